Context: an optimization exercise on an open-source flow, tuned for small area. The choices shown serve that exercise and are no tape-out recipe. Where RTL was checked, it was by simulation tests only, not by an equivalence proof against the original. Runs are listed by start time; runs that overlapped did not see each other's results, and the first one shown may already differ from the original design. The series may have gaps, and a smaller design here may also do less where the tests do not look. Only the layout flow was run in runs 6 to 9; the RTL was not checked for function there.

===== design/flow/config.mk =====
export PLATFORM = sky130hd
export DESIGN_NAME = uart_pwm_top
export DESIGN_NICKNAME = uart_pwm_top
export VERILOG_FILES = /design/flow/design.v
export SDC_FILE = /design/flow/constraint.sdc
export NUM_CORES = 4
export LEC_CHECK = 0
export CAP_MARGIN = 20
export CORE_MARGIN = 2
export CORE_UTILIZATION = 40
export SLEW_MARGIN = 20

===== design/flow/constraint.sdc =====
create_clock -name core_clock -period 20.0 [get_ports {clk}]
set_input_delay 4.0000 -clock core_clock [delete_from_list [all_inputs] [get_ports {clk}]]
set_output_delay 4.0000 -clock core_clock [all_outputs]
set_load 0.01 [all_outputs]

===== design/flow/design.v =====
`timescale 1ns / 1ps
module uart_rx #(
    parameter integer CLK_FREQ = 50_000_000,    
    parameter integer BAUD_RATE = 115200,       
    parameter integer OVERSAMPLING = 16,        
    parameter integer RX_BUFFER_DEPTH = 32      
) (
    input  logic        clk_50mhz,      
    input  logic        rst_n,          
    input  logic        rx_in,          
    input  logic         fifo_read,       
    output logic [7:0]  rx_data,        
    output logic        rx_valid,       
    output logic        eos_flag,       
    output logic        buffer_full,     
    output logic [7:0]   fifo_data,       
    output logic         fifo_empty       
);
    localparam integer BAUD_TICK_DIVIDER = CLK_FREQ / BAUD_RATE;
    localparam integer SAMPLE_POINT = BAUD_TICK_DIVIDER / 2;  
    typedef enum logic [1:0] {
        IDLE,
        START_BIT,
        DATA_BITS,
        STOP_BIT
    } rx_state_e;
    rx_state_e current_state, next_state;
    logic [9:0]           baud_tick_counter;  
    logic                 baud_tick;          
    logic [3:0]           bit_count_reg;      
    logic [7:0]           data_reg;
    logic                 rx_in_d1, rx_in_d2;  
    logic [4:0]           head_ptr, tail_ptr;
    logic [7:0]           rx_buffer [RX_BUFFER_DEPTH-1:0];
    logic [5:0]           buffer_count;
    logic [7:0]           rx_data_reg;
    logic                 rx_valid_reg;
    logic                 eos_flag_reg;
    logic                 buffer_full_reg;
    always_ff @(posedge clk_50mhz or negedge rst_n) begin
        if (!rst_n) begin
            baud_tick_counter <= '0;
            baud_tick         <= 1'b0;
        end else begin
            if (baud_tick_counter == BAUD_TICK_DIVIDER - 1) begin
                baud_tick_counter <= '0;
                baud_tick         <= 1'b1;
            end else begin
                baud_tick_counter <= baud_tick_counter + 1;
                baud_tick         <= 1'b0;
            end
            if (current_state == IDLE && !rx_in_d2) begin
                baud_tick_counter <= '0;
            end
        end
    end
    always_ff @(posedge clk_50mhz or negedge rst_n) begin
        if (!rst_n) begin
            rx_in_d1 <= 1'b1;  
            rx_in_d2 <= 1'b1;
        end else begin
            rx_in_d1 <= rx_in;
            rx_in_d2 <= rx_in_d1;
        end
    end
    always_ff @(posedge clk_50mhz or negedge rst_n) begin
        if (!rst_n) begin
            current_state <= IDLE;
            bit_count_reg <= '0;
            data_reg      <= '0;
            rx_data_reg   <= '0;
            rx_valid_reg  <= 1'b0;
            eos_flag_reg  <= 1'b0;
        end else begin
            current_state <= next_state;
            rx_valid_reg  <= 1'b0;  
            case (current_state)
                IDLE: begin
                    if (!rx_in_d2) begin  
                        bit_count_reg <= '0;
                        data_reg      <= '0;
                    end
                end
                START_BIT: begin
                    eos_flag_reg <= 1'b0;  
                    if (baud_tick_counter == SAMPLE_POINT) begin  
                        if (rx_in_d2) begin  
                        end
                    end
                    if (baud_tick) begin  
                        bit_count_reg <= '0;  
                    end
                end
                DATA_BITS: begin
                    if (baud_tick_counter == SAMPLE_POINT) begin  
                        data_reg <= {rx_in_d2, data_reg[7:1]};  
                    end
                    if (baud_tick) begin  
                        bit_count_reg <= bit_count_reg + 1;
                        if (bit_count_reg == 8) begin
                            rx_data_reg <= data_reg;  
                        end
                    end
                end
                STOP_BIT: begin
                    if (baud_tick_counter == SAMPLE_POINT) begin  
                    end
                    if (baud_tick) begin  
                        rx_valid_reg <= 1'b1;
                        if (data_reg == 8'h0D || data_reg == 8'h0A) begin  
                            eos_flag_reg <= 1'b1;
                        end
                        bit_count_reg <= '0;  
                        data_reg      <= '0;
                    end
                end
            endcase
        end
    end
    always_comb begin
        next_state = current_state;
        case (current_state)
            IDLE: begin
                if (!rx_in_d2) begin  
                    next_state = START_BIT;
                end
            end
            START_BIT: begin
                if (baud_tick_counter == BAUD_TICK_DIVIDER - 1) begin 
                    if (rx_in_d2) begin 
                        next_state = IDLE;  
                    end else begin
                        next_state = DATA_BITS;
                    end
                end
            end
            DATA_BITS: begin
                if (bit_count_reg == 8 && baud_tick) begin
                    next_state = STOP_BIT;
                end
            end
            STOP_BIT: begin
                if (baud_tick) begin 
                    next_state = IDLE;
                end
            end
        endcase
    end
    always_ff @(posedge clk_50mhz or negedge rst_n) begin
        if (!rst_n) begin
            head_ptr <= '0;
            tail_ptr <= '0;
            buffer_count <= '0;
            buffer_full_reg <= 1'b0;
        end else begin
            if (rx_valid_reg && !buffer_full_reg) begin
                rx_buffer[head_ptr] <= rx_data_reg;
                head_ptr <= head_ptr + 1;
            end
            if (fifo_read && (buffer_count > 0)) begin
                tail_ptr <= tail_ptr + 1;
            end
            if ((rx_valid_reg && !buffer_full_reg) && !(fifo_read && buffer_count > 0)) begin
                buffer_count <= buffer_count + 1;
            end
            else if (!(rx_valid_reg && !buffer_full_reg) && (fifo_read && buffer_count > 0)) begin
                buffer_count <= buffer_count - 1;
            end
            if (eos_flag_reg) begin  
                head_ptr     <= '0;
                tail_ptr     <= '0;
                buffer_count <= '0;
            end
            buffer_full_reg <= (buffer_count == RX_BUFFER_DEPTH);
        end
    end
    assign rx_data = rx_data_reg;
    assign rx_valid = rx_valid_reg;
    assign eos_flag = eos_flag_reg;
    assign buffer_full = buffer_full_reg;
    assign fifo_data = rx_buffer[tail_ptr];
    assign fifo_empty = (buffer_count == 0);
endmodule
`timescale 1ns / 1ps
module uart_tx #(
    parameter integer CLK_FREQ = 50_000_000,    
    parameter integer BAUD_RATE = 115200        
) (
    input  logic        clk_50mhz,      
    input  logic        rst_n,          
    input  logic        tx_start,       
    input  logic [7:0]  tx_data,        
    output logic        tx_out,         
    output logic        tx_busy         
);
    localparam integer BaudTickDivider = CLK_FREQ / BAUD_RATE;
    typedef enum logic [2:0] {
        IDLE,
        START_BIT,
        DATA_BITS,
        STOP_BIT,
        INTER_BYTE_DELAY
    } tx_state_e;
    tx_state_e current_state, next_state;
    logic [9:0]           baud_tick_counter;
    logic                 baud_tick;
    logic [7:0]           shifter_reg;    
    logic [3:0]           bit_count;      
    logic                 tx_reg;         
    logic                 tx_busy_reg;
    always_ff @(posedge clk_50mhz or negedge rst_n) begin
        if (!rst_n) begin
            baud_tick_counter <= '0;
            baud_tick         <= 1'b0;
        end else begin
            if (baud_tick_counter == BaudTickDivider - 1) begin
                baud_tick_counter <= '0;
                baud_tick         <= 1'b1;
            end else begin
                baud_tick_counter <= baud_tick_counter + 1;
                baud_tick         <= 1'b0;
            end
        end
    end
    always_ff @(posedge clk_50mhz) begin
        if (!rst_n) begin
            current_state <= IDLE;
            shifter_reg   <= '0;
            bit_count     <= '0;
            tx_reg        <= 1'b1;  
            tx_busy_reg   <= 1'b0;
        end else begin
            tx_busy_reg <= (current_state != IDLE);
            case (current_state)
                IDLE: begin
                    tx_reg <= 1'b1;  
                    if (tx_start) begin
                        shifter_reg   <= tx_data;  
                        current_state <= START_BIT;
                        tx_reg        <= 1'b0;     
                    end
                end
                START_BIT: begin
                    if (baud_tick) begin
                        current_state <= DATA_BITS;
                        tx_reg        <= shifter_reg[0];  
                        shifter_reg   <= shifter_reg >> 1;  
                        bit_count     <= '0;
                    end
                end
                DATA_BITS: begin
                    if (baud_tick) begin
                        if (bit_count == 7) begin
                            current_state <= STOP_BIT;
                            tx_reg        <= 1'b1;  
                        end else begin
                            bit_count     <= bit_count + 1;
                            tx_reg        <= shifter_reg[0];  
                            shifter_reg   <= shifter_reg >> 1;  
                        end
                    end
                end
                STOP_BIT: begin
                    if (baud_tick) begin
                        current_state <= INTER_BYTE_DELAY;
                    end
                end
                INTER_BYTE_DELAY: begin
                    if (baud_tick) begin
                        current_state <= IDLE;
                    end
                end
                default: current_state <= IDLE;
            endcase
        end
    end
    assign tx_out  = tx_reg;
    assign tx_busy = tx_busy_reg;
endmodule
`timescale 1ns / 1ps
module pwm_gen #(
    parameter integer CLK_FREQ = 50_000_000,
    parameter integer REF_FREQ = 50_000
)(
    input  logic        clk,
    input  logic        rst_n,
    input  logic [1:0]  pow2,        
    input  logic [1:0]  pow5,        
    input  logic [6:0]  duty_cycle,  
    output logic        pwm_out,
    output logic        cycle_done
);
    localparam int Div50K = CLK_FREQ / REF_FREQ;  
    logic [9:0] cnt_50k;
    logic       ce_50k;
    always_ff @(posedge clk or negedge rst_n) begin
        if (!rst_n) begin
            cnt_50k <= '0;
            ce_50k  <= 1'b0;
        end else begin
            if (cnt_50k == Div50K - 1) begin
                cnt_50k <= '0;
                ce_50k  <= 1'b1;
            end else begin
                cnt_50k <= cnt_50k + 1'b1;
                ce_50k  <= 1'b0;
            end
        end
    end
    logic [1:0] active_pow2;
    logic [1:0] active_pow5;
    logic [6:0] active_dc;
    always_ff @(posedge clk or negedge rst_n) begin
        if (!rst_n) begin
            active_pow2 <= 2'd0;
            active_pow5 <= 2'd0;
            active_dc   <= 7'd0;
        end else if (cycle_done) begin
            active_pow2 <= pow2;
            active_pow5 <= pow5;
            active_dc   <= duty_cycle;
        end
    end
    logic [9:0] val_pow2;
    logic [9:0] val_pow5;
    logic [9:0] n_period;
    always_comb begin
        case (active_pow2)
            2'd0: val_pow2 = 1;  2'd1: val_pow2 = 2;
            2'd2: val_pow2 = 4;  2'd3: val_pow2 = 8;
            default: val_pow2 = 1;
        endcase
        case (active_pow5)
            2'd0: val_pow5 = 1;  2'd1: val_pow5 = 5;
            2'd2: val_pow5 = 25; 2'd3: val_pow5 = 125;
            default: val_pow5 = 1;
        endcase
    end
    assign n_period = val_pow2 * val_pow5;
    logic [9:0] period_cnt;
    assign cycle_done = (period_cnt >= n_period - 1) && ce_50k;
    always_ff @(posedge clk or negedge rst_n) begin
        if (!rst_n) begin
            period_cnt <= '0;
        end else if (ce_50k) begin
            if (period_cnt >= n_period - 1) begin
                period_cnt <= '0;
            end else begin
                period_cnt <= period_cnt + 1'b1;
            end
        end
    end
    logic [16:0] mult_res;
    logic [9:0]  n_pulse;
    assign mult_res = n_period * active_dc;
    assign n_pulse  = (mult_res + 99) / 100;
    logic [9:0] cnt_start;
    logic [9:0] cnt_end;
    assign cnt_start = (n_period - n_pulse) >> 1;
    assign cnt_end   = cnt_start + n_pulse - 1;
    always_ff @(posedge clk or negedge rst_n) begin
        if (!rst_n) begin
            pwm_out <= 1'b0;
        end else begin
            if (active_dc == 0) begin
                pwm_out <= 1'b0;
            end else if (period_cnt >= cnt_start && period_cnt <= cnt_end) begin
                pwm_out <= 1'b1;
            end else begin
                pwm_out <= 1'b0;
            end
        end
    end
endmodule
`timescale 1ns / 1ps
module uart_pwm_top (
    input  logic        clk,
    input  logic        rst_n,
    input  logic        rx_in,
    input  logic        fifo_read,
    output logic [7:0]  rx_data,
    output logic        rx_valid,
    output logic        eos_flag,
    output logic        buffer_full,
    output logic [7:0]  fifo_data,
    output logic        fifo_empty,
    input  logic        tx_start,
    input  logic [7:0]  tx_data,
    output logic        tx_out,
    output logic        tx_busy,
    input  logic [1:0]  pow2,
    input  logic [1:0]  pow5,
    input  logic [6:0]  duty_cycle,
    output logic        pwm_out,
    output logic        cycle_done
);
    uart_rx u_rx (
        .clk_50mhz   (clk),
        .rst_n       (rst_n),
        .rx_in       (rx_in),
        .fifo_read   (fifo_read),
        .rx_data     (rx_data),
        .rx_valid    (rx_valid),
        .eos_flag    (eos_flag),
        .buffer_full (buffer_full),
        .fifo_data   (fifo_data),
        .fifo_empty  (fifo_empty)
    );
    uart_tx u_tx (
        .clk_50mhz (clk),
        .rst_n     (rst_n),
        .tx_start  (tx_start),
        .tx_data   (tx_data),
        .tx_out    (tx_out),
        .tx_busy   (tx_busy)
    );
    pwm_gen u_pwm (
        .clk        (clk),
        .rst_n      (rst_n),
        .pow2       (pow2),
        .pow5       (pow5),
        .duty_cycle (duty_cycle),
        .pwm_out    (pwm_out),
        .cycle_done (cycle_done)
    );
endmodule

===== design/flow/run.sh =====
#!/bin/bash
# synth_recipe.tcl (not shown) runs the flow's synth.tcl, then flattens the netlist and writes it again
# the make line also repeats each setting of config.mk as NAME=value (left out here)
make -C /OpenROAD-flow-scripts/flow DESIGN_CONFIG=/design/flow/config.mk WORK_HOME=/design/flow/orfs CLKGATE_MAP_FILE= SYNTH_SCRIPT=/design/flow/synth_recipe.tcl finish

==> impl_metrics.yaml, run 1 <==
logic_synthesis:
  ys_warn_count: 4
  yosysMostFrequentCell: "edfxtp_1"
  synth_cell_types: 121
  synth_cells: 2089
  ys_ff_latch: 371
  syn_nets: 2313
  syn_area_per_cell_um2: 10.97
  synth.yosys.seq_area_share: 0.4575
  synth_edf_count: 256
  async_flop_share: 0.2642
  synth_common_cells: "edfxtp_1, nor2_1, ha_1, nand2_1, inv_1"
  yosys-top-cells-area: "edfxtp_1, dfrtp_1, ha_1, fa_1, nor2_1"
  syn_area_um2: 22910
  synth_top_area_frac: 0.3355
  synth_top_area_cell: "edfxtp_1"
  synth_flop_cell: "edfxtp_1"
min_path:
  hp-class: "flip-flop to flip-flop"
  hold_end: "u_rx.rx_in_d2$_DFF_PN1_"
  hold_depth: 0
  holdCritStartpoint: "u_rx.rx_in_d1$_DFF_PN1_"
die:
  io_pins: 48
  core-area_um2: 56500
  initial_core_util: 0.4055
  fp.dieH_um: 243.3
  die_area_um2: 59210
  fp-row-count: 87
  die_x_um: 243.3
cells_and_area:
  layout-drive-gt1-share: 0.09462
  num_antenna_cells: 0
  largest_register_ffs: 256
  nets: 2349
  top_register: "u_rx.rx_buffer"
  syn_to_final_growth_pct: 11.56
  fill_cells: 5242
sta:
  slew_headroom: 0.2081
  setup_viol: 0
  worst_pin_slew_ns: 1.184
  hold_violations: 0
  finalCritPeriodShare: 0.9208
  clock_skew_ns: 0.02296
  fmax_mhz: 54.30
  finalMaxSlewViolations: 0
  rsz0062_at_grt: "no"
  finalSetupTns_ns: 0
  fin_crit_ns: 18.42
clocking:
  clock_latency_ns: 0.57
  cts_tree: "built"
  clkTransAtPathRegs_ns: 0.06
  clockBufferDepth: 3
  htreeDepth: 2
  cts_sinks: 371
  cts_made_buffers: 42
  root_buffer: "clkbuf_16"
global_route:
  grt.total_usage: 0.2024
  grt_pass1_wl_mm: 94.69
  grt_overflow_total: 0
  antenna_found_initial: 0
  grt_max_degree: 70
  grt_pass1_vias: 16730
critical_path:
  cp_max_fo: 12
  timing.rr.end: "u_pwm.pwm_out$_DFF_PN0_"
  worstSetupStartpoint: "u_pwm.active_pow2[1]$_DFFE_PN0P_"
  critPathMaxStageDelay_ns: 0.59
  cp_top_family: "compound AO/OA/AOI/OAI gates"
  r2r_cells: 69
  cp.arrival_ns: 18.88
  path_buf_inv: 6
  crit_top_cell: "ha_1"
  reg2reg_from: "u_pwm.active_pow2[1]$_DFFE_PN0P_"
  required_ns: 20.47
  crit_slowest_cell: "nor2_1"
  worstSetupEndpointType: "flip-flop"
  crit_type: "flip-flop to flip-flop"
  r2r_setup_slack_ns: 1.58
  cp-start-kind: "flip-flop"
drt:
  first_pass_iters: 6
  vias: 16800
  routedWlPerCell_um: 20.62
  drcViolationCount: 0
  drtAntennaViolNets: 0
  via_per_inst: 5.770
  drt-initial-drc-count: 1361
  drt-total-wl_mm: 60.05
placement:
  portBuffers: 47
  place_congestion: 0.8828
  dp_hpwl_mm: 42.47
run_status:
  status: "no timing/DRC/antenna violations"
flow_run:
  max_cap_violations: 0
[worst max path at each step]
stage / endpoint / cells past startpoint / slack, ns
5_1_grt: u_pwm.pwm_out$_DFF_PN0_ / 67 / 0.1
6_report: u_pwm.pwm_out$_DFF_PN0_ / 69 / 1.58
2_1_floorplan: u_pwm.pwm_out$_DFF_PN0_ / 72 / 3.51
3_5_place_dp: u_pwm.pwm_out$_DFF_PN0_ / 67 / 1.06
4_1_cts: u_pwm.pwm_out$_DFF_PN0_ / 67 / 0.99
3_3_place_gp: u_pwm.pwm_out$_DFF_PN0_ / 67 / 1.59
[cells by family (layout without fill, tap and decap cells)]
family | after synthesis | after routing | share of synthesized area
simple gates | 654 | 654 | 0.1448
mux | 53 | 53 | 0.02545
buf+inv | 186 | 253 | 0.03342
compound gates | 522 | 522 | 0.1725
xor+xnor | 99 | 99 | 0.03817
fa+ha+maj | 204 | 204 | 0.1281
flops | 371 | 371 | 0.4575
[metal layers]
metal  part of all wire  track usage  wire, µm
met2               0.47       0.3307     27970
met3              0.063      0.02985      3765
met5                  0            0         0
met4              0.029      0.06424      1746
met1               0.44       0.2771     26570
[area by class of cell]
type / instances / area (µm²) / share of cell area
timing repair buffer: 72 / 659.4 / 0.02580
clock inverter: 19 / 173.9 / 0.006804
inverter: 106 / 400.4 / 0.01566
sequential: 371 / 10490 / 0.4102
multi-input combinational: 1532 / 11730 / 0.4588
clock buffer: 56 / 1169 / 0.04572
tap: 756 / 945.9 / 0.03701
[cells in the final DEF, fill, tap and decap left out, drive strengths merged, types with 19 or more instances in the layout]
master,netlist,final
nor2b,25,25
dfrtp,96,96
and2,75,75
clkdlybuf4s50,0,46
ha,148,148
buf,24,26
fa,52,52
nand2b,19,19
xor2,46,46
nor2,179,179
a21o,29,29
and3,25,25
a211oi,21,21
o21ai,78,78
nor3,36,36
xnor2,53,53
nand4,34,34
inv,105,109
a22oi,68,68
nand3,58,58
a21oi,106,106
mux2,29,29
nand2,140,140
edfxtp,256,256
o211ai,23,23
clkbuf,56,56
mux2i,24,24
[what timing repair did]
action / in CTS / in global routing
hold buffers: 0 / 0
buffers inserted: 0 / 3
setup endpoints to repair: 0 / 1
resized for setup: 0 / 4
[through the flow]
| stage | hold slack [ns] | worst slack (ns) | util | area, µm² | std cells |
|---|---|---|---|---|---|
| 3_3_place_gp | 0.3494 | 1.586 | 0.4271 | 24130 | 2832 |
| 3_5_place_dp | 0.3587 | 1.063 | 0.4278 | 24170 | 2834 |
| 4_1_cts | 0.3694 | 0.9901 | 0.4516 | 25510 | 2909 |
| 6_report | 0.3687 | 1.585 | 0.4524 | 25560 | 2912 |
| 2_1_floorplan | 0.3452 | 3.506 | - | 22910 | 2089 |
| 5_1_grt | 0.3741 | 0.09888 | 0.4524 | 25560 | 2912 |
Power of run 1 is not shown: the default activity estimate is doubtful for this run.
==> run 2: changes to the inputs <==
==> design/flow/design.v (replaced) <==
`timescale 1ns / 1ps
module uart_rx #(
    parameter integer CLK_FREQ = 50_000_000,
    parameter integer BAUD_RATE = 115200,
    parameter integer OVERSAMPLING = 16,
    parameter integer RX_BUFFER_DEPTH = 32
) (
    input  logic        clk_50mhz,
    input  logic        rst_n,
    input  logic        rx_in,
    input  logic        fifo_read,
    output logic [7:0]  rx_data,
    output logic        rx_valid,
    output logic        eos_flag,
    output logic        buffer_full,
    output logic [7:0]  fifo_data,
    output logic        fifo_empty
);
    localparam logic [1:0] IDLE = 2'd0, START_BIT = 2'd1, DATA_BITS = 2'd2, STOP_BIT = 2'd3;
    logic [1:0] state;
    logic [8:0] cnt;
    logic       tick;
    logic       rx_in_d1, rx_in_d2;
    logic [8:0] sh;
    logic [7:0] rx_data_reg;
    logic       rx_valid_reg;
    logic       eos_flag_reg;
    assign tick = &cnt;
    always_ff @(posedge clk_50mhz or negedge rst_n) begin
        if (!rst_n) begin
            rx_in_d1 <= 1'b1;
            rx_in_d2 <= 1'b1;
        end else begin
            rx_in_d1 <= rx_in;
            rx_in_d2 <= rx_in_d1;
        end
    end
    always_ff @(posedge clk_50mhz or negedge rst_n) begin
        if (!rst_n) cnt <= 9'd511;
        else if (state == IDLE && !rx_in_d2) cnt <= 9'd511;
        else if (tick) cnt <= 9'd78;
        else cnt <= cnt + 9'd1;
    end
    always_ff @(posedge clk_50mhz or negedge rst_n) begin
        if (!rst_n) begin
            state        <= IDLE;
            rx_data_reg  <= 8'd0;
            rx_valid_reg <= 1'b0;
            eos_flag_reg <= 1'b0;
        end else begin
            rx_valid_reg <= 1'b0;
            case (state)
                IDLE: if (!rx_in_d2) state <= START_BIT;
                START_BIT: begin
                    eos_flag_reg <= 1'b0;
                    if (cnt == 9'd510) state <= rx_in_d2 ? IDLE : DATA_BITS;
                end
                DATA_BITS: if (tick && sh[0]) begin
                    state       <= STOP_BIT;
                    rx_data_reg <= sh[8:1];
                end
                STOP_BIT: if (tick) begin
                    state        <= IDLE;
                    rx_valid_reg <= 1'b1;
                    if (rx_data_reg == 8'h0D || rx_data_reg == 8'h0A) eos_flag_reg <= 1'b1;
                end
            endcase
        end
    end
    always_ff @(posedge clk_50mhz) begin
        if (state != DATA_BITS) sh <= 9'h100;
        else if (cnt == 9'd294) sh <= {rx_in_d2, sh[8:1]};
    end
    logic [255:0] ring;
    logic [4:0]   rp, wp;
    logic [5:0]   count;
    logic         pending;
    logic         buffer_full_reg;
    logic         wr, rd, ins;
    assign wr  = rx_valid_reg && !buffer_full_reg;
    assign rd  = fifo_read && (count != 6'd0);
    assign ins = pending && (wp == 5'd1);
    always_ff @(posedge clk_50mhz) begin
        ring <= {(ins ? rx_data_reg : ring[7:0]), ring[255:8]};
    end
    always_ff @(posedge clk_50mhz or negedge rst_n) begin
        if (!rst_n) begin
            rp              <= 5'd0;
            wp              <= 5'd0;
            count           <= 6'd0;
            pending         <= 1'b0;
            buffer_full_reg <= 1'b0;
        end else begin
            buffer_full_reg <= (count == 6'd32);
            if (eos_flag_reg) begin
                rp      <= 5'd0;
                wp      <= 5'd0;
                count   <= 6'd0;
                pending <= 1'b0;
            end else begin
                rp <= rd ? rp : rp - 5'd1;
                wp <= wr ? wp : wp - 5'd1;
                if (wr && !rd) count <= count + 6'd1;
                else if (!wr && rd) count <= count - 6'd1;
                if (wr) pending <= 1'b1;
                else if (ins) pending <= 1'b0;
            end
        end
    end
    logic [7:0] ring_out;
    assign ring_out = ring[rp*8 +: 8];
    assign rx_data     = rx_data_reg;
    assign rx_valid    = rx_valid_reg;
    assign eos_flag    = eos_flag_reg;
    assign buffer_full = buffer_full_reg;
    assign fifo_data   = (pending && count == 6'd1) ? rx_data_reg : ring_out;
    assign fifo_empty  = (count == 6'd0);
endmodule
`timescale 1ns / 1ps
module uart_tx #(
    parameter integer CLK_FREQ = 50_000_000,
    parameter integer BAUD_RATE = 115200
) (
    input  logic        clk_50mhz,
    input  logic        rst_n,
    input  logic        tx_start,
    input  logic [7:0]  tx_data,
    output logic        tx_out,
    output logic        tx_busy
);
    logic [8:0] cnt;
    logic       tick;
    assign tick = &cnt;
    always_ff @(posedge clk_50mhz or negedge rst_n) begin
        if (!rst_n) cnt <= 9'd511;
        else if (tick) cnt <= 9'd78;
        else cnt <= cnt + 9'd1;
    end
    logic [3:0] seq;
    logic [8:0] sh;      
    logic       busy_q;
    always_ff @(posedge clk_50mhz) begin
        if (!rst_n) begin
            seq    <= 4'd0;
            sh[0]  <= 1'b1;
            busy_q <= 1'b0;
        end else begin
            busy_q <= (seq != 4'd0);
            if (seq == 4'd0) begin
                sh  <= {tx_data, ~tx_start};
                seq <= tx_start ? 4'd5 : 4'd0;
            end else if (tick) begin
                sh  <= {1'b1, sh[8:1]};
                seq <= seq + 4'd1;
            end
        end
    end
    assign tx_out  = sh[0];
    assign tx_busy = busy_q;
endmodule
`timescale 1ns / 1ps
module pwm_gen #(
    parameter integer CLK_FREQ = 50_000_000,
    parameter integer REF_FREQ = 50_000
)(
    input  logic        clk,
    input  logic        rst_n,
    input  logic [1:0]  pow2,
    input  logic [1:0]  pow5,
    input  logic [6:0]  duty_cycle,
    output logic        pwm_out,
    output logic        cycle_done
);
    logic [9:0] kcnt;
    logic       ce;
    assign ce = &kcnt;
    always_ff @(posedge clk or negedge rst_n) begin
        if (!rst_n) kcnt <= 10'd23;
        else if (ce) kcnt <= 10'd24;
        else kcnt <= kcnt + 10'd1;
    end
    logic [1:0] a2, a5;
    logic [6:0] dc;
    logic [9:0] n_val;       
    logic [9:0] h_start;     
    logic [9:0] h_end;       
    logic       w0;          
    logic [6:0] thr;         
    always_comb begin
        unique case ({a2, a5})
            4'b00_00: begin n_val = 10'd24;   h_start = -10'sd0;   h_end = 10'd0;   thr = 7'd1;   end  
            4'b01_00: begin n_val = 10'd25;   h_start = -10'sd1;   h_end = 10'd0;   thr = 7'd1;   end  
            4'b10_00: begin n_val = 10'd27;   h_start = -10'sd2;   h_end = 10'd1;   thr = 7'd51;  end  
            4'b11_00: begin n_val = 10'd31;   h_start = -10'sd4;   h_end = 10'd3;   thr = 7'd76;  end  
            4'b00_01: begin n_val = 10'd28;   h_start = -10'sd2;   h_end = 10'd2;   thr = 7'd61;  end  
            4'b01_01: begin n_val = 10'd33;   h_start = -10'sd5;   h_end = 10'd4;   thr = 7'd81;  end  
            4'b10_01: begin n_val = 10'd43;   h_start = -10'sd10;  h_end = 10'd9;   thr = 7'd91;  end  
            4'b11_01: begin n_val = 10'd63;   h_start = -10'sd20;  h_end = 10'd19;  thr = 7'd96;  end  
            4'b00_10: begin n_val = 10'd48;   h_start = -10'sd12;  h_end = 10'd12;  thr = 7'd93;  end  
            4'b01_10: begin n_val = 10'd73;   h_start = -10'sd25;  h_end = 10'd24;  thr = 7'd97;  end  
            4'b10_10: begin n_val = 10'd123;  h_start = -10'sd50;  h_end = 10'd49;  thr = 7'd99;  end  
            4'b11_10: begin n_val = 10'd223;  h_start = -10'sd100; h_end = 10'd99;  thr = 7'd127; end  
            4'b00_11: begin n_val = 10'd148;  h_start = -10'sd62;  h_end = 10'd62;  thr = 7'd99;  end  
            4'b01_11: begin n_val = 10'd273;  h_start = -10'sd125; h_end = 10'd124; thr = 7'd127; end  
            4'b10_11: begin n_val = 10'd523;  h_start = -10'sd250; h_end = 10'd249; thr = 7'd127; end  
            default:  begin n_val = 10'd1023; h_start = -10'sd500; h_end = 10'd499; thr = 7'd127; end  
        endcase
    end
    assign w0 = (a2 != 2'd0);    
    logic [9:0] h;
    logic       first;       
    assign cycle_done = ce & (h == h_end);
    always_ff @(posedge clk or negedge rst_n) begin
        if (!rst_n) begin
            a2    <= 2'd0;
            a5    <= 2'd0;
            dc    <= 7'd0;
            h     <= 10'd0;
            first <= 1'b1;
        end else if (cycle_done) begin
            a2    <= pow2;
            a5    <= pow5;
            dc    <= duty_cycle;
            first <= 1'b1;
        end else if (ce) begin
            h     <= h + 10'd1;
            first <= 1'b0;
        end else if (first) begin
            h     <= h_start;
        end
    end
    logic [9:0] np;
    logic [6:0] acc;
    logic       run;
    logic [7:0] sum;
    assign sum = {1'b0, acc} + {1'b0, dc};
    always_ff @(posedge clk) begin
        if (cycle_done) begin
            np  <= 10'd0;
            acc <= 7'd99;
            run <= 1'b1;
        end else if (run) begin
            if (sum >= 8'd100) begin
                acc <= 7'(sum - 8'd100);
                np  <= np + 10'd1;
            end else begin
                acc <= sum[6:0];
            end
            if (kcnt == n_val) run <= 1'b0;
        end
    end
    logic [9:0] m;
    logic       sgn;
    assign sgn = h[9];
    assign m   = {h[8:0] ^ {9{sgn}}, w0 ^ sgn};
    always_ff @(posedge clk or negedge rst_n) begin
        if (!rst_n) pwm_out <= 1'b0;
        else if (first) pwm_out <= (dc >= thr);
        else pwm_out <= (m < np);
    end
endmodule
`timescale 1ns / 1ps
module uart_pwm_top (
    input  logic        clk,
    input  logic        rst_n,
    input  logic        rx_in,
    input  logic        fifo_read,
    output logic [7:0]  rx_data,
    output logic        rx_valid,
    output logic        eos_flag,
    output logic        buffer_full,
    output logic [7:0]  fifo_data,
    output logic        fifo_empty,
    input  logic        tx_start,
    input  logic [7:0]  tx_data,
    output logic        tx_out,
    output logic        tx_busy,
    input  logic [1:0]  pow2,
    input  logic [1:0]  pow5,
    input  logic [6:0]  duty_cycle,
    output logic        pwm_out,
    output logic        cycle_done
);
    uart_rx u_rx (
        .clk_50mhz   (clk),
        .rst_n       (rst_n),
        .rx_in       (rx_in),
        .fifo_read   (fifo_read),
        .rx_data     (rx_data),
        .rx_valid    (rx_valid),
        .eos_flag    (eos_flag),
        .buffer_full (buffer_full),
        .fifo_data   (fifo_data),
        .fifo_empty  (fifo_empty)
    );
    uart_tx u_tx (
        .clk_50mhz (clk),
        .rst_n     (rst_n),
        .tx_start  (tx_start),
        .tx_data   (tx_data),
        .tx_out    (tx_out),
        .tx_busy   (tx_busy)
    );
    pwm_gen u_pwm (
        .clk        (clk),
        .rst_n      (rst_n),
        .pow2       (pow2),
        .pow5       (pow5),
        .duty_cycle (duty_cycle),
        .pwm_out    (pwm_out),
        .cycle_done (cycle_done)
    );
endmodule
--- a/design/flow/config.mk
+++ b/design/flow/config.mk
@@ -8,4 +8,6 @@
 export CAP_MARGIN = 20
 export CORE_MARGIN = 2
-export CORE_UTILIZATION = 40
+export CORE_UTILIZATION = 70
+export CTS_BUF_LIST = sky130_fd_sc_hd__clkbuf_4
+export CTS_CLUSTER_SIZE = 30
 export SLEW_MARGIN = 20
==> run 2 against run 1 <==
Effect of this change:
- first-iteration DRC count down 69%
- critical path type is now flip-flop to primary output
- worst hold slack worse by 0.059 ns
- synthesized cell count down 42%
- sequential cell count up 9
- critical endpoint is now fifo_data[0]
- sequential share of layout area up 8.2 points
- final cell count down 44%
- highest routed layer unchanged
- routed wire length down 54%
==> impl_metrics.yaml, run 2 <==
placement:
  portBuffers: 47
  dp_hpwl_mm: 17.41
  dp_cells: 1476
  place_congestion: 0.8321
min_path:
  hold_depth: 0
  hp-class: "flip-flop to flip-flop"
sta:
  hold_violations: 0
  fin_crit_ns: 8.248
  slew_headroom: 0.2584
  hold-worst-slack_ns: 0.3100
  fmax_mhz: 121.2
  finalCritPeriodShare: 0.4124
  setup_viol: 0
  finalSetupTns_ns: 0
  clock_skew_ns: 0.05886
  finalMaxSlewViolations: 0
  worst_pin_slew_ns: 1.108
  rsz0062_at_grt: "no"
drt:
  drt-initial-drc-count: 428
  via_per_inst: 5.678
  first_pass_iters: 7
  vias: 9300
  routedWlPerCell_um: 16.83
  drt-total-wl_mm: 27.57
  drtAntennaViolNets: 0
  drcViolationCount: 0
global_route:
  antenna_found_initial: 1
  grt.total_usage: 0.2613
  grt_max_degree: 68
  grt_overflow_total: 0
  grt_pass1_wl_mm: 46.22
  grt_pass1_vias: 9442
logic_synthesis:
  synth_flop_cell: "dfxtp_1"
  syn_area_um2: 14740
  synth.yosys.seq_area_share: 0.5517
  ys_warn_count: 3
  ys_ff_latch: 380
  syn_nets: 1293
  syn_area_per_cell_um2: 12.15
  synth_edf_count: 8
  synth_cell_types: 72
  async_flop_share: 0.2184
  yosysMostFrequentCell: "dfxtp_1"
  synth_top_area_frac: 0.3924
  synth_cells: 1214
  synth_common_cells: "dfxtp_1, nand2_1, mux4_2, nor2_1, dfrtp_1"
  synth_top_area_cell: "dfxtp_1"
  yosys-top-cells-area: "dfxtp_1, mux4_2, dfrtp_1, ha_1, dfstp_2"
cells_and_area:
  final_common_cell: "dfxtp_1"
  final_cell_mix: "dfxtp_1, clkbuf_4, nand2_1"
  syn_to_final_growth_pct: 12.14
  seqCellArea_um2: 8139
  layout-drive-gt1-share: 0.2144
  largest_register_ffs: 256
  nets: 1372
  final_cells: 1638
  multi_input_area_um2: 6211
  top_register: "u_rx.ring"
  fill_cells: 1295
critical_path:
  crit_type: "flip-flop to primary output"
  cp.arrival_ns: 4.25
  cp-start-kind: "flip-flop"
  cp_max_fo: 46
  r2r_cells: 8
  required_ns: 16.00
  worstSetupEndpointType: "primary output"
clocking:
  postCtsSetupBuffers: 0
  cts_made_buffers: 90
  htreeDepth: 3
  cts_tree: "built"
  cts_resized: 0
  clock_latency_ns: 0.72
  clkTransAtPathRegs_ns: 0.06
  clockBufferDepth: 3
  cts_hold_buf: 0
  cts_sinks: 380
  root_buffer: "clkbuf_4"
run_status:
  status: "no timing/DRC/antenna violations"
die:
  die_area_um2: 22240
  io_pins: 48
  core-area_um2: 20820
  initial_core_util: 0.7081
  fp-row-count: 53
  fp.dieH_um: 149.1
  die_x_um: 149.1
flow_run:
  max_cap_violations: 0
run 2: cell count changes after synthesis, moves of 72 or more:
| cell | change |
|---|---|
| dfxtp_1 | +272 |
| edfxtp_1 | -248 |
| nor2_1 | -108 |
| ha_1 | -94 |
| mux4_2 | +81 |
| inv_1 | -72 |
run 2: cell families after synthesis:
group | after synthesis | synth area share
DFF | 380 | 0.5517
AOI/OAI and AO/OA | 165 | 0.06908
xor gates and xnor gates | 70 | 0.04158
muxes | 127 | 0.1566
buffers and inverters | 99 | 0.02707
adders and majority gates | 55 | 0.04718
and+or+nand+nor | 318 | 0.1068
run 2: worst paths after layout:
check                                           to  slack (ns)               startpoint
setup / recovery                      fifo_data[0]       11.75   u_rx.rp[0]$_DFFE_PN0P_
hold / removal               u_rx.ring[56]$_DFF_P_        0.31    u_rx.ring[64]$_DFF_P_
setup reg to reg            u_pwm.h[3]$_DFFE_PN0P_       16.17  u_pwm.a5[1]$_DFFE_PN0P_
hold reg to reg              u_rx.ring[56]$_DFF_P_        0.31    u_rx.ring[64]$_DFF_P_
max in group asynchronous   u_rx.rp[0]$_DFFE_PN0P_       15.59                    rst_n
min in group asynchronous  u_pwm.a2[1]$_DFFE_PN0P_        3.21                    rst_n
run 2: area by class of cell:
class	instances	share of cell area
diodes	1	0.0001514
clock buffers	136	0.06175
clock inverters	25	0.01059
inverters	32	0.007265
multi-input cells	735	0.3757
flip-flops and latches	380	0.4923
well taps	275	0.02081
repair buffers	54	0.03148
run 2: metrics by stage:
stage | worst slack, ns | area [µm²] | utilization
2_1_floorplan | 13.49 | 14740 | -
3_3_place_gp | 12.42 | 15330 | 0.7365
3_5_place_dp | 12.39 | 15330 | 0.7365
4_1_cts | 11.60 | 16530 | 0.7939
5_1_grt | 11.41 | 16530 | 0.7940
6_report | 11.75 | 16530 | 0.7940
run 2: critical path, stage by stage (launching register included):
cell and delay, ns:
dfrtp_4 0.72, buf_4 0.76, mux4_2 0.58, mux4_2 0.49, mux2i_1 0.32, o21ai_0 0.15, clkdlybuf4s50_1 0.52
run 2: routing by layer:
metal / wire length [µm] / track usage
met5: 0 / 0
met1: 12660 / 0.3578
met3: 1016 / 0.05291
met4: 557 / 0.08857
met2: 13340 / 0.4226
Power of run 2 is not shown: the default activity estimate is doubtful for this run.
==> run 3: changes to the inputs <==
--- a/design/flow/config.mk
+++ b/design/flow/config.mk
@@ -9,5 +9,3 @@
 export CORE_MARGIN = 2
 export CORE_UTILIZATION = 70
-export CTS_BUF_LIST = sky130_fd_sc_hd__clkbuf_4
-export CTS_CLUSTER_SIZE = 30
 export SLEW_MARGIN = 20
==> run 3 against run 2 <==
Effect of this change:
- still clean
- global-route usage up 1.4 points
- via count down 1.5%
- clock skew down 0.037 ns
- fmax up 2.2%
- non-clock buffer count unchanged
- first-iteration DRC count up 23%
- synthesized cell count unchanged
- die area unchanged
- worst setup slack better by 0.18 ns
- clock-buffer cell count down 86
==> impl_metrics.yaml, run 3 <==
global_route:
  antenna_found_initial: 0
  grt_max_degree: 68
  grt_overflow_total: 0
  grt_pass1_vias: 9449
  grt.total_usage: 0.2751
  grt_pass1_wl_mm: 48.34
critical_path:
  path_buf_inv: 2
  worstSetupEndpointType: "primary output"
  path_cells: "buf_4 > mux4_2 > mux4_2 > mux2i_1 > o21ai_0 > clkdlybuf4s50_1"
  crit_type: "flip-flop to primary output"
  timing.rr.end: "u_pwm.h[3]$_DFFE_PN0P_"
  cp_max_fo: 46
  required_ns: 16.00
  crit_top_cell: "mux4_2"
  r2r_setup_slack_ns: 16.16
  reg2reg_from: "u_pwm.a5[1]$_DFFE_PN0P_"
  cp-start-kind: "flip-flop"
  cp_top_family: "multiplexers"
  crit_slowest_cell: "buf_4"
  r2r_cells: 8
  cp.arrival_ns: 4.07
  critPathMaxStageDelay_ns: 0.74
cells_and_area:
  syn_to_final_growth_pct: 12.47
  layout-drive-gt1-share: 0.1634
  largest_register_ffs: 256
  final_common_cell: "dfxtp_1"
  num_antenna_cells: 0
  top_register: "u_rx.ring"
  nets: 1319
  final_cell_mix: "dfxtp_1, nand2_1, mux4_2"
  fill_cells: 1216
logic_synthesis:
  syn_nets: 1293
  ys_warn_count: 3
  async_flop_share: 0.2184
  synth-simple-area-share: 0.1068
  synth-xor-area-share: 0.04158
  synth_common_cells: "dfxtp_1, nand2_1, mux4_2, nor2_1, dfrtp_1"
  synth_edf_count: 8
  ys_ff_latch: 380
  yosysMostFrequentCell: "dfxtp_1"
  synth_fa_ha_area_frac: 0.04718
  synth_top_area_cell: "dfxtp_1"
  synth_cell_types: 72
  synth_cells: 1214
  synth_top_family_by_area: "multiplexers"
  yosys-top-cells-area: "dfxtp_1, mux4_2, dfrtp_1, ha_1, dfstp_2"
  synth_compound_area_frac: 0.06908
  synth.yosys.seq_area_share: 0.5517
  synth_top_area_frac: 0.3924
  synthMuxAreaShare: 0.1566
  syn_area_um2: 14740
  syn_area_per_cell_um2: 12.15
  synth_flop_cell: "dfxtp_1"
die:
  die_area_um2: 22240
  io_pins: 48
  fp.dieH_um: 149.1
  core-area_um2: 20820
  die_x_um: 149.1
  initial_core_util: 0.7081
  fp-row-count: 53
sta:
  slew_headroom: 0.2643
  fmax_mhz: 123.9
  fin_crit_ns: 8.070
  worst_pin_slew_ns: 1.099
  rsz0062_at_grt: "no"
  clock_skew_ns: 0.02177
  finalSetupTns_ns: 0
  finalMaxSlewViolations: 0
  fin_ws_ns: 11.93
  setup_viol: 0
  finalCritPeriodShare: 0.4035
  hold_violations: 0
placement:
  portBuffers: 47
  dp_hpwl_mm: 17.41
  place_congestion: 0.8321
  place_ws_ns: 12.39
drt:
  drtAntennaViolNets: 0
  drt-total-wl_mm: 29.31
  drt-initial-drc-count: 528
  drcViolationCount: 0
  routedWlPerCell_um: 19.01
  first_pass_iters: 5
  vias: 9156
  via_per_inst: 5.938
clocking:
  clockBufferDepth: 3
  cts_made_buffers: 37
  cts_hold_buf: 0
  cts_tree: "built"
  htreeDepth: 2
  cts_resized: 0
  root_buffer: "clkbuf_16"
  cts_sinks: 380
  clock_latency_ns: 0.54
  postCtsSetupBuffers: 0
  clkTransAtPathRegs_ns: 0.07
min_path:
  hold_depth: 0
  hp-class: "flip-flop to flip-flop"
  holdCritStartpoint: "u_rx.ring[66]$_DFF_P_"
  hold_end: "u_rx.ring[58]$_DFF_P_"
flow_run:
  max_cap_violations: 0
run_status:
  status: "no timing/DRC/antenna violations"
## run 3: area by class of cell
| cell class | instances | area [µm²] | area share |
|---|---|---|---|
| sequential | 380 | 8139 | 0.4908 |
| inverter | 32 | 120.1 | 0.007244 |
| tap | 275 | 344.1 | 0.02075 |
| clock buffer | 50 | 1080 | 0.06512 |
| clock inverter | 16 | 167.7 | 0.01011 |
| multi-input combinational | 735 | 6211 | 0.3746 |
| timing repair buffer | 54 | 520.5 | 0.03139 |
## run 3: per-layer routing
metal	share of wire	track usage	vias to the layer above
met5	0	0	-
met4	0.021	0.08143	0
met3	0.042	0.04343	54
met2	0.49	0.4675	210
met1	0.44	0.3697	4519
li1	-	-	4373
## run 3: cell families after synthesis
logic type / after synthesis
DFF: 380
xor gates and xnor gates: 70
muxes: 127
and+or+nand+nor: 318
adders and majority gates: 55
buffers and inverters: 99
AOI/OAI and AO/OA: 165
## run 3: worst max-delay path by stage
| stage | from | to | slack (ns) | cells after the start |
|---|---|---|---|---|
| 6_report | u_rx.rp[0]$_DFFE_PN0P_ | fifo_data[0] | 11.93 | 6 |
| 5_1_grt | u_rx.rp[0]$_DFFE_PN0P_ | fifo_data[0] | 11.65 | 6 |
| 4_1_cts | u_rx.rp[0]$_DFFE_PN0P_ | fifo_data[0] | 11.84 | 6 |
| 3_5_place_dp | u_rx.rp[0]$_DFFE_PN0P_ | fifo_data[0] | 12.39 | 6 |
| 3_3_place_gp | u_rx.rp[0]$_DFFE_PN0P_ | fifo_data[0] | 12.42 | 6 |
| 2_1_floorplan | u_rx.rp[0]$_DFFE_PN0P_ | fifo_data[4] | 13.49 | 7 |
## run 3: metrics by stage
| stage | instance area (µm²) | std cells | util | hold WS (ns) |
|---|---|---|---|---|
| final | 16580 | 1542 | 0.7964 | 0.3397 |
| after global routing | 16580 | 1542 | 0.7964 | 0.3452 |
| after CTS | 16580 | 1542 | 0.7964 | 0.3390 |
| after detailed placement | 15330 | 1476 | 0.7365 | 0.3318 |
| after global placement | 15330 | 1476 | 0.7365 | 0.3285 |
| after floorplan | 14740 | 1214 | - | 0.3259 |
Power of run 3 is not shown: the default activity estimate is doubtful for this run.
==> run 4: changes to the inputs <==
==> design/flow/flow/run.sh (new file) <==
#!/bin/bash
# Standard layout with two changes: port buffers use the smallest buffer, and
# clock tree synthesis inserts no dummy loads.
set -euo pipefail
bash standard.sh \
  'BUFFER_PORTS_ARGS=-buffer_cell sky130_fd_sc_hd__buf_1' \
  'CTS_ARGS=-sink_clustering_enable -repair_clock_nets -dont_use_dummy_load' \
  finish > flow_make.log 2>&1
==> design/flow/standard.sh (new file) <==
#!/bin/bash
# synth_recipe.tcl (not shown) runs the flow's synth.tcl, then flattens the netlist and writes it again
# the make line also repeats each setting of config.mk as NAME=value (left out here)
make -C /OpenROAD-flow-scripts/flow DESIGN_CONFIG=/design/flow/config.mk WORK_HOME=/design/flow/orfs CLKGATE_MAP_FILE= SYNTH_SCRIPT=/design/flow/synth_recipe.tcl "${@:-finish}"
removed: design/flow/run.sh
==> run 4 against run 3 <==
Effect of this change:
- design area is 3.7% lower
- register-to-register slack better by 0.03 ns
- clock-buffer cell count is 13 lower
- area after synthesis stayed put
- highest routed layer unchanged
- worst hold slack worse by 0.016 ns
- die area stayed put
- global-route usage is 1.3 points lower
- still clean on timing, DRC and antenna
- critical path depth stayed put
==> impl_metrics.yaml, run 4 <==
die:
  fp-row-count: 53
  core-area_um2: 20820
  die_x_um: 149.1
  fp.dieH_um: 149.1
  die_area_um2: 22240
  io_pins: 48
  initial_core_util: 0.7081
clocking:
  clock_latency_ns: 0.53
  postCtsSetupBuffers: 0
  htreeDepth: 2
  clkTransAtPathRegs_ns: 0.06
  cts_sinks: 380
  cts_hold_buf: 0
  cts_made_buffers: 37
  cts_tree: "built"
  cts_resized: 0
  clockBufferDepth: 3
  root_buffer: "clkbuf_16"
logic_synthesis:
  synth_top_area_frac: 0.3924
  synth_cell_types: 72
  syn_area_um2: 14740
  yosysMostFrequentCell: "dfxtp_1"
  async_flop_share: 0.2184
  yosys-top-cells-area: "dfxtp_1, mux4_2, dfrtp_1, ha_1, dfstp_2"
  syn_area_per_cell_um2: 12.15
  syn_nets: 1293
  synth_cells: 1214
  synth_top_area_cell: "dfxtp_1"
  synth.yosys.seq_area_share: 0.5517
  synth_edf_count: 8
  synth_common_cells: "dfxtp_1, nand2_1, mux4_2, nor2_1, dfrtp_1"
  ys_ff_latch: 380
  ys_warn_count: 3
  synth_flop_cell: "dfxtp_1"
cells_and_area:
  final_common_cell: "dfxtp_1"
  fill_cells: 1351
  largest_register_ffs: 256
  num_antenna_cells: 0
  layout-drive-gt1-share: 0.1494
  top_register: "u_rx.ring"
  final_cell_mix: "dfxtp_1, nand2_1, mux4_2"
  syn_to_final_growth_pct: 8.333
  nets: 1319
min_path:
  holdCritStartpoint: "u_rx.ring[133]$_DFF_P_"
  hold_end: "u_rx.ring[125]$_DFF_P_"
  hp-class: "flip-flop to flip-flop"
  hold_depth: 0
global_route:
  grt.total_usage: 0.2622
  antenna_found_initial: 0
  grt_max_degree: 68
  grt_pass1_vias: 9181
  grt_overflow_total: 0
  grt_pass1_wl_mm: 46.40
critical_path:
  crit_type: "flip-flop to primary output"
  required_ns: 16.00
  worstSetupEndpointType: "primary output"
  r2r_cells: 8
  cp.arrival_ns: 3.67
  cp_max_fo: 41
  r2r_setup_slack_ns: 16.19
  worstSetupStartpoint: "u_rx.rp[0]$_DFFE_PN0P_"
  timing.rr.end: "u_pwm.h[3]$_DFFE_PN0P_"
  cp-start-kind: "flip-flop"
  reg2reg_from: "u_pwm.a5[1]$_DFFE_PN0P_"
drt:
  drtAntennaViolNets: 0
  drt-initial-drc-count: 377
  routedWlPerCell_um: 18.79
  via_per_inst: 5.956
  drcViolationCount: 0
  vias: 9012
  drt-total-wl_mm: 28.43
  first_pass_iters: 5
sta:
  rsz0062_at_grt: "no"
  fin_crit_ns: 7.666
  fmax_mhz: 130.4
  finalSetupTns_ns: 0
  finalMaxSlewViolations: 0
  worst_pin_slew_ns: 1.080
  finalCritPeriodShare: 0.3833
  hold_violations: 0
  slew_headroom: 0.2766
  setup_viol: 0
  hold-worst-slack_ns: 0.3233
  clock_skew_ns: 0.04324
placement:
  place_congestion: 0.8191
  portBuffers: 47
  dp_hpwl_mm: 17.55
run_status:
  status: "no timing/DRC/antenna violations"
flow_run:
  max_cap_violations: 0
run 4: cell type report:
type / instances / area [µm²] / area share
timing repair buffer: 54 / 232.7 / 0.01457
inverter: 32 / 120.1 / 0.007520
clock buffer: 37 / 925.9 / 0.05797
multi-input combinational: 735 / 6211 / 0.3888
tap: 275 / 344.1 / 0.02154
sequential: 380 / 8139 / 0.5096
run 4: worst max-delay path by stage:
stage                     slack [ns]      endpoint  cells past startpoint
after floorplan                13.49  fifo_data[4]                      7
after global placement         12.84  fifo_data[7]                      6
after detailed placement       12.77  fifo_data[7]                      6
after CTS                      12.23  fifo_data[7]                      6
after global routing           12.08  fifo_data[7]                      6
final                          12.33  fifo_data[7]                      6
run 4: metrics by stage:
stage                       util  area, µm²  setup slack, ns  std cells
after floorplan                -      14740            13.49       1214
after global routing      0.7671      15970            12.08       1513
after global placement    0.7226      15050            12.84       1476
after detailed placement  0.7226      15050            12.77       1476
final                     0.7671      15970            12.33       1513
after CTS                 0.7671      15970            12.23       1513
run 4: cell families after synthesis:
family | Yosys count | synth area share
muxes | 127 | 0.1566
xor gates and xnor gates | 70 | 0.04158
AOI/OAI and AO/OA | 165 | 0.06908
DFF | 380 | 0.5517
and+or+nand+nor | 318 | 0.1068
adders and majority gates | 55 | 0.04718
buffers and inverters | 99 | 0.02707
run 4: metal layers:
layer  share of wire  up-vias  track usage
met5               0        -            0
met4           0.022        0      0.07143
met3           0.038       47      0.03792
met2            0.50      183       0.4516
met1            0.44     4447       0.3514
li1                -     4335            -
run 4: critical path, cell delays in order, from the launching register on:
cell	delay, ns
dfrtp_4	0.74
buf_4	0.73
mux4_2	0.60
mux4_2	0.49
mux2i_1	0.21
o21ai_0	0.17
buf_1	0.19
Power of run 4 is not shown: the default activity estimate is doubtful for this run.
==> run 5: changes to the inputs <==
==> design/flow/flow/run.sh (replaced) <==
#!/bin/bash
# Standard layout with two changes: port buffers use the smallest buffer, and
# clock tree synthesis inserts no dummy loads.
set -euo pipefail
bash standard.sh \
  'BUFFER_PORTS_ARGS=-buffer_cell sky130_fd_sc_hd__buf_1' \
  'CTS_ARGS=-sink_clustering_enable -repair_clock_nets -dont_use_dummy_load -buf_list sky130_fd_sc_hd__clkbuf_8' \
  finish > flow_make.log 2>&1
==> run 5 against run 4 <==
Effect of this change:
- still clean on timing, DRC and antenna
- first-iteration DRC count is 6.1% higher
- design area fell by 0.97%
- clock skew is 0.023 ns higher
- worst hold slack got worse by 0.017 ns
- clock-buffer cell count is 19 higher
- global-route usage decreased by 0.48 points
- highest routed layer unchanged
==> impl_metrics.yaml, run 5 <==
run_status:
  status: "no timing/DRC/antenna violations"
logic_synthesis:
  async_flop_share: 0.2184
  synth_flop_cell: "dfxtp_1"
  syn_area_per_cell_um2: 12.15
  synth_cell_types: 72
  synth_cells: 1214
  yosys-top-cells-area: "dfxtp_1, mux4_2, dfrtp_1, ha_1, dfstp_2"
  synth_top_area_frac: 0.3924
  syn_nets: 1293
  synth_common_cells: "dfxtp_1, nand2_1, mux4_2, nor2_1, dfrtp_1"
  synth_edf_count: 8
  synth_top_area_cell: "dfxtp_1"
  syn_area_um2: 14740
  ys_ff_latch: 380
  synth.yosys.seq_area_share: 0.5517
  yosysMostFrequentCell: "dfxtp_1"
  ys_warn_count: 3
die:
  initial_core_util: 0.7081
  fp.dieH_um: 149.1
  die_area_um2: 22240
  io_pins: 48
  die_x_um: 149.1
  fp-row-count: 53
  core-area_um2: 20820
clocking:
  root_buffer: "clkbuf_8"
  postCtsSetupBuffers: 0
  cts_made_buffers: 56
  clock_latency_ns: 0.60
  cts_tree: "built"
  cts_hold_buf: 0
  cts_resized: 0
  clkTransAtPathRegs_ns: 0.06
  clockBufferDepth: 3
  cts_sinks: 380
  htreeDepth: 2
global_route:
  grt.total_usage: 0.2574
  grt_max_degree: 68
  antenna_found_initial: 0
  grt_pass1_wl_mm: 45.71
  grt_overflow_total: 0
  grt_pass1_vias: 9264
placement:
  place_ws_ns: 12.77
  dp_hpwl_mm: 17.55
  portBuffers: 47
  place_congestion: 0.8191
sta:
  hold-worst-slack_ns: 0.3064
  slew_headroom: 0.2937
  fin_crit_ns: 7.709
  finalMaxSlewViolations: 0
  finalCritPeriodShare: 0.3854
  worst_pin_slew_ns: 1.055
  finalSetupTns_ns: 0
  fmax_mhz: 129.7
  hold_violations: 0
  rsz0062_at_grt: "no"
  fin_ws_ns: 12.29
  setup_viol: 0
  clock_skew_ns: 0.06597
critical_path:
  timing.rr.end: "u_pwm.h[3]$_DFFE_PN0P_"
  cp.arrival_ns: 3.71
  worstSetupEndpointType: "primary output"
  worstSetupStartpoint: "u_rx.rp[0]$_DFFE_PN0P_"
  r2r_setup_slack_ns: 16.21
  crit_type: "flip-flop to primary output"
  cp_max_fo: 41
  r2r_cells: 8
  required_ns: 16.00
  cp-start-kind: "flip-flop"
  crit_path_end: "fifo_data[7]"
  reg2reg_from: "u_pwm.a5[1]$_DFFE_PN0P_"
cells_and_area:
  layout-drive-gt1-share: 0.1623
  final_cell_mix: "dfxtp_1, nand2_1, mux4_2"
  final_common_cell: "dfxtp_1"
  nets: 1338
  syn_to_final_growth_pct: 7.281
  num_antenna_cells: 0
  top_register: "u_rx.ring"
  post-route-util: 0.7596
  largest_register_ffs: 256
drt:
  vias: 9052
  drtAntennaViolNets: 0
  drt-initial-drc-count: 400
  via_per_inst: 5.909
  routedWlPerCell_um: 18.08
  first_pass_iters: 5
  drt-total-wl_mm: 27.70
  drcViolationCount: 0
flow_run:
  max_cap_violations: 0
min_path:
  hp-class: "flip-flop to flip-flop"
## run 5: layout make-up
class | count | area, µm²
well taps | 275 | 344.1
fillers | 1395 | 5005
multi-input cells | 735 | 6211
repair buffers | 54 | 232.7
inverters | 32 | 120.1
clock buffers | 56 | 770.7
flip-flops and latches | 380 | 8139
## run 5: logic make-up after synthesis
group | after synthesis | synth area share
mux | 127 | 0.1566
buf+inv | 99 | 0.02707
compound gates | 165 | 0.06908
flops | 380 | 0.5517
simple gates | 318 | 0.1068
xor+xnor | 70 | 0.04158
fa+ha+maj | 55 | 0.04718
## run 5: routing by layer
layer  share of wire  track usage
met1            0.45       0.3451
met2            0.49       0.4359
met3           0.039      0.04006
met4           0.020      0.08095
met5               0            0
## run 5: how the worst min path moves through the flow
| stage | startpoint | endpoint | slack (ns) | cells after the start |
|---|---|---|---|---|
| detailed placement | u_rx.ring[232]$_DFF_P_ | u_rx.ring[224]$_DFF_P_ | 0.33 | 0 |
| CTS | u_rx.ring[109]$_DFF_P_ | u_rx.ring[101]$_DFF_P_ | 0.31 | 0 |
| finish | u_rx.ring[109]$_DFF_P_ | u_rx.ring[101]$_DFF_P_ | 0.31 | 0 |
| floorplan | u_rx.ring[112]$_DFF_P_ | u_rx.ring[104]$_DFF_P_ | 0.33 | 0 |
| global placement | u_rx.ring[38]$_DFF_P_ | u_rx.ring[30]$_DFF_P_ | 0.33 | 0 |
| global route | u_rx.ring[16]$_DFF_P_ | u_rx.ring[8]$_DFF_P_ | 0.33 | 0 |
## run 5: per-stage QoR
stage	instance area (µm²)	cells
2_1_floorplan	14740	1214
3_3_place_gp	15050	1476
3_5_place_dp	15050	1476
4_1_cts	15820	1532
5_1_grt	15820	1532
6_report	15820	1532
## run 5: worst max-delay path, cell delays in order, from the launching register on
cell and delay [ns]:
dfrtp_4 0.75, buf_4 0.72, mux4_2 0.59, mux4_2 0.51, mux2i_1 0.22, o21ai_0 0.18, buf_1 0.19
Power of run 5 is not shown: the default activity estimate is doubtful for this run.
==> run 6: changes to the inputs <==
--- a/design/flow/design.v
+++ b/design/flow/design.v
@@ -108,6 +108,11 @@
         end
     end
-    logic [7:0] ring_out;
-    assign ring_out = ring[rp*8 +: 8];
+    logic [7:0]  ring_out;
+    logic [31:0] rsel;
+    always_comb begin
+        rsel     = 32'd1 << rp;
+        ring_out = 8'd0;
+        for (int i = 0; i < 32; i++) ring_out = ring_out | (ring[i*8 +: 8] & {8{rsel[i]}});
+    end
     assign rx_data     = rx_data_reg;
     assign rx_valid    = rx_valid_reg;
@@ -172,90 +177,113 @@
     output logic        cycle_done
 );
-    logic [9:0] kcnt;
-    logic       ce;
-    assign ce = &kcnt;
+    logic [2:0] c8;
+    logic [2:0] k0, k1, k2;      
+    logic       ce, u0, u9, mz;
+    assign ce = (&c8) & k0[2] & ~k0[0] & k1[2] & k2[2];
+    assign u0 = (c8 == 3'd0) & (k0 == 3'd0) & (k1 == 3'd0) & (k2 == 3'd0);
+    assign u9 = c8[0] & k0[2] & ~k0[0];
     always_ff @(posedge clk or negedge rst_n) begin
-        if (!rst_n) kcnt <= 10'd23;
-        else if (ce) kcnt <= 10'd24;
-        else kcnt <= kcnt + 10'd1;
+        if (!rst_n) begin
+            c8 <= 3'd7;
+            k0 <= 3'd5;
+            k1 <= 3'd4;
+            k2 <= 3'd4;
+        end else begin
+            c8 <= c8 + 3'd1;
+            k0 <= k0[2] ? 3'd0 : k0 + 3'd1;
+            if (k0[2]) begin
+                k1 <= k1[2] ? 3'd0 : k1 + 3'd1;
+                if (k1[2]) k2 <= k2[2] ? 3'd0 : k2 + 3'd1;
+            end
+        end
     end
     logic [1:0] a2, a5;
-    logic [6:0] dc;
-    logic [9:0] n_val;       
-    logic [9:0] h_start;     
-    logic [9:0] h_end;       
-    logic       w0;          
-    logic [6:0] thr;         
+    logic [6:0] d;           
+    logic       first;       
+    logic       asc;         
+    assign mz = (a2 == 2'd3 || !c8[0]) && (a2[1] || !c8[1]) && (a2 != 2'd0 || !c8[2]) &&
+                (a5 == 2'd3 || k0 == 3'd0) && (a5[1] || k1 == 3'd0) && (a5 != 2'd0 || k2 == 3'd0);
+    logic [2:0] p;               
+    logic [2:0] q0, q1, q2;      
+    logic [2:0] pmask;
+    logic       cp, cq0, cq1, last, mid;
+    assign pmask = (a2 == 2'd0) ? 3'b000 : (a2 == 2'd1) ? 3'b001 : (a2 == 2'd2) ? 3'b011 : 3'b111;
+    assign cp    = (p == pmask);
+    assign cq0   = cp  & (a5 == 2'd0 || q0[2]);
+    assign cq1   = cq0 & (!a5[1] || q1[2]);
+    assign last  = cq1 & (a5 != 2'd3 || q2[2]);
+    assign mid   = (p == ((a2 == 2'd0) ? 3'b000 : (a2 == 2'd1) ? 3'b001 : (a2 == 2'd2) ? 3'b010 : 3'b100)) &&
+                   (a5 == 2'd0 || q0 == 3'd2) && (!a5[1] || q1 == 3'd2) && (a5 != 2'd3 || q2 == 3'd2);
+    assign cycle_done = ce & last;
+    logic [10:0] t;
+    logic        t_up, t_en, two, t_le1, t_le0, t_lem2, t_lem3, neg_next;
+    logic        u1;
+    assign u1  = (c8 == 3'd1) & (k0 == 3'd0) & (k1 == 3'd0) & (k2 == 3'd0);
+    assign two = asc | ~mid;
+    assign t_up = first | asc | (mid & (a2 != 2'd0));
+    assign t_en = first ? (mz && d == 7'd0) : (u0 | (u1 & two));
+    assign t_le0  = t[10] | (t == 11'd0);
+    assign t_le1  = t_le0 | (t == 11'd1);
+    assign t_lem2 = t[10] & ~(&t);
+    assign t_lem3 = t_lem2 & ~(t == 11'h7FE);
+    assign neg_next = asc ? t_lem3 : mid ? ((a2 != 2'd0) ? t_lem2 : t_le0) : t_le1;
+    logic [6:0] thr;
     always_comb begin
         unique case ({a2, a5})
-            4'b00_00: begin n_val = 10'd24;   h_start = -10'sd0;   h_end = 10'd0;   thr = 7'd1;   end  
-            4'b01_00: begin n_val = 10'd25;   h_start = -10'sd1;   h_end = 10'd0;   thr = 7'd1;   end  
-            4'b10_00: begin n_val = 10'd27;   h_start = -10'sd2;   h_end = 10'd1;   thr = 7'd51;  end  
-            4'b11_00: begin n_val = 10'd31;   h_start = -10'sd4;   h_end = 10'd3;   thr = 7'd76;  end  
-            4'b00_01: begin n_val = 10'd28;   h_start = -10'sd2;   h_end = 10'd2;   thr = 7'd61;  end  
-            4'b01_01: begin n_val = 10'd33;   h_start = -10'sd5;   h_end = 10'd4;   thr = 7'd81;  end  
-            4'b10_01: begin n_val = 10'd43;   h_start = -10'sd10;  h_end = 10'd9;   thr = 7'd91;  end  
-            4'b11_01: begin n_val = 10'd63;   h_start = -10'sd20;  h_end = 10'd19;  thr = 7'd96;  end  
-            4'b00_10: begin n_val = 10'd48;   h_start = -10'sd12;  h_end = 10'd12;  thr = 7'd93;  end  
-            4'b01_10: begin n_val = 10'd73;   h_start = -10'sd25;  h_end = 10'd24;  thr = 7'd97;  end  
-            4'b10_10: begin n_val = 10'd123;  h_start = -10'sd50;  h_end = 10'd49;  thr = 7'd99;  end  
-            4'b11_10: begin n_val = 10'd223;  h_start = -10'sd100; h_end = 10'd99;  thr = 7'd127; end  
-            4'b00_11: begin n_val = 10'd148;  h_start = -10'sd62;  h_end = 10'd62;  thr = 7'd99;  end  
-            4'b01_11: begin n_val = 10'd273;  h_start = -10'sd125; h_end = 10'd124; thr = 7'd127; end  
-            4'b10_11: begin n_val = 10'd523;  h_start = -10'sd250; h_end = 10'd249; thr = 7'd127; end  
-            default:  begin n_val = 10'd1023; h_start = -10'sd500; h_end = 10'd499; thr = 7'd127; end  
+            4'b00_00: thr = 7'd1;     
+            4'b01_00: thr = 7'd1;     
+            4'b10_00: thr = 7'd51;    
+            4'b11_00: thr = 7'd76;    
+            4'b00_01: thr = 7'd61;    
+            4'b01_01: thr = 7'd81;    
+            4'b10_01: thr = 7'd91;    
+            4'b11_01: thr = 7'd96;    
+            4'b00_10: thr = 7'd93;    
+            4'b01_10: thr = 7'd97;    
+            4'b10_10: thr = 7'd99;    
+            4'b00_11: thr = 7'd99;    
+            default:  thr = 7'd127;   
         endcase
     end
-    assign w0 = (a2 != 2'd0);    
-    logic [9:0] h;
-    logic       first;       
-    assign cycle_done = ce & (h == h_end);
     always_ff @(posedge clk or negedge rst_n) begin
         if (!rst_n) begin
-            a2    <= 2'd0;
-            a5    <= 2'd0;
-            dc    <= 7'd0;
-            h     <= 10'd0;
-            first <= 1'b1;
-        end else if (cycle_done) begin
-            a2    <= pow2;
-            a5    <= pow5;
-            dc    <= duty_cycle;
-            first <= 1'b1;
-        end else if (ce) begin
-            h     <= h + 10'd1;
-            first <= 1'b0;
-        end else if (first) begin
-            h     <= h_start;
-        end
-    end
-    logic [9:0] np;
-    logic [6:0] acc;
-    logic       run;
-    logic [7:0] sum;
-    assign sum = {1'b0, acc} + {1'b0, dc};
-    always_ff @(posedge clk) begin
-        if (cycle_done) begin
-            np  <= 10'd0;
-            acc <= 7'd99;
-            run <= 1'b1;
-        end else if (run) begin
-            if (sum >= 8'd100) begin
-                acc <= 7'(sum - 8'd100);
-                np  <= np + 10'd1;
+            a2      <= 2'd0;
+            a5      <= 2'd0;
+            d       <= 7'd0;
+            first   <= 1'b1;
+            asc     <= 1'b0;
+            p       <= 3'd0;
+            q0      <= 3'd0;
+            q1      <= 3'd0;
+            q2      <= 3'd0;
+            pwm_out <= 1'b0;
+        end else begin
+            if (cycle_done) begin
+                a2    <= pow2;
+                a5    <= pow5;
+                d     <= duty_cycle;
+                first <= 1'b1;
+                asc   <= 1'b0;
+                p     <= 3'd0;
+                q0    <= 3'd0;
+                q1    <= 3'd0;
+                q2    <= 3'd0;
             end else begin
-                acc <= sum[6:0];
+                if (u9 && d != 7'd0) d <= d - 7'd1;
+                if (ce) begin
+                    first <= 1'b0;
+                    p     <= cp ? 3'd0 : ((p + 3'd1) & pmask);
+                    if (cp)  q0 <= (a5 == 2'd0 || q0[2]) ? 3'd0 : q0 + 3'd1;
+                    if (cq0) q1 <= (!a5[1] || q1[2]) ? 3'd0 : q1 + 3'd1;
+                    if (cq1) q2 <= (a5 != 2'd3 || q2[2]) ? 3'd0 : q2 + 3'd1;
+                end
+                if (ce && mid) asc <= 1'b1;
             end
-            if (kcnt == n_val) run <= 1'b0;
+            if (u0) pwm_out <= first ? (d >= thr) : neg_next;
         end
     end
-    logic [9:0] m;
-    logic       sgn;
-    assign sgn = h[9];
-    assign m   = {h[8:0] ^ {9{sgn}}, w0 ^ sgn};
-    always_ff @(posedge clk or negedge rst_n) begin
-        if (!rst_n) pwm_out <= 1'b0;
-        else if (first) pwm_out <= (dc >= thr);
-        else pwm_out <= (m < np);
+    always_ff @(posedge clk) begin
+        if (cycle_done) t <= -11'sd2;
+        else if (t_en) t <= t_up ? t + 11'd1 : t - 11'd1;
     end
 endmodule
==> design/flow/flow/run.sh (replaced) <==
#!/bin/bash
# The standard layout (standard.sh) with three changes:
#  * synthesis maps the logic with an area-oriented ABC script (flow/abc.script)
#    in place of ORFS's abc_speed.script; the scripts folder is otherwise
#    ORFS's own, copied here unchanged;
#  * port buffers use the smallest buffer;
#  * clock tree synthesis uses clkbuf_8 and inserts no dummy loads.
set -euo pipefail
rm -rf orfs_scripts
cp -r "$FLOW_HOME/scripts" orfs_scripts
cp flow/abc.script orfs_scripts/abc_speed.script
bash standard.sh \
  "SCRIPTS_DIR=$PWD/orfs_scripts" \
  'BUFFER_PORTS_ARGS=-buffer_cell sky130_fd_sc_hd__buf_1' \
  'CTS_ARGS=-sink_clustering_enable -repair_clock_nets -dont_use_dummy_load -buf_list sky130_fd_sc_hd__clkbuf_8 -sink_clustering_size 16' \
  finish > flow_make.log 2>&1
==> design/flow/flow/abc.script (new file) <==
strash
&get -n
&st
&syn2
&dch -f
&nf -a -R 1000
&put
mfs2
strash
&get -n
&st
&dch -f
&nf -a -R 1000
&put
==> run 6 against run 5 <==
Effect of this change:
- register-to-register slack better by 0.78 ns
- worst hold slack worse by 0.014 ns
- critical path depth grew 4
- non-clock buffer count decreased by 1
- critical endpoint is now cycle_done
- largest cell class unchanged
==> impl_metrics.yaml, run 6 <==
run_status:
  status: "no timing/DRC/antenna violations"
die:
  io_pins: 48
  die_area_um2: 19700
  core-area_um2: 18090
  die_x_um: 140.4
  fp.dieH_um: 140.4
  initial_core_util: 0.7198
  fp-row-count: 49
clocking:
  cts_made_buffers: 55
  postCtsSetupBuffers: 0
  cts_hold_buf: 0
  cts_resized: 0
  clock_latency_ns: 0.60
  clkTransAtPathRegs_ns: 0.07
  cts_sinks: 378
  root_buffer: "clkbuf_8"
  cts_tree: "built"
  htreeDepth: 2
  clockBufferDepth: 3
drt:
  via_per_inst: 6.390
  drcViolationCount: 0
  routedWlPerCell_um: 20.80
  drt-initial-drc-count: 954
  vias: 9393
  first_pass_iters: 7
  drtAntennaViolNets: 0
  drt-total-wl_mm: 30.57
cells_and_area:
  num_antenna_cells: 0
  top_register: "u_rx.ring"
  largest_register_ffs: 256
  layout-drive-gt1-share: 0.07333
  fill_cells: 1177
  final_cell_mix: "dfxtp_1, nor2_1, nand2_1"
  syn_to_final_growth_pct: 9.746
  nets: 1327
  final_common_cell: "dfxtp_1"
  largestRegisters: "u_rx.ring: 256 flops, u_pwm.t: 11 flops"
placement:
  place_congestion: 0.9290
  portBuffers: 47
  dp_hpwl_mm: 20.51
  place_ws_ns: 13.14
sta:
  finalMaxSlewViolations: 0
  finalSetupTns_ns: 0
  setup_viol: 0
  worst_pin_slew_ns: 0.8694
  hold_violations: 0
  rsz0062_at_grt: "no"
  fmax_mhz: 134.3
  fin_crit_ns: 7.444
  fin_ws_ns: 12.56
  slew_headroom: 0.4188
  clock_skew_ns: 0.06842
  finalCritPeriodShare: 0.3722
logic_synthesis:
  ys_warn_count: 3
  synth_cell_types: 52
  synth_common_cells: "dfxtp_1, nor2_1, nand2_1, a21oi_1"
  synth_edf_count: 8
  syn_nets: 1217
  synth.yosys.seq_area_share: 0.6240
  synth_top_area_frac: 0.4337
  yosys-top-cells-area: "dfxtp_1, dfrtp_1, ha_1, dfstp_2, a222oi_1"
  syn_area_per_cell_um2: 11.49
  synth_cells: 1133
  synth_flop_cell: "dfxtp_1"
  syn_area_um2: 13020
  ys_ff_latch: 378
  synth_top_area_cell: "dfxtp_1"
  yosysMostFrequentCell: "dfxtp_1"
  async_flop_share: 0.2328
flow_run:
  max_cap_violations: 0
global_route:
  grt_overflow_total: 0
  grt_pass1_wl_mm: 48.84
  grt_pass1_vias: 9311
  grt.total_usage: 0.3160
  antenna_found_initial: 0
  grt_max_degree: 57
critical_path:
  cp_max_fo: 33
  cp-start-kind: "flip-flop"
  cp.arrival_ns: 3.44
  crit_slowest_cell: "dfrtp_1"
  critPathMaxStageDelay_ns: 0.53
  required_ns: 16.00
  crit_type: "flip-flop to primary output"
  worstSetupEndpointType: "primary output"
  path_cells: "nor2_1 > clkinv_1 > ha_1 > nand4_1 > or2_0 > nor2_1 > o211ai_1 > buf_4 > clkinv_1 > buf_1"
min_path:
  hp-class: "flip-flop to flip-flop"
==> run 6: cell types whose count changed after synthesis, moves of 19 or more <==
cell | previous run | this run
mux4_2 | 81 | 1
clkinv_1 | 0 | 46
clkbuf_1 | 45 | 0
a222oi_1 | 1 | 45
a22oi_1 | 1 | 33
inv_1 | 32 | 0
xor2_1 | 39 | 12
and2_0 | 0 | 26
mux2i_1 | 27 | 2
nand2_1 | 106 | 81
mux2_2 | 19 | 0
nand4_1 | 12 | 31
==> run 6: kinds of logic after synthesis <==
family,synth area share
xor gates and xnor gates,0.01682
muxes,0.01711
AOI/OAI and AO/OA,0.1389
and+or+nand+nor,0.1323
buffers and inverters,0.01326
DFF,0.6240
adders and majority gates,0.05767
==> run 6: per-layer routing <==
metal  wire length [µm]  track usage  share of wire  vias up
li1                   -            -              -     4369
met1              12700       0.4145           0.42     4486
met2              14270       0.5121           0.47      421
met3               2156      0.05880          0.071      117
met4               1439       0.1505          0.047        0
met5                  0            0              0        -
==> run 6: final cells by class <==
cell class	instances	area (µm²)	share of cell area
sequential	378	8123	0.5686
multi-input combinational	709	4722	0.3305
clock buffer	55	757.0	0.05299
inverter	46	172.7	0.01209
timing repair buffer	53	225.2	0.01576
tap	229	286.5	0.02006
==> run 6: final timing paths <==
| check | cells past startpoint | end | slack (ns) | startpoint |
|---|---|---|---|---|
| max | 10 | cycle_done | 12.56 | u_pwm.a2[1]$_DFFE_PN0P_ |
| min | 0 | u_rx.ring[106]$_DFF_P_ | 0.29 | u_rx.ring[114]$_DFF_P_ |
| max reg2reg | 10 | u_pwm.d[5]$_DFFE_PN0P_ | 16.99 | u_pwm.a2[1]$_DFFE_PN0P_ |
| min reg2reg | 0 | u_rx.ring[106]$_DFF_P_ | 0.29 | u_rx.ring[114]$_DFF_P_ |
| max in group asynchronous | 2 | u_pwm.k1[0]$_DFFE_PN0P_ | 15.45 | rst_n |
| min in group asynchronous | 1 | u_rx.rx_data_reg[0]$_DFFE_PN0P_ | 3.42 | rst_n |
==> run 6: worst max-delay path, delay by kind of cell (launching register included) <==
kind / cells / cell delay [ns]
simple gates: 4 / 1.18
buf+inv: 4 / 0.71
flops: 1 / 0.53
fa+ha+maj: 1 / 0.31
compound gates: 1 / 0.16
==> run 6: stage by stage <==
| step | hold slack [ns] | cells | area, µm² | utilization |
|---|---|---|---|---|
| after global placement | 0.3316 | 1415 | 13530 | 0.7480 |
| after global routing | 0.3107 | 1470 | 14290 | 0.7899 |
| final | 0.2929 | 1470 | 14290 | 0.7899 |
| after detailed placement | 0.3361 | 1415 | 13530 | 0.7480 |
| after floorplan | 0.3262 | 1133 | 13020 | - |
| after CTS | 0.3029 | 1470 | 14290 | 0.7899 |
Power of run 6 is not shown: the default activity estimate is doubtful for this run.
==> run 7: changes to the inputs <==
--- a/design/flow/flow/run.sh
+++ b/design/flow/flow/run.sh
@@ -13,4 +13,4 @@
   "SCRIPTS_DIR=$PWD/orfs_scripts" \
   'BUFFER_PORTS_ARGS=-buffer_cell sky130_fd_sc_hd__buf_1' \
-  'CTS_ARGS=-sink_clustering_enable -repair_clock_nets -dont_use_dummy_load -buf_list sky130_fd_sc_hd__clkbuf_8 -sink_clustering_size 16' \
+  'CTS_ARGS=-sink_clustering_enable -repair_clock_nets -dont_use_dummy_load -buf_list sky130_fd_sc_hd__clkbuf_8' \
   finish > flow_make.log 2>&1
==> run 7 against run 6 <==
Effect of this change:
- still clean on timing, DRC and antenna
- sequential share of layout area is the same
- critical path depth shrank 2
- synthesized cell count is the same
- global-route usage is essentially flat
- non-clock buffer count is the same
- register-to-register slack is essentially flat
- clock skew shrank 0.0035 ns
- worst setup slack lost 0.025 ns
- utilization is the same
- first-iteration DRC count shrank 0.21%
- fmax shrank 0.33%
- via count shrank 0.40%
- highest routed layer unchanged
==> impl_metrics.yaml, run 7 <==
min_path:
  hp-class: "flip-flop to flip-flop"
  hold_depth: 0
  hold_end: "u_rx.ring[106]$_DFF_P_"
  holdCritStartpoint: "u_rx.ring[114]$_DFF_P_"
global_route:
  grt.total_usage: 0.3157
  grt_max_degree: 57
  antenna_found_initial: 0
  grt_pass1_wl_mm: 48.80
  grt_overflow_total: 0
  grt_pass1_vias: 9308
sta:
  setup_viol: 0
  finalCritPeriodShare: 0.3734
  slew_headroom: 0.4241
  rsz0062_at_grt: "no"
  clock_skew_ns: 0.06494
  fmax_mhz: 133.9
  worst_pin_slew_ns: 0.8615
  finalMaxSlewViolations: 0
  fin_crit_ns: 7.469
  hold_violations: 0
  finalSetupTns_ns: 0
drt:
  drcViolationCount: 0
  first_pass_iters: 9
  vias: 9355
  drtAntennaViolNets: 0
  drt-total-wl_mm: 30.56
  routedWlPerCell_um: 20.79
  drt-initial-drc-count: 952
  via_per_inst: 6.364
clocking:
  cts_tree: "built"
  clock_latency_ns: 0.59
  clockBufferDepth: 3
  htreeDepth: 2
  root_buffer: "clkbuf_8"
  cts_resized: 0
  cts_hold_buf: 0
  postCtsSetupBuffers: 0
  cts_sinks: 378
  cts_made_buffers: 55
  clkTransAtPathRegs_ns: 0.06
cells_and_area:
  largestRegisters: "u_rx.ring: 256 flops, u_pwm.t: 11 flops"
  multi_input_area_um2: 4722
  final_cell_mix: "dfxtp_1, nor2_1, nand2_1"
  final_common_cell: "dfxtp_1"
  num_antenna_cells: 0
  seqCellArea_um2: 8123
  fill_cells: 1177
  nets: 1327
  syn_to_final_growth_pct: 9.746
  largest_register_ffs: 256
  layout-drive-gt1-share: 0.07333
  top_register: "u_rx.ring"
die:
  initial_core_util: 0.7198
  fp.dieH_um: 140.4
  die_x_um: 140.4
  io_pins: 48
  fp-row-count: 49
  die_area_um2: 19700
  core-area_um2: 18090
critical_path:
  cp.arrival_ns: 3.47
  r2r_setup_slack_ns: 16.99
  reg2reg_from: "u_pwm.a2[1]$_DFFE_PN0P_"
  crit_top_cell: "nor2b_1"
  crit_type: "flip-flop to primary output"
  worstSetupEndpointType: "primary output"
  r2r_cells: 10
  critPathMaxStageDelay_ns: 0.72
  required_ns: 16.00
  timing.rr.end: "u_pwm.d[5]$_DFFE_PN0P_"
  crit_slowest_cell: "a2111oi_0"
  path_cells: "nor2b_1 > nor2b_1 > and2_0 > a222oi_1 > nand4_1 > a2111oi_0 > a21oi_1 > buf_1"
  cp-start-kind: "flip-flop"
  cp_max_fo: 14
logic_synthesis:
  async_flop_share: 0.2328
  synth-simple-area-share: 0.1323
  synth_cell_types: 52
  synth.yosys.seq_area_share: 0.6240
  synthMuxAreaShare: 0.01711
  synth_top_area_frac: 0.4337
  syn_area_per_cell_um2: 11.49
  ys_ff_latch: 378
  synth_common_cells: "dfxtp_1, nor2_1, nand2_1, a21oi_1"
  synth_flop_cell: "dfxtp_1"
  synth_top_family_by_area: "compound AO/OA/AOI/OAI gates"
  yosysMostFrequentCell: "dfxtp_1"
  synth_compound_area_frac: 0.1389
  synth_fa_ha_area_frac: 0.05767
  synth_edf_count: 8
  synth_cells: 1133
  syn_nets: 1217
  ys_warn_count: 3
  yosys-top-cells-area: "dfxtp_1, dfrtp_1, ha_1, dfstp_2, a222oi_1"
  synth-xor-area-share: 0.01682
  syn_area_um2: 13020
  synth_top_area_cell: "dfxtp_1"
placement:
  dp_hpwl_mm: 20.51
  portBuffers: 47
  place_congestion: 0.9290
flow_run:
  max_cap_violations: 0
run_status:
  status: "no timing/DRC/antenna violations"
-- run 7: critical path: cells and delay by family (launching register included) --
| family | cells | cell delay (ns) |
|---|---|---|
| buf+inv | 1 | 0.17 |
| simple gates | 4 | 0.86 |
| compound gates | 3 | 1.34 |
| flops | 1 | 0.55 |
-- run 7: metal layers --
| metal | vias to the layer above | track usage | routed length [µm] |
|---|---|---|---|
| li1 | 4369 | - | - |
| met1 | 4460 | 0.4138 | 12580 |
| met2 | 420 | 0.5121 | 14300 |
| met3 | 106 | 0.05880 | 2260 |
| met4 | 0 | 0.1505 | 1423 |
| met5 | - | 0 | 0 |
-- run 7: how the worst max path moves through the flow --
stage,start,endpoint,cells past startpoint
after global placement,u_pwm.a2[1]$_DFFE_PN0P_,cycle_done,10
after global routing,u_pwm.a2[1]$_DFFE_PN0P_,cycle_done,10
after detailed placement,u_pwm.a2[1]$_DFFE_PN0P_,cycle_done,10
after floorplan,u_pwm.a2[1]$_DFFE_PN0P_,cycle_done,8
final,u_rx.rp[4]$_DFFE_PN0P_,fifo_data[6],8
after CTS,u_pwm.a2[1]$_DFFE_PN0P_,cycle_done,10
-- run 7: cell families (layout without fill, tap and decap cells) --
| logic type | after synthesis | count (layout) |
|---|---|---|
| AO/OA/AOI/OAI | 257 | 257 |
| XOR/XNOR | 25 | 25 |
| adder cells (fa/ha/maj) | 60 | 60 |
| buffers and inverters | 46 | 154 |
| flip-flops | 378 | 378 |
| multiplexers | 19 | 19 |
| AND/OR/NAND/NOR | 348 | 348 |
-- run 7: through the flow --
| step | hold WS [ns] | util | cell area [µm²] | setup slack [ns] | std cells |
|---|---|---|---|---|---|
| after floorplan | 0.3262 | - | 13020 | 13.12 | 1133 |
| after CTS | 0.3029 | 0.7899 | 14290 | 12.54 | 1470 |
| after detailed placement | 0.3361 | 0.7480 | 13530 | 13.14 | 1415 |
| after global placement | 0.3316 | 0.7480 | 13530 | 13.21 | 1415 |
| after global routing | 0.3107 | 0.7899 | 14290 | 12.24 | 1470 |
| final | 0.2887 | 0.7899 | 14290 | 12.53 | 1470 |
-- run 7: area by class of cell --
class,instances,share of cell area
Clock buffer,55,0.05299
Inverter,46,0.01209
Multi-Input combinational cell,709,0.3305
Sequential cell,378,0.5686
Tap cell,229,0.02006
Timing Repair Buffer,53,0.01576
Power of run 7 is not shown: the default activity estimate is doubtful for this run.
==> run 8: changes to the inputs <==
--- a/design/flow/design.v
+++ b/design/flow/design.v
@@ -27,5 +27,5 @@
     logic       eos_flag_reg;
     assign tick = &cnt;
-    always_ff @(posedge clk_50mhz or negedge rst_n) begin
+    always_ff @(posedge clk_50mhz) begin
         if (!rst_n) begin
             rx_in_d1 <= 1'b1;
@@ -36,11 +36,9 @@
         end
     end
-    always_ff @(posedge clk_50mhz or negedge rst_n) begin
-        if (!rst_n) cnt <= 9'd511;
-        else if (state == IDLE && !rx_in_d2) cnt <= 9'd511;
-        else if (tick) cnt <= 9'd78;
-        else cnt <= cnt + 9'd1;
+    always_ff @(posedge clk_50mhz) begin
+        if (!rst_n || (state == IDLE && !rx_in_d2) || cnt == 9'h149) cnt <= 9'h1FF;
+        else cnt <= {cnt[7:0], cnt[8] ^ cnt[4]};
     end
-    always_ff @(posedge clk_50mhz or negedge rst_n) begin
+    always_ff @(posedge clk_50mhz) begin
         if (!rst_n) begin
             state        <= IDLE;
@@ -54,5 +52,5 @@
                 START_BIT: begin
                     eos_flag_reg <= 1'b0;
-                    if (cnt == 9'd510) state <= rx_in_d2 ? IDLE : DATA_BITS;
+                    if (cnt == 9'h149) state <= rx_in_d2 ? IDLE : DATA_BITS;
                 end
                 DATA_BITS: if (tick && sh[0]) begin
@@ -70,39 +68,58 @@
     always_ff @(posedge clk_50mhz) begin
         if (state != DATA_BITS) sh <= 9'h100;
-        else if (cnt == 9'd294) sh <= {rx_in_d2, sh[8:1]};
+        else if (cnt == 9'h1B2) sh <= {rx_in_d2, sh[8:1]};
     end
+    function automatic [4:0] nxt(input [4:0] x);
+        nxt = {x[3:0], x[4] ^ x[2] ^ (x[3:0] == 4'd0)};
+    endfunction
     logic [255:0] ring;
-    logic [4:0]   rp, wp;
-    logic [5:0]   count;
-    logic         pending;
+    logic [4:0]   rp, wp, rp_n, wp_n;
+    logic         empty, full, pending, byp;
     logic         buffer_full_reg;
-    logic         wr, rd, ins;
-    assign wr  = rx_valid_reg && !buffer_full_reg;
-    assign rd  = fifo_read && (count != 6'd0);
-    assign ins = pending && (wp == 5'd1);
+    logic         wr, rd, ins, eq_n;
+    assign wr   = rx_valid_reg && !buffer_full_reg;
+    assign rd   = fifo_read && !empty;
+    assign ins  = pending && (wp == 5'd16);      
+    assign rp_n = rd ? rp : nxt(rp);
+    assign wp_n = wr ? wp : nxt(wp);
+    assign eq_n = (rp_n == wp_n);
     always_ff @(posedge clk_50mhz) begin
         ring <= {(ins ? rx_data_reg : ring[7:0]), ring[255:8]};
     end
-    always_ff @(posedge clk_50mhz or negedge rst_n) begin
+    always_ff @(posedge clk_50mhz) begin
         if (!rst_n) begin
             rp              <= 5'd0;
             wp              <= 5'd0;
-            count           <= 6'd0;
+            empty           <= 1'b1;
+            full            <= 1'b0;
             pending         <= 1'b0;
+            byp             <= 1'b0;
             buffer_full_reg <= 1'b0;
         end else begin
-            buffer_full_reg <= (count == 6'd32);
+            buffer_full_reg <= full;
             if (eos_flag_reg) begin
                 rp      <= 5'd0;
                 wp      <= 5'd0;
-                count   <= 6'd0;
+                empty   <= 1'b1;
+                full    <= 1'b0;
                 pending <= 1'b0;
+                byp     <= 1'b0;
             end else begin
-                rp <= rd ? rp : rp - 5'd1;
-                wp <= wr ? wp : wp - 5'd1;
-                if (wr && !rd) count <= count + 6'd1;
-                else if (!wr && rd) count <= count - 6'd1;
-                if (wr) pending <= 1'b1;
-                else if (ins) pending <= 1'b0;
+                rp <= rp_n;
+                wp <= wp_n;
+                if (wr && !rd) begin
+                    empty <= 1'b0;
+                    full  <= eq_n;
+                end else if (rd && !wr) begin
+                    empty <= eq_n;
+                    full  <= 1'b0;
+                end
+                if (wr) begin
+                    pending <= 1'b1;
+                    byp     <= empty;    
+                end else if (ins) begin
+                    pending <= 1'b0;
+                    byp     <= 1'b0;
+                end
             end
         end
@@ -110,6 +127,37 @@
     logic [7:0]  ring_out;
     logic [31:0] rsel;
+    assign rsel[ 0] = (rp == 5'd0);
+    assign rsel[31] = (rp == 5'd1);
+    assign rsel[30] = (rp == 5'd2);
+    assign rsel[29] = (rp == 5'd4);
+    assign rsel[28] = (rp == 5'd9);
+    assign rsel[27] = (rp == 5'd18);
+    assign rsel[26] = (rp == 5'd5);
+    assign rsel[25] = (rp == 5'd11);
+    assign rsel[24] = (rp == 5'd22);
+    assign rsel[23] = (rp == 5'd12);
+    assign rsel[22] = (rp == 5'd25);
+    assign rsel[21] = (rp == 5'd19);
+    assign rsel[20] = (rp == 5'd7);
+    assign rsel[19] = (rp == 5'd15);
+    assign rsel[18] = (rp == 5'd31);
+    assign rsel[17] = (rp == 5'd30);
+    assign rsel[16] = (rp == 5'd28);
+    assign rsel[15] = (rp == 5'd24);
+    assign rsel[14] = (rp == 5'd17);
+    assign rsel[13] = (rp == 5'd3);
+    assign rsel[12] = (rp == 5'd6);
+    assign rsel[11] = (rp == 5'd13);
+    assign rsel[10] = (rp == 5'd27);
+    assign rsel[ 9] = (rp == 5'd23);
+    assign rsel[ 8] = (rp == 5'd14);
+    assign rsel[ 7] = (rp == 5'd29);
+    assign rsel[ 6] = (rp == 5'd26);
+    assign rsel[ 5] = (rp == 5'd21);
+    assign rsel[ 4] = (rp == 5'd10);
+    assign rsel[ 3] = (rp == 5'd20);
+    assign rsel[ 2] = (rp == 5'd8);
+    assign rsel[ 1] = (rp == 5'd16);
     always_comb begin
-        rsel     = 32'd1 << rp;
         ring_out = 8'd0;
         for (int i = 0; i < 32; i++) ring_out = ring_out | (ring[i*8 +: 8] & {8{rsel[i]}});
@@ -119,6 +167,6 @@
     assign eos_flag    = eos_flag_reg;
     assign buffer_full = buffer_full_reg;
-    assign fifo_data   = (pending && count == 6'd1) ? rx_data_reg : ring_out;
-    assign fifo_empty  = (count == 6'd0);
+    assign fifo_data   = byp ? rx_data_reg : ring_out;
+    assign fifo_empty  = empty;
 endmodule
 `timescale 1ns / 1ps
@@ -137,8 +185,7 @@
     logic       tick;
     assign tick = &cnt;
-    always_ff @(posedge clk_50mhz or negedge rst_n) begin
-        if (!rst_n) cnt <= 9'd511;
-        else if (tick) cnt <= 9'd78;
-        else cnt <= cnt + 9'd1;
+    always_ff @(posedge clk_50mhz) begin
+        if (!rst_n || cnt == 9'h149) cnt <= 9'h1FF;
+        else cnt <= {cnt[7:0], cnt[8] ^ cnt[4]};
     end
     logic [3:0] seq;
@@ -183,5 +230,5 @@
     assign u0 = (c8 == 3'd0) & (k0 == 3'd0) & (k1 == 3'd0) & (k2 == 3'd0);
     assign u9 = c8[0] & k0[2] & ~k0[0];
-    always_ff @(posedge clk or negedge rst_n) begin
+    always_ff @(posedge clk) begin
         if (!rst_n) begin
             c8 <= 3'd7;
@@ -246,5 +293,5 @@
         endcase
     end
-    always_ff @(posedge clk or negedge rst_n) begin
+    always_ff @(posedge clk) begin
         if (!rst_n) begin
             a2      <= 2'd0;
==> design/flow/flow/run.sh (replaced) <==
#!/bin/bash
# The standard layout (standard.sh) with these changes:
#  * synthesis maps the logic with an area-oriented ABC script (flow/abc.script)
#    in place of ORFS's abc_speed.script; the scripts folder is otherwise
#    ORFS's own, copied here unchanged;
#  * synthesis leaves adders to ABC (no ADDER_MAP_FILE half/full-adder cells);
#  * port buffers use the smallest buffer;
#  * clock tree synthesis uses clkbuf_8, clusters of up to 16 sinks and no
#    dummy loads.
set -euo pipefail
rm -rf orfs_scripts
cp -r "$FLOW_HOME/scripts" orfs_scripts
cp flow/abc.script orfs_scripts/abc_speed.script
bash standard.sh \
  "SCRIPTS_DIR=$PWD/orfs_scripts" \
  'ADDER_MAP_FILE=' \
  'BUFFER_PORTS_ARGS=-buffer_cell sky130_fd_sc_hd__buf_1' \
  'CTS_ARGS=-sink_clustering_enable -repair_clock_nets -dont_use_dummy_load -buf_list sky130_fd_sc_hd__clkbuf_8 -sink_buffer_max_cap_derate 0.03' \
  finish > flow_make.log 2>&1
==> run 8 against run 7 <==
Effect of this change:
- sequential share of layout area up 2.3 points
- via count down 5.3%
- synthesized cell count shrank 4.9%
- routed wire length decreased by 5.2%
- design area fell by 8.6%
- first-iteration DRC count decreased by 1.8%
- register-to-register slack lost 1.1 ns
- fmax up 1.6%
- critical path depth up 4
- global-route usage up 1.4 points
- clock-buffer cell count unchanged
- area after synthesis down 9.6%
==> impl_metrics.yaml, run 8 <==
critical_path:
  cp_max_fo: 22
  timing.rr.end: "u_pwm.thr[4]$_DFF_P_"
  crit_type: "flip-flop to primary output"
  critPathMaxStageDelay_ns: 0.55
  path_cells: "nand2_1 > nor2_1 > a21oi_1 > o41ai_1 > o21ai_0 > nor2_1 > o21ai_0 > nor2_1 > o21ai_1 > buf_4 > clkinv_1 > buf_1"
  reg2reg_from: "u_pwm.a2[1]$_SDFFE_PN0P_"
  r2r_setup_slack_ns: 15.92
  path_buf_inv: 3
  crit_slowest_cell: "dfxtp_1"
  r2r_cells: 18
  cp-start-kind: "flip-flop"
  crit_top_cell: "nor2_1"
  worstSetupEndpointType: "primary output"
  required_ns: 16.00
  cp_top_family: "simple AND/OR/NAND/NOR gates"
  cp.arrival_ns: 3.35
drt:
  drt-initial-drc-count: 935
  routedWlPerCell_um: 20.54
  drt-total-wl_mm: 28.96
  drtAntennaViolNets: 0
  via_per_inst: 6.283
  first_pass_iters: 10
  vias: 8859
  drcViolationCount: 0
die:
  fp-row-count: 47
  die_area_um2: 17860
  initial_core_util: 0.7120
  core-area_um2: 16520
  die_x_um: 133.7
  fp.dieH_um: 133.7
  io_pins: 48
global_route:
  antenna_found_initial: 0
  grt_pass1_vias: 8713
  grt_overflow_total: 0
  grt_max_degree: 45
  grt.total_usage: 0.3299
  grt_pass1_wl_mm: 45.82
sta:
  finalCritPeriodShare: 0.3677
  fin_crit_ns: 7.354
  rsz0062_at_grt: "no"
  clock_skew_ns: 0.06484
  fmax_mhz: 136.0
  finalMaxSlewViolations: 0
  fin_ws_ns: 12.65
  worst_pin_slew_ns: 1.184
  hold_violations: 0
  setup_viol: 0
  slew_headroom: 0.2080
  finalSetupTns_ns: 0
clocking:
  cts_tree: "built"
  clkTransAtPathRegs_ns: 0.06
  cts_resized: 0
  postCtsSetupBuffers: 0
  cts_sinks: 382
  clock_latency_ns: 0.59
  root_buffer: "clkbuf_8"
  clockBufferDepth: 3
  cts_hold_buf: 0
  htreeDepth: 2
  cts_made_buffers: 55
logic_synthesis:
  synth_cell_types: 52
  yosysMostFrequentCell: "dfxtp_1"
  async_flop_share: 0
  syn_area_per_cell_um2: 10.93
  synth_top_area_frac: 0.6363
  synth_cells: 1077
  synth_top_area_cell: "dfxtp_1"
  synth_edf_count: 8
  ys_ff_latch: 382
  yosys-top-cells-area: "dfxtp_1, a222oi_1, nand2_1, nor2_1, o21ai_0"
  synth_flop_cell: "dfxtp_1"
  ys_warn_count: 3
  syn_area_um2: 11770
  synth.yosys.seq_area_share: 0.6567
  syn_nets: 1101
  synth_common_cells: "dfxtp_1, nand2_1, nor2_1, o21ai_0, a21oi_1"
cells_and_area:
  layout-drive-gt1-share: 0.05630
  final_cell_mix: "dfxtp_1, nand2_1, nor2_1"
  largest_register_ffs: 256
  top_register: "u_rx.ring"
  nets: 1216
  num_antenna_cells: 0
  fill_cells: 1072
  final_common_cell: "dfxtp_1"
  multi_input_area_um2: 3960
  seqCellArea_um2: 7727
  largestRegisters: "u_rx.ring: 256 flops, u_pwm.t: 11 flops"
  syn_to_final_growth_pct: 10.98
  design_area_um2: 13060
min_path:
  hold_depth: 0
  holdCritStartpoint: "u_rx.ring[249]$_DFF_P_"
  hp-class: "flip-flop to flip-flop"
  hold_end: "u_rx.ring[241]$_DFF_P_"
flow_run:
  max_cap_violations: 0
run_status:
  status: "no timing/DRC/antenna violations"
placement:
  place_congestion: 0.8541
  place_ws_ns: 13.25
  portBuffers: 47
  place_area_um2: 12300
  dp_hpwl_mm: 18.81
run 8: changes by cell type in the layout (fill, tap and decap cells not counted), moves of 25 or more:
| cell | change |
|---|---|
| o21ai_0 | +27 |
| dfrtp_1 | -60 |
| dfxtp_1 | +92 |
| nand2_1 | +26 |
| clkinv_1 | -25 |
| ha_1 | -60 |
| dfstp_2 | -28 |
run 8: worst max-delay path by stage:
stage	start	to	slack, ns	cells past startpoint
global route	u_pwm.a2[1]$_SDFFE_PN0P_	cycle_done	12.26	12
global placement	u_pwm.a2[1]$_SDFFE_PN0P_	cycle_done	13.35	12
floorplan	u_pwm.a2[0]$_SDFFE_PN0P_	cycle_done	13.28	10
detailed placement	u_pwm.a2[1]$_SDFFE_PN0P_	cycle_done	13.25	12
CTS	u_pwm.a2[1]$_SDFFE_PN0P_	cycle_done	12.66	12
finish	u_pwm.a2[1]$_SDFFE_PN0P_	cycle_done	12.65	12
run 8: final cells by class:
| class | instances | share of cell area |
|---|---|---|
| timing repair buffer | 58 | 0.01993 |
| sequential | 382 | 0.5917 |
| clock buffer | 55 | 0.05797 |
| tap | 220 | 0.02108 |
| inverter | 21 | 0.006036 |
| multi-input combinational | 674 | 0.3032 |
run 8: cell families after synthesis:
kind of cell	count (synthesis)	share of synthesized area
flops	382	0.6567
mux	16	0.01404
xor+xnor	22	0.01638
compound gates	277	0.1616
buf+inv	21	0.006700
fa+ha+maj	2	0.001701
simple gates	357	0.1428
run 8: stage by stage:
stage,hold slack (ns),utilization,std cells
floorplan,0.3269,-,1077
global placement,0.3305,0.7445,1355
detailed placement,0.3353,0.7445,1355
CTS,0.2973,0.7903,1410
global route,0.3098,0.7903,1410
finish,0.2962,0.7903,1410
run 8: metal layers:
layer  vias up  routed length [µm]  GRT usage
met5         -                   0          0
met4         0                1321     0.1602
met3       100                2481    0.07192
met2       450               13350     0.5295
met1      4122               11810     0.4275
li1       4187                   -          -
run 8: worst reg2reg max path: cells and delay by family (launching register included):
kind                   cells  cell delay (ns)
buffers and inverters      2             0.51
AND/OR/NAND/NOR            7             1.57
AO/OA/AOI/OAI              9             1.34
flip-flops                 1             0.55
Power of run 8 is not shown: the default activity estimate is doubtful for this run.
==> run 9: changes to the inputs <==
--- a/design/flow/design.v
+++ b/design/flow/design.v
@@ -275,22 +275,17 @@
     assign t_lem3 = t_lem2 & ~(t == 11'h7FE);
     assign neg_next = asc ? t_lem3 : mid ? ((a2 != 2'd0) ? t_lem2 : t_le0) : t_le1;
-    logic [6:0] thr;
-    always_comb begin
-        unique case ({a2, a5})
-            4'b00_00: thr = 7'd1;     
-            4'b01_00: thr = 7'd1;     
-            4'b10_00: thr = 7'd51;    
-            4'b11_00: thr = 7'd76;    
-            4'b00_01: thr = 7'd61;    
-            4'b01_01: thr = 7'd81;    
-            4'b10_01: thr = 7'd91;    
-            4'b11_01: thr = 7'd96;    
-            4'b00_10: thr = 7'd93;    
-            4'b01_10: thr = 7'd97;    
-            4'b10_10: thr = 7'd99;    
-            4'b00_11: thr = 7'd99;    
-            default:  thr = 7'd127;   
-        endcase
-    end
+    logic [15:0] nsel;
+    logic        pwm0;
+    assign nsel = 16'd1 << {a5, a2};
+    assign pwm0 = (nsel[0] | nsel[1]) & (d != 7'd0)    
+                | nsel[2]  & (d >= 7'd51)               
+                | nsel[3]  & (d >= 7'd76)               
+                | nsel[4]  & (d >= 7'd61)               
+                | nsel[5]  & (d >= 7'd81)               
+                | nsel[6]  & (d >= 7'd91)               
+                | nsel[7]  & (d >= 7'd96)               
+                | nsel[8]  & (d >= 7'd93)               
+                | nsel[9]  & (d >= 7'd97)               
+                | (nsel[10] | nsel[12]) & (d >= 7'd99);   
     always_ff @(posedge clk) begin
         if (!rst_n) begin
@@ -327,5 +322,5 @@
                 if (ce && mid) asc <= 1'b1;
             end
-            if (u0) pwm_out <= first ? (d >= thr) : neg_next;
+            if (u0) pwm_out <= first ? pwm0 : neg_next;
         end
     end
--- a/design/flow/flow/run.sh
+++ b/design/flow/flow/run.sh
@@ -16,4 +16,4 @@
   'ADDER_MAP_FILE=' \
   'BUFFER_PORTS_ARGS=-buffer_cell sky130_fd_sc_hd__buf_1' \
-  'CTS_ARGS=-sink_clustering_enable -repair_clock_nets -dont_use_dummy_load -buf_list sky130_fd_sc_hd__clkbuf_8 -sink_buffer_max_cap_derate 0.03' \
+  'CTS_ARGS=-sink_clustering_enable -repair_clock_nets -dont_use_dummy_load -buf_list sky130_fd_sc_hd__clkbuf_16 -sink_clustering_size 24 -sink_clustering_max_diameter 80' \
   finish > flow_make.log 2>&1
==> run 9 against run 8 <==
Effect of this change:
- still clean on timing, DRC and antenna
- synthesized cell count is essentially flat
- sequential share of layout area rose by 1.0 points
- first-iteration DRC count up 0.96%
- register-to-register slack improved by 0.87 ns
- worst setup slack improved by 0.15 ns
- utilization shrank 2.2 points
- global-route usage is 1.5 points lower
- critical path depth decreased by 6
- sequential cell count fell by 7
- final cell count down 2.8%
- via count decreased by 1.7%
- die area down 1.2%
- critical path type unchanged
- critical endpoint unchanged
==> impl_metrics.yaml, run 9 <==
logic_synthesis:
  synth-xor-area-share: 0.01130
  synth_edf_count: 8
  synth-simple-area-share: 0.1499
  synth_fa_ha_area_frac: 0
  synth_top_area_cell: "dfxtp_1"
  synth_top_family_by_area: "compound AO/OA/AOI/OAI gates"
  synth_top_area_frac: 0.6322
  yosysMostFrequentCell: "dfxtp_1"
  syn_nets: 1102
  ys_ff_latch: 375
  synth_common_cells: "dfxtp_1, nor2_1, nand2_1, o21ai_0, a21oi_1"
  synth_cells: 1078
  syn_area_um2: 11620
  async_flop_share: 0
  synth_flop_cell: "dfxtp_1"
  syn_area_per_cell_um2: 10.78
  synth.yosys.seq_area_share: 0.6529
  synthMuxAreaShare: 0.009475
  synth_cell_types: 50
  yosys-top-cells-area: "dfxtp_1, a222oi_1, nor2_1, o21ai_0, a21oi_1"
  synth_compound_area_frac: 0.1707
  ys_warn_count: 3
die:
  die_area_um2: 17650
  io_pins: 48
  core-area_um2: 16410
  initial_core_util: 0.7083
  fp-row-count: 47
  die_x_um: 132.8
  fp.dieH_um: 132.8
global_route:
  grt.total_usage: 0.3144
  grt_overflow_total: 0
  grt_pass1_wl_mm: 43.46
  grt_max_degree: 43
  antenna_found_initial: 0
  grt_pass1_vias: 8158
drt:
  first_pass_iters: 9
  drt-total-wl_mm: 27.84
  drcViolationCount: 0
  drtAntennaViolNets: 0
  vias: 8712
  drt-initial-drc-count: 944
  via_per_inst: 6.359
  routedWlPerCell_um: 20.32
cells_and_area:
  num_antenna_cells: 0
  largestRegisters: "u_rx.ring: 256 flops, u_pwm.t: 11 flops"
  post-route-util: 0.7683
  syn_to_final_growth_pct: 8.473
  top_register: "u_rx.ring"
  layout-drive-gt1-share: 0.02435
  seqCellArea_um2: 7587
  largest_register_ffs: 256
  design_area_um2: 12610
  fill_cells: 1102
  final_common_cell: "dfxtp_1"
  final_cell_mix: "dfxtp_1, nor2_1, nand2_1"
  multi_input_area_um2: 3978
  final_cells: 1370
  nets: 1176
clocking:
  cts_resized: 0
  cts_sinks: 375
  postCtsSetupBuffers: 0
  root_buffer: "clkbuf_16"
  cts_hold_buf: 0
  cts_made_buffers: 19
  htreeDepth: 1
  clkTransAtPathRegs_ns: 0.09
  cts_tree: "built"
  clockBufferDepth: 3
  clock_latency_ns: 0.52
placement:
  dp_cells: 1351
  portBuffers: 47
  dp_hpwl_mm: 18.06
  place_area_um2: 12130
  place_congestion: 0.8773
sta:
  slew_headroom: 0.2010
  fmax_mhz: 138.8
  clock_skew_ns: 0.04008
  rsz0062_at_grt: "no"
  fin_crit_ns: 7.207
  setup_viol: 0
  hold_violations: 0
  finalMaxSlewViolations: 0
  finalSetupTns_ns: 0
  finalCritPeriodShare: 0.3603
  worst_pin_slew_ns: 1.194
min_path:
  hold_end: "u_rx.ring[45]$_DFF_P_"
  hp-class: "flip-flop to flip-flop"
  holdCritStartpoint: "u_rx.ring[53]$_DFF_P_"
  hold_depth: 0
run_status:
  status: "no timing/DRC/antenna violations"
critical_path:
  worstSetupEndpointType: "primary output"
  timing.rr.end: "u_pwm.t[7]$_SDFFE_PP1P_"
  path_cells: "and2_0 > nand3_1 > a2111oi_0 > o21ai_0 > nor3_1 > buf_1"
  crit_slowest_cell: "a2111oi_0"
  r2r_setup_slack_ns: 16.79
  cp_max_fo: 9
  cp-start-kind: "flip-flop"
  cp.arrival_ns: 3.21
  reg2reg_from: "u_pwm.a2[1]$_SDFFE_PN0P_"
  path_buf_inv: 1
  r2r_cells: 11
  required_ns: 16.00
  critPathMaxStageDelay_ns: 0.88
  cp_top_family: "compound AO/OA/AOI/OAI gates"
  crit_type: "flip-flop to primary output"
flow_run:
  max_cap_violations: 0
## run 9: changes by cell type in the layout (fill, tap and decap cells not counted), sizes merged, moves of 10 or more
cell | before | now
a21oi | 62 | 72
clkbuf | 56 | 20
nand2 | 107 | 88
nor2 | 100 | 122
## run 9: stage by stage
step | hold WS, ns | setup WS [ns]
after floorplan | 0.3298 | 13.93
after global placement | 0.3327 | 13.54
after detailed placement | 0.3358 | 13.38
after CTS | 0.3365 | 12.81
after global routing | 0.3424 | 12.61
final | 0.3286 | 12.79
## run 9: worst max-delay path by stage
stage                                start           end  cells past startpoint
detailed placement  u_pwm.k0[2]$_SDFF_PN1_    cycle_done                      6
global placement     u_rx.rp[2]$_SDFF_PP0_  fifo_data[1]                      9
floorplan           u_pwm.k0[2]$_SDFF_PN1_    cycle_done                      5
finish              u_pwm.k0[2]$_SDFF_PN1_    cycle_done                      6
global route        u_pwm.k0[2]$_SDFF_PN1_    cycle_done                      6
CTS                 u_pwm.k0[2]$_SDFF_PN1_    cycle_done                      6
## run 9: final cells by class
type / instances / area share
tap: 220 / 0.02184
timing repair buffer: 53 / 0.01767
inverter: 18 / 0.005360
sequential: 375 / 0.6019
multi-input combinational: 685 / 0.3155
clock buffer: 19 / 0.03772
## run 9: layer usage
metal,wire length (µm),vias up,track usage
li1,-,4147,-
met1,11120,4066,0.4009
met2,13180,404,0.5276
met5,0,-,0
met3,2285,95,0.06015
met4,1251,0,0.1320
## run 9: logic make-up after synthesis
family / count (synthesis)
AO/OA/AOI/OAI: 290
buffers and inverters: 18
XOR/XNOR: 15
multiplexers: 11
flip-flops: 375
AND/OR/NAND/NOR: 369
## run 9: worst reg2reg max path: stages (launching register included)
cell     delay [ns]
dfxtp_1        0.68
nand2_1        0.20
xnor2_1        0.16
nor4_1         0.60
nor2b_1        0.30
nor3_1         0.13
or3b_1         0.50
nor2_1         0.12
nand2_1        0.05
o21ai_0        0.09
and3_1         0.18
o21ai_0        0.08
Power of run 9 is not shown: the default activity estimate is doubtful for this run.

afterwards: timing with drivers on the ports:
The flow's constraints put no driver on any port. The routed layouts listed below were extracted and timed again, unchanged, in two steps. Step 1 assumes that a clkbuf_16 drives the clock port and a buf_2 every other input. Step 2, shift: input delay + t, output delay - t, t = (earliest + latest rising clock arrival at the registers) / 2. This alone moves slack from input paths to output paths. a / b / c = ideal ports / drivers / drivers and shift; a / b = the first two.
run	t (ns)	setup WS [ns]	clock arrival spread, ns	cell pins on the clock port's net
run 1	0.615	1.585 / 1.585 / 1.585	0.027 / 0.027	1
run 2	0.729	11.752 / 11.714 / 12.443	0.062 / 0.062	1
run 3	0.573	11.930 / 11.883 / 12.456	0.030 / 0.029	1
run 4	0.552	12.334 / 12.287 / 12.839	0.048 / 0.048	1
run 5	0.607	12.291 / 12.247 / 12.854	0.071 / 0.072	1
run 6	0.600	12.556 / 12.514 / 13.114	0.081 / 0.082	1
run 7	0.598	12.531 / 12.489 / 13.087	0.079 / 0.080	1
run 8	0.594	12.646 / 12.607 / 13.200	0.083 / 0.083	1
run 9	0.548	12.793 / 12.748 / 13.296	0.046 / 0.046	1
After both steps setup and hold are still met in every run listed.
